Context: an optimization exercise on an open-source flow, tuned for small area. The choices shown serve that exercise and are no tape-out recipe. Where RTL was checked, it was by simulation tests only, not by an equivalence proof against the original. The runs stand in the order in which they began. Some may have run side by side, so a run need not build on the results above it, and the first need not be the original design. Some runs may be left out. An edit can pass the tests and still lose a function that they never use. Function not checked in run 14: the RTL went through the layout flow alone. Power and IR drop assume default switching activity.

File: flow/config.mk
export PLATFORM = sky130hd
export DESIGN_NAME = usb_link
export DESIGN_NICKNAME = usb_link
export VERILOG_FILES = /design/flow/design.v
export SDC_FILE = /design/flow/constraint.sdc
export NUM_CORES = 4
export LEC_CHECK = 0
export CAP_MARGIN = 20
export CORE_MARGIN = 2
export CORE_UTILIZATION = 40
export SLEW_MARGIN = 20
File: flow/design.v
`timescale 1ns / 1ps
module crc5(c, d, c_out);
input	[4:0]	c;
input	[10:0]	d;
output	[4:0]	c_out;
assign c_out[0] =	d[10] ^ d[9] ^ d[6] ^ d[5] ^ d[3] ^
			d[0] ^ c[0] ^ c[3] ^ c[4];
assign c_out[1] =	d[10] ^ d[7] ^ d[6] ^ d[4] ^ d[1] ^
			c[0] ^ c[1] ^ c[4];
assign c_out[2] =	d[10] ^ d[9] ^ d[8] ^ d[7] ^ d[6] ^
			d[3] ^ d[2] ^ d[0] ^ c[0] ^ c[1] ^
			c[2] ^ c[3] ^ c[4];
assign c_out[3] =	d[10] ^ d[9] ^ d[8] ^ d[7] ^ d[4] ^ d[3] ^
			d[1] ^ c[1] ^ c[2] ^ c[3] ^ c[4];
assign c_out[4] =	d[10] ^ d[9] ^ d[8] ^ d[5] ^ d[4] ^ d[2] ^
			c[2] ^ c[3] ^ c[4];
endmodule
module crc16 (
    input [7:0] data,
    input [15:0] crc_in,
    output [15:0] crc_out
);
wire [7:0] d;
wire [15:0] c;
assign d = data;
assign c = crc_in;
assign crc_out[0] = c[10]^c[11]^c[12]^c[13]^c[14]^c[15]^c[8]^c[9]^d[0]^d[1]^d[2]^d[3]^d[4]^d[5]^d[6]^d[7];
assign crc_out[1] = c[10]^c[11]^c[12]^c[13]^c[14]^c[15]^c[9]^d[0]^d[1]^d[2]^d[3]^d[4]^d[5]^d[6];
assign crc_out[2] = c[8]^c[9]^d[6]^d[7];
assign crc_out[3] = c[10]^c[9]^d[5]^d[6];
assign crc_out[4] = c[10]^c[11]^d[4]^d[5];
assign crc_out[5] = c[11]^c[12]^d[3]^d[4];
assign crc_out[6] = c[12]^c[13]^d[2]^d[3];
assign crc_out[7] = c[13]^c[14]^d[1]^d[2];
assign crc_out[8] = c[0]^c[14]^c[15]^d[0]^d[1];
assign crc_out[9] = c[1]^c[15]^d[0];
assign crc_out[10] = c[2];
assign crc_out[11] = c[3];
assign crc_out[12] = c[4];
assign crc_out[13] = c[5];
assign crc_out[14] = c[6];
assign crc_out[15] = c[10]^c[11]^c[12]^c[13]^c[14]^c[15]^c[7]^c[8]^c[9]^d[0]^d[1]^d[2]^d[3]^d[4]^d[5]^d[6]^d[7];
endmodule
module crc5_r (
    input clk,
    input rst_n,
    input [6:0] self_addr,
    output reg crc5_err,  
    input rx_lp_sop,
    input rx_lp_eop,
    input rx_lp_valid,
    output rx_lp_ready,
    input [7:0] rx_lp_data,
    output reg [3:0] rx_endp,
    input rx_handshake_on,
    output reg [3:0] rx_pid, 
    output reg rx_pid_en, 
    input rx_ready, 
    output [7:0] rx_data,
    output rx_sop,
    output rx_eop,
    output rx_valid
);
    wire rx_lp_transok;
    assign rx_lp_transok = rx_lp_ready && rx_lp_valid;
    assign rx_lp_ready = rx_ready;
    wire addr_match;  
    reg addr_ok; 
    wire crc5_err_temp; 
    wire addr_ok_temp;
    assign addr_match = (rx_lp_data[6:0] == self_addr); 
    always @(posedge clk or negedge rst_n) begin
        if (~rst_n) begin
            addr_ok <= 1'b0;
        end else begin
            addr_ok <= addr_match;
        end
    end
    wire [10:0] d;
    wire [4:0] c_out;
    reg endp_bit; 
    always @(posedge clk or negedge rst_n) begin
        if (~rst_n) begin
            endp_bit <= 1'b0;
        end else if (rx_lp_transok && addr_match) begin
            endp_bit <= rx_lp_data[7];
        end else;
    end
    crc5 crc5_u0 (
    .c(5'h1f),
    .d(d),
    .c_out(c_out)
    );
    assign d = {self_addr[0],self_addr[1],self_addr[2],self_addr[3],self_addr[4],self_addr[5],self_addr[6], endp_bit, rx_lp_data[0], rx_lp_data[1], rx_lp_data[2]};
    assign crc5_right = (rx_lp_data[7:3] == {~c_out[0], ~c_out[1], ~c_out[2], ~c_out[3], ~c_out[4]});
    assign crc5_err_temp = (~addr_ok && crc5_right) || (addr_ok && ~crc5_right);
    assign addr_ok_temp = (addr_ok || crc5_right);
    always @(posedge clk or negedge rst_n) begin
        if (!rst_n) begin
            crc5_err <= 1'b0;
        end else if (crc5_err) begin
            crc5_err <= 1'b0;
        end else if (rx_lp_transok && rx_lp_eop) begin
            crc5_err <= crc5_err_temp;
        end else;
    end
    always @(posedge clk or negedge rst_n) begin
        if (!rst_n) begin
            rx_endp <= 4'b0000;
        end else if (rx_lp_transok && addr_ok && rx_lp_eop) begin
            rx_endp <= {rx_lp_data[2:0], endp_bit};
        end else;
    end
    wire pid_h_l_ok;  
    wire pid_is_not_data;  
    wire pid_ok_en;  
    reg pid_ok;  
    wire rx_pid_en_token;  
    wire rx_pid_en_handshake;  
    assign pid_h_l_ok = (rx_lp_data[3:0] == ~rx_lp_data[7:4]);
    assign pid_is_not_data = (rx_lp_data[3:0] != 4'b0011) && (rx_lp_data[3:0] != 4'b1011);
    assign pid_ok_en = pid_h_l_ok && rx_lp_sop && rx_lp_transok && pid_is_not_data && ~rx_handshake_on;
    assign rx_pid_en_token = rx_lp_transok && rx_lp_eop && addr_ok_temp && pid_ok;
    assign rx_pid_en_handshake = rx_lp_transok && rx_lp_eop && pid_h_l_ok && rx_handshake_on;
    always @(posedge clk or negedge rst_n) begin
        if (!rst_n) begin
           pid_ok <= 1'b0; 
        end else if (pid_ok_en) begin
            pid_ok <= 1'b1;
        end else if (rx_lp_eop && rx_lp_transok) begin
            pid_ok <= 1'b0;
        end else;
    end
    always @(posedge clk or negedge rst_n) begin
        if (!rst_n) begin
            rx_pid <= 4'b0000;
        end else if (rx_lp_transok && rx_lp_sop) begin
            rx_pid <= rx_lp_data[3:0];
        end else;
    end
    always @(posedge clk or negedge rst_n) begin
        if (!rst_n) begin
            rx_pid_en <= 1'b0;
        end else if (rx_pid_en_token || rx_pid_en_handshake) begin
            rx_pid_en <= 1'b1;
        end else begin
            rx_pid_en <= 1'b0;
        end
    end
    assign rx_sop = rx_lp_sop;
    assign rx_eop = rx_lp_eop;
    assign rx_valid = rx_lp_valid;
    assign rx_data = rx_lp_data;
endmodule
module crc16_r(  
    input clk,
    input rst_n,
    input rx_data_on,  
    output rx_sop_en,  
    output rx_lt_eop_en,  
    input rx_sop,
    input rx_eop,
    input rx_valid,
    output rx_ready,
    input [7:0] rx_data,
    output rx_lt_sop,
    output rx_lt_eop,
    output rx_lt_valid,
    input rx_lt_ready,
    output [7:0] rx_lt_data,
    output crc16_err
);
    wire rx_transok;
    wire tran_buf;
    reg sop_reg;
    reg eop_reg;
    reg valid_reg;
    reg [7:0] data_reg;
    assign rx_transok = rx_valid && rx_ready;
    assign tran_buf = rx_data_on && rx_transok;
    always @(posedge clk or negedge rst_n) begin
        if (!rst_n) begin
           sop_reg <= 1'b0; 
        end else if (tran_buf) begin
            sop_reg <= rx_sop;
        end else;
    end
    always @(posedge clk or negedge rst_n) begin
        if (!rst_n) begin
           eop_reg <= 1'b0; 
        end else if (tran_buf) begin
            eop_reg <= rx_eop;
        end else;
    end
    always @(posedge clk or negedge rst_n) begin
        if (!rst_n) begin
           valid_reg <= 1'b0; 
        end else if (rx_ready && rx_data_on) begin
            valid_reg <= rx_valid;
        end else;
    end
    always @(posedge clk or negedge rst_n) begin
        if (!rst_n) begin
           data_reg <= 8'b00000000; 
        end else if (tran_buf) begin
            data_reg <= rx_data;
        end else;
    end
    assign rx_lt_sop = sop_reg;
    assign rx_lt_eop = eop_reg;
    assign rx_lt_valid = valid_reg;
    assign rx_lt_data = data_reg;
    assign rx_sop_en = rx_data_on && rx_transok && rx_sop; 
    assign rx_lt_eop_en = rx_data_on && rx_lt_valid && rx_lt_ready && rx_lt_eop;
    reg [15:0] crc_reg;
    wire [15:0] crc_reg_inv;
    reg crc_check_ok;
    wire [15:0] crc_out;
    crc16 u_crc16(
        .data(data_reg),
        .crc_in(crc_reg),
        .crc_out(crc_out)
    );
    always @(posedge clk or negedge rst_n) begin
        if (!rst_n) begin
            crc_reg <= 16'hffff;
        end else if (tran_buf && sop_reg) begin
            crc_reg <= 16'hffff;
        end else if (tran_buf) begin
            crc_reg <= crc_out;
        end else;
    end
    always@(posedge clk or negedge rst_n) begin
        if (!rst_n) begin
            crc_check_ok <= 1'b1;
        end else if (tran_buf && rx_eop) begin
            crc_check_ok <= (crc_reg_inv == {data_reg, rx_data});
        end else;
    end
    assign crc_reg_inv = ~{crc_reg[8], crc_reg[9],crc_reg[10], crc_reg[11],crc_reg[12], crc_reg[13],crc_reg[14],crc_reg[15],crc_reg[0],crc_reg[1],crc_reg[2],crc_reg[3],crc_reg[4], crc_reg[5],crc_reg[6], crc_reg[7]};
    assign crc16_err = ~crc_check_ok;
    assign rx_ready = rx_lt_ready || (~valid_reg);
endmodule
`timescale 1ns / 1ps
module crc5_t(
    input clk,
    input rst_n,
    output tx_to_sop,
    output reg tx_to_eop,
    output tx_to_valid,
    input tx_to_ready,
    output reg [7:0] tx_to_data,
    output reg tx_con_pid_en,
    output [3:0] tx_con_pid,
    input [3:0] tx_pid,
    input [6:0] tx_addr,
    input [3:0] tx_endp,
    input tx_valid,  
    output reg tx_ready 
);
wire tx_transok;
wire tx_to_transok;
reg [1:0] send_cnt; 
reg valid_reg;  
reg [3:0] pid_reg;
reg [6:0] addr_reg;
reg [3:0] endp_reg;
wire [10:0] d;
wire [4:0] c_out; 
wire [4:0] crc_out; 
assign tx_transok = tx_valid && tx_ready; 
assign tx_to_transok = tx_to_valid && tx_to_ready; 
assign tx_to_sop = (send_cnt == 2'b00);
assign tx_to_valid = valid_reg;
always @(posedge clk or negedge rst_n) begin
    if (!rst_n) begin
        tx_to_eop <= 1'b0;
    end else if (tx_transok && (tx_pid[1:0] == 2'b10)) begin
        tx_to_eop <= 1'b1;
    end else if (tx_transok && (tx_pid[1:0] != 2'b10)) begin 
        tx_to_eop <= 1'b0;
    end else if (tx_to_transok && (send_cnt == 2'b01)) begin
        tx_to_eop <= 1'b1;
    end else if (tx_to_transok && (send_cnt == 2'b10)) begin
        tx_to_eop <= 1'b0;
    end else;
end
always @(posedge clk or negedge rst_n) begin
    if (!rst_n) begin
        tx_to_data <= 8'b11110000;
    end else if (tx_transok) begin
        tx_to_data <= {~tx_pid, tx_pid};
    end else if(tx_to_transok) begin 
        if (send_cnt == 2'b00) begin
            if (pid_reg[1:0] == 2'b10) begin
                tx_to_data <= tx_to_data;
            end else begin
                tx_to_data <= {endp_reg[0], addr_reg};
            end
        end else if (send_cnt == 2'b01) begin
            tx_to_data <= {crc_out, endp_reg[3:1]};
        end else if (send_cnt == 2'b10) begin
            tx_to_data <= {~tx_pid, tx_pid};
        end else;
    end else; 
end
assign tx_con_pid = pid_reg;
always @(posedge clk or negedge rst_n) begin
    if (!rst_n) begin
        tx_con_pid_en <= 1'b0;
    end else if(tx_to_transok) begin
        tx_con_pid_en <=1'b0;
    end else if(tx_transok) begin
        tx_con_pid_en <= 1'b1;
    end else;
end
always @(posedge clk or negedge rst_n) begin
    if (!rst_n) begin
        tx_ready <= 1'b1;
    end else if (tx_to_transok) begin
        if (pid_reg[1:0] == 2'b10) begin  
            tx_ready <= 1'b1;
        end else if ((pid_reg[1:0] == 2'b01) && (send_cnt == 2'b10)) begin  
            tx_ready <= 1'b1;
        end else;
    end else if (tx_valid) begin
        tx_ready <= 1'b0;
    end else;
end
always @(posedge clk or negedge rst_n) begin
    if (!rst_n) begin
        pid_reg <= 4'b0000;
    end else if (tx_transok) begin
        pid_reg <= tx_pid;
    end else;
end
always @(posedge clk or negedge rst_n) begin
    if (!rst_n) begin
        addr_reg <= 7'b0000000;
    end else if (tx_transok) begin
        addr_reg <= tx_addr;
    end else;
end
always @(posedge clk or negedge rst_n) begin
    if (!rst_n) begin
        endp_reg <= 4'b0000;
    end else if (tx_transok) begin
        endp_reg <= tx_endp;
    end else;
end
always @(posedge clk or negedge rst_n) begin
    if (!rst_n) begin
        valid_reg <= 1'b0;
    end else if (tx_to_transok) begin
        if (pid_reg[1:0] == 2'b10) begin  
            valid_reg <= 1'b0;
        end else if ((pid_reg[1:0] == 2'b01) && (send_cnt == 2'b10)) begin  
            valid_reg <= 1'b0;
        end else;
    end else if (tx_transok) begin
        valid_reg <= 1'b1;
    end else;
end
always @(posedge clk or negedge rst_n) begin
    if (!rst_n) begin
        send_cnt <= 2'b00;
    end else if (tx_to_transok) begin
        if (pid_reg[1:0] == 2'b10) begin  
            send_cnt <= 2'b00; 
        end else if (pid_reg[1:0] == 2'b01) begin  
            if (send_cnt == 2'b10) begin
                send_cnt <= 2'b00;
            end else begin
                send_cnt <= send_cnt + 1'b1;
            end
        end else;
    end else;
end
assign d = {addr_reg[0], addr_reg[1], addr_reg[2], addr_reg[3], addr_reg[4], addr_reg[5], addr_reg[6], endp_reg[0], endp_reg[1], endp_reg[2], endp_reg[3]};
assign crc_out = {~c_out[0], ~c_out[1], ~c_out[2], ~c_out[3], ~c_out[4]};
crc5 crc5_tx_u0 (
    .c(5'h1f),
    .d(d),
    .c_out(c_out)
);
endmodule
`timescale 1ns / 1ps
module control_t(
    input clk,
    input rst_n,
    input tx_data_on,
    output tx_lp_eop_en,
    input tx_to_sop,
    input tx_to_eop,
    input tx_to_valid,
    output tx_to_ready,
    input [7:0] tx_to_data,
    input tx_lt_sop,
    input tx_lt_eop,
    input tx_lt_valid,
    output tx_lt_ready,
    input [7:0] tx_lt_data,
    input tx_lt_cancle,  
    output reg tx_lp_sop,
    output reg tx_lp_eop,
    output reg tx_lp_valid,
    input tx_lp_ready,
    output reg [7:0] tx_lp_data,
    output reg tx_lp_cancle  
);
wire sop_buf;
wire eop_buf;
wire valid_buf;
wire ready_buf;
wire [7:0] data_buf;
wire cancle_buf;
assign tx_to_ready = ~tx_data_on && ready_buf;  
assign tx_lt_ready = tx_data_on && ready_buf;  
assign tx_lp_eop_en = tx_lp_valid & tx_lp_ready & tx_lp_eop;  
always @(posedge clk, negedge rst_n) begin
    if (!rst_n) begin
        tx_lp_sop <= 1'b0;
    end else if (ready_buf && valid_buf) begin
        tx_lp_sop <= sop_buf;
    end else;  
end
always @(posedge clk, negedge rst_n) begin
    if (!rst_n) begin
        tx_lp_eop <= 1'b0;
    end else if (ready_buf && valid_buf) begin
        tx_lp_eop <= eop_buf;
    end else;
end
always @(posedge clk, negedge rst_n) begin
    if (!rst_n) begin
        tx_lp_data <= 8'b00000000;
    end else if (ready_buf && valid_buf) begin
        tx_lp_data <= data_buf;
    end else;
end
always @(posedge clk, negedge rst_n) begin
    if (!rst_n) begin
        tx_lp_cancle <= 1'b0;
    end else if (ready_buf && valid_buf) begin
        tx_lp_cancle <= cancle_buf;
    end else;
end
always @(posedge clk, negedge rst_n) begin
    if (!rst_n) begin
        tx_lp_valid <= 1'b0;
    end else if (tx_lp_eop_en) begin
        tx_lp_valid <= 1'b0;
    end else if (ready_buf) begin
        tx_lp_valid <= valid_buf;
    end else;
end
assign sop_buf = tx_data_on ? tx_lt_sop : tx_to_sop;
assign eop_buf = tx_data_on ? tx_lt_eop : tx_to_eop;
assign valid_buf = tx_data_on ? tx_lt_valid : tx_to_valid;
assign data_buf = tx_data_on ? tx_lt_data : tx_to_data;
assign cancle_buf = tx_data_on && tx_lt_cancle; 
assign ready_buf = tx_lp_valid ? tx_lp_ready : 1'b1;
endmodule
`timescale 1ns / 1ps
module link_control(
    input clk,
    input rst_n,
    input rx_pid_en,  
    input [3:0] rx_pid,
    input crc5_err,
    input rx_sop_en,  
    input rx_lt_eop_en,  
    input tx_con_pid_en,  
    input [3:0] tx_con_pid,
    input tx_lp_eop_en,  
    output reg rx_data_on,       
    output reg rx_handshake_on,  
    output reg tx_data_on,       
    input ms,  
    input [15:0] time_threshold,  
    input [5:0] delay_threshole,  
    output reg time_out,  
    output d_oe  
);
wire master_send_rt;  
wire master_send_wt;  
wire slave_receive_rt;  
wire slave_receive_wt;  
wire ms_receive_hs;  
reg slave_has_received_rt;  
reg [1:0] master_finish_sending_wr;
reg master_finish_sending_rt;
reg [5:0] delay_cnt;
wire delay_done;
reg delay_on;
reg master_d_oe;
reg slave_d_oe;
reg [15:0] timer;
reg rx_sop_en_regd;  
assign master_send_rt = ms && (tx_con_pid == 4'b1001) && tx_con_pid_en;
assign master_send_wt = ms && (tx_con_pid == 4'b0001) && tx_con_pid_en;
assign slave_receive_rt = !ms && (rx_pid == 4'b1001) && rx_pid_en && (~crc5_err);  
assign slave_receive_wt = !ms && (rx_pid == 4'b0001) && rx_pid_en && (~crc5_err);
assign ms_receive_hs = (rx_pid == 4'b0010) && rx_pid_en;
always @(posedge clk, negedge rst_n) begin
    if (!rst_n) begin
        slave_has_received_rt <= 1'b0;
    end else if (slave_receive_rt) begin
        slave_has_received_rt <= 1'b1;
    end else if (tx_lp_eop_en) begin
        slave_has_received_rt <= 1'b0;
    end else;
end
always @(posedge clk or negedge rst_n) begin
    if (!rst_n) begin
        master_finish_sending_wr <= 2'd0;
    end else if (master_send_wt) begin
        master_finish_sending_wr <= 2'd1; 
    end else if (tx_lp_eop_en && master_finish_sending_wr == 2'd1) begin
        master_finish_sending_wr <= 2'd2; 
    end else if (tx_lp_eop_en && master_finish_sending_wr == 2'd2) begin
        master_finish_sending_wr <= 2'd0;
    end else;
end
always @(posedge clk or negedge rst_n) begin
    if (!rst_n) begin
        rx_data_on <= 1'b0;
    end else if (slave_receive_wt || master_send_rt) begin  
        rx_data_on <= 1'b1;
    end else if (rx_lt_eop_en) begin
        rx_data_on <= 1'b0;
    end else;
end
always @(posedge clk or negedge rst_n) begin
    if (!rst_n) begin
        rx_handshake_on <= 1'b0;
    end else if (tx_lp_eop_en && (slave_has_received_rt || master_finish_sending_wr == 2'd2)) begin  
        rx_handshake_on <= 1'b1;
    end else if (ms_receive_hs) begin
        rx_handshake_on <= 1'b0;
    end else;
end
always @(posedge clk or negedge rst_n) begin
    if (!rst_n) begin
        tx_data_on <= 1'b0;
    end else if (slave_receive_rt || (tx_lp_eop_en && (master_finish_sending_wr == 2'd1))) begin  
        tx_data_on <= 1'b1;
    end else if (tx_lp_eop_en) begin
        tx_data_on <= 1'b0;
    end else;
end
always @(posedge clk or negedge rst_n) begin
    if (!rst_n) begin
        master_finish_sending_rt <= 1'b0;
    end else if (master_send_rt) begin
        master_finish_sending_rt <= 1'b1; 
    end else if (tx_lp_eop_en) begin
        master_finish_sending_rt <= 1'b0; 
    end else;
end
always @(posedge clk or negedge rst_n) begin
    if (!rst_n) begin
        delay_cnt <= 6'd0;
    end else if (delay_on) begin
        if (delay_done) begin
            delay_cnt <= 6'd0;
        end else begin
            delay_cnt <= delay_cnt + 6'd1;
        end
    end else begin
        delay_cnt <= 6'd0;
    end
end
assign delay_done = (delay_cnt == delay_threshole);
always @(posedge clk or negedge rst_n) begin
    if (!rst_n) begin
        delay_on <= 1'b0;
    end else if (ms) begin
        if (tx_lp_eop_en && (master_finish_sending_rt || (master_finish_sending_wr == 2'd2))) begin  
            delay_on <= 1'b1;
        end else if (delay_done) begin
            delay_on <= 1'b0;
        end else;
    end else begin
        if (tx_lp_eop_en) begin
            delay_on <= 1'b1;
        end else if (delay_done) begin
            delay_on <= 1'b0;
        end else;
    end 
end
always @(posedge clk or negedge rst_n) begin
    if (!rst_n) begin
        master_d_oe <= 1'b1;
    end else if (delay_done) begin
        master_d_oe <= 1'b0;
    end else if (ms_receive_hs || (rx_lt_eop_en && ms)) begin
        master_d_oe <= 1'b1;
    end else;
end
always @(posedge clk or negedge rst_n) begin
    if (!rst_n) begin
        slave_d_oe <= 1'b0;
    end else if (delay_done) begin
        slave_d_oe <= 1'b0;
    end else if (slave_receive_rt || rx_lt_eop_en && (!ms)) begin
        slave_d_oe <= 1'b1;
    end else;
end
assign d_oe = ms ? master_d_oe : slave_d_oe;
always @(posedge clk or negedge rst_n) begin
    if (!rst_n) begin
        timer <= 16'd0;
    end else if (ms_receive_hs || rx_sop_en_regd || rx_sop_en) begin  
        timer <= 16'd0;
    end else if (rx_handshake_on || rx_data_on) begin  
        timer <= timer + 16'd1;
    end else;
end
always @(posedge clk or negedge rst_n) begin
    if (!rst_n) begin
        time_out <= 1'b0;
    end else if (time_out) begin
        time_out <= 1'b0;
    end else if (timer == time_threshold) begin
        time_out <= 1'b1;
    end else;
end
always @(posedge clk or negedge rst_n) begin
    if (!rst_n) begin
        rx_sop_en_regd <= 1'b0;
    end else if (rx_sop_en) begin
        rx_sop_en_regd <= 1'b1;
    end else if (rx_lt_eop_en) begin
        rx_sop_en_regd <= 1'b0;
    end else;
end
endmodule
`timescale 1ns / 1ps
module usb_link(
    input clk,
    input rst_n,
    input [6:0] self_addr,
    output crc5_err,
    output crc16_err,
    input ms,
    input [15:0] time_threshold,
    input [5:0] delay_threshole,
    output time_out,
    output d_oe,
    input rx_lp_sop,
    input rx_lp_eop,
    input rx_lp_valid,
    output rx_lp_ready,
    input [7:0] rx_lp_data,
    output tx_lp_sop,
    output tx_lp_eop,
    output tx_lp_valid,
    input tx_lp_ready,
    output [7:0] tx_lp_data,
    output tx_lp_cancle,
    output rx_pid_en,        
    output [3:0] rx_pid,     
    output [3:0] rx_endp,
    output rx_lt_sop,
    output rx_lt_eop,
    output rx_lt_valid,
    input rx_lt_ready,
    output [7:0] rx_lt_data,
    input [3:0] tx_pid,
    input [6:0] tx_addr,
    input [3:0] tx_endp,
    input tx_valid,
    output tx_ready,
    input tx_lt_sop,
    input tx_lt_eop,
    input tx_lt_valid,
    output tx_lt_ready,
    input [7:0] tx_lt_data,
    input tx_lt_cancle
);
wire rx_handshake_on;
wire rx_sop;
wire rx_eop;
wire rx_valid;
wire rx_ready;  
wire [7:0] rx_data;
wire rx_data_on;
wire rx_sop_en;
wire rx_lt_eop_en;
wire tx_to_sop;
wire tx_to_eop;
wire tx_to_valid;
wire tx_to_ready;
wire [7:0] tx_to_data;
wire tx_con_pid_en;
wire [3:0] tx_con_pid;
wire tx_data_on;
wire tx_lp_eop_en;
crc5_r crc5_ru_u0(
    .clk             ( clk             ),  
    .rst_n           ( rst_n           ),  
    .self_addr       ( self_addr       ),  
    .crc5_err        ( crc5_err        ),  
    .rx_handshake_on ( rx_handshake_on ),  
    .rx_pid_en       ( rx_pid_en       ),  
    .rx_pid          ( rx_pid          ),  
    .rx_lp_sop       ( rx_lp_sop       ),  
    .rx_lp_eop       ( rx_lp_eop       ),  
    .rx_lp_valid     ( rx_lp_valid     ),  
    .rx_lp_ready     ( rx_lp_ready     ),  
    .rx_lp_data      ( rx_lp_data      ),  
    .rx_endp         ( rx_endp         ),  
    .rx_sop          (rx_sop), 
    .rx_eop          (rx_eop), 
    .rx_valid        (rx_valid), 
    .rx_ready        (rx_ready), 
    .rx_data         (rx_data) 
);
crc16_r crc16_ru_u0(
    .clk          ( clk          ),  
    .rst_n        ( rst_n        ),  
    .rx_data_on   ( rx_data_on   ),  
    .rx_sop_en    ( rx_sop_en    ),  
    .rx_lt_eop_en ( rx_lt_eop_en ),  
    .rx_sop       ( rx_sop       ),  
    .rx_eop       ( rx_eop       ),  
    .rx_valid     ( rx_valid     ),  
    .rx_ready     ( rx_ready     ),  
    .rx_data      ( rx_data      ),  
    .rx_lt_sop    ( rx_lt_sop    ),  
    .rx_lt_eop    ( rx_lt_eop    ),  
    .rx_lt_valid  ( rx_lt_valid  ),  
    .rx_lt_ready  ( rx_lt_ready  ),  
    .rx_lt_data   ( rx_lt_data   ),  
    .crc16_err    ( crc16_err    )  
);
crc5_t crc5_tu_u0(
    .clk           ( clk           ),  
    .rst_n         ( rst_n         ),  
    .tx_to_sop     ( tx_to_sop     ),  
    .tx_to_eop     ( tx_to_eop     ),  
    .tx_to_valid   ( tx_to_valid   ),  
    .tx_to_ready   ( tx_to_ready   ),  
    .tx_to_data    ( tx_to_data    ),  
    .tx_con_pid_en ( tx_con_pid_en ),  
    .tx_con_pid    ( tx_con_pid    ),  
    .tx_pid        ( tx_pid        ),  
    .tx_addr       ( tx_addr       ),  
    .tx_endp       ( tx_endp       ),  
    .tx_valid      ( tx_valid      ),  
    .tx_ready      ( tx_ready      )  
);
control_t control_tu_u0(
    .clk          ( clk          ),  
    .rst_n        ( rst_n        ),  
    .tx_data_on   ( tx_data_on   ),  
    .tx_lp_eop_en ( tx_lp_eop_en ),  
    .tx_to_sop    ( tx_to_sop    ),  
    .tx_to_eop    ( tx_to_eop    ),  
    .tx_to_valid  ( tx_to_valid  ),  
    .tx_to_ready  ( tx_to_ready  ),  
    .tx_to_data   ( tx_to_data   ),  
    .tx_lt_sop    ( tx_lt_sop    ),  
    .tx_lt_eop    ( tx_lt_eop    ),  
    .tx_lt_valid  ( tx_lt_valid  ),  
    .tx_lt_ready  ( tx_lt_ready  ),  
    .tx_lt_data   ( tx_lt_data   ),  
    .tx_lt_cancle ( tx_lt_cancle ),  
    .tx_lp_sop    ( tx_lp_sop    ),  
    .tx_lp_eop    ( tx_lp_eop    ),  
    .tx_lp_valid  ( tx_lp_valid  ),  
    .tx_lp_ready  ( tx_lp_ready  ),  
    .tx_lp_data   ( tx_lp_data   ),  
    .tx_lp_cancle ( tx_lp_cancle )  
);
link_control link_control_u0(
    .clk             ( clk             ),  
    .rst_n           ( rst_n           ),  
    .rx_pid_en       ( rx_pid_en       ),  
    .rx_pid          ( rx_pid          ),  
    .crc5_err        ( crc5_err        ),  
    .rx_sop_en       ( rx_sop_en       ),  
    .rx_lt_eop_en    ( rx_lt_eop_en    ),  
    .tx_con_pid_en   ( tx_con_pid_en   ),  
    .tx_con_pid      ( tx_con_pid      ),  
    .tx_lp_eop_en    ( tx_lp_eop_en    ),  
    .rx_data_on      ( rx_data_on      ),  
    .rx_handshake_on ( rx_handshake_on ),  
    .tx_data_on      ( tx_data_on      ),  
    .ms              ( ms              ),  
    .time_threshold  ( time_threshold  ),  
    .delay_threshole ( delay_threshole ),  
    .time_out        ( time_out        ),  
    .d_oe            ( d_oe            )  
);
endmodule
File: flow/run.sh
#!/bin/bash
# synth_recipe.tcl (not shown) runs the flow's synth.tcl, then flattens the netlist and writes it again
# the make line also repeats each setting of config.mk as NAME=value (left out here)
make -C /OpenROAD-flow-scripts/flow DESIGN_CONFIG=/design/flow/config.mk WORK_HOME=/design/flow/orfs CLKGATE_MAP_FILE= SYNTH_SCRIPT=/design/flow/synth_recipe.tcl finish
File: flow/constraint.sdc
create_clock -name core_clock -period 5.0 [get_ports {clk}]
set_input_delay 1.0000 -clock core_clock [delete_from_list [all_inputs] [get_ports {clk}]]
set_output_delay 1.0000 -clock core_clock [all_outputs]
set_load 0.01 [all_outputs]
==> out/qor.yml, run 1 <==
run_status:
  status: "no timing/DRC/antenna violations"
global_route:
  grt_max_degree: 42
  grt_use_met2_pct: 29.3
  busiest_layer: "met2"
  track_usage_pct: 18.4
  grt_pass1_wl_um: 24100
  use_met1_pct: 24.5
  grt-ovfl-total: 0
  grt_antenna_before_repair: 0
  grt_pass1_vias: 5001
  grt_util_met3_pct: 4.34
floorplan:
  die_y_um: 129
  boundaryPins: 112
  die_w_um: 129
  start_util_pct: 41.1
  core_mm2: 0.0153
  num_rows: 45
  fp.dieArea_mm2: 0.0167
worst_setup_path:
  cp_top_family: "buffers and inverters"
  worstPathRequired_ps: 4000
  crit_chain: "clkdlybuf4s50_1, mux2_2, clkdlybuf4s50_1"
  crit_top_cell: "clkdlybuf4s50_1"
  start_kind: "input port"
  crit_cells: 3
  cp_slowest_cell: "clkdlybuf4s50_1"
  critPathMaxFanout: 4
  ff2ff_setup_slack_ps: 2320
  rr_worst_depth: 7
  crit_type: "input port to output pin"
  critPathBufInv: 2
  cp-end-kind: "output pin"
  max_stage_delay_ps: 550
  r2r-start: "crc5_tu_u0.send_cnt[0]"
  reg2reg_to: "crc5_tu_u0.tx_to_data[4]"
  cp_data_arrival_time_ps: 2410
yosys:
  synth_flop_cell: "dfrtp_1"
  synth-edff-count: 0
  synthDistinctLibCells: 52
  synth_warnings: 6
  synth-async-reset-ratio_pct: 100
  ys_ff_latch: 116
  syn_avg_cell_area_um2: 9.58
  netlist_area_mm2: 0.00627
  synth_cells: 654
  synthesis.nets: 736
  ys_seq_area_share_pct: 46.8
place:
  port_buffers: 111
  dp_hpwl_um: 10800
  gp_congestion: 0.817
power:
  power_per_cell_area_mw_per_mm2: 459
  power.leakage_nw: 3.60
  ir_drop_v: 0.000235
  p_total_mw: 3.75
min_path:
  hp-start: "link_control_u0.time_out"
  holdPathEnd: "link_control_u0.time_out"
  hp-class: "flip-flop to flip-flop"
  whs_path_depth: 1
clocking:
  cts_root_buf: "clkbuf_16"
  cts_sinks: 116
  worstSkewPairLatency_ps: 420
  cts_hold_buffers: 0
  cts_setup_buffers: 0
  clk_path_buf_depth: 2
  tritoncts: "done"
  h-tree-depth: 4
  cts_resized: 0
  cts-buffers-inserted: 17
  clk_pin_slew_ps: 50
routing:
  wl_per_cell_um: 15.0
  drc: 0
  drtPass1Iterations: 4
  ant_nets: 0
  via_count: 4848
  vias_per_cell: 4.93
  routed_wl_um: 14700
  dr.first_iter.drc_count: 256
timing:
  hold_viol_final: 0
  fin_skew_ps: 14.1
  max_freq_mhz: 293
  rsz0062_at_grt: "false"
  post-route-min-period_ps: 3410
  relSlewSlack_pct: 30.4
  period_share_pct: 68.2
  drv_slew: 0
  tns_ps: 0
  setup_viol: 0
  tightestPinTransition_ps: 1040
finish:
  layout_commonest_cell: "clkdlybuf4s50_1"
  nets: 841
  drive_above_1_share_pct: 10.1
  diodes: 0
  areaGrowthSynthToFinish_pct: 30.3
  num-fill-cells: 1406
  mostFrequentLayoutCells: "110 x clkdlybuf4s50_1, 109 x nand2_1, 93 x dfrtp_1, 78 x nor2_1, 63 x xnor2_1"
run:
  cap_violations: 0
[area by class of cell]
| class | instances | area (um2) | area share [%] |
|---|---|---|---|
| clock buffer | 23 | 478 | 5.85 |
| sequential | 116 | 2930 | 35.9 |
| timing repair buffer | 113 | 1120 | 13.8 |
| clock inverter | 9 | 150 | 1.84 |
| inverter | 17 | 63.8 | 0.781 |
| tap | 211 | 264 | 3.23 |
| multi-input combinational | 494 | 3160 | 38.6 |
[worst max-delay path by stage]
stage	from	end	slack [ps]
2_1_floorplan	rx_lp_data[0]	crc5_ru_u0.crc5_err	2420
3_3_place_gp	ms	d_oe	1610
3_5_place_dp	ms	d_oe	1590
4_1_cts	ms	d_oe	1580
5_1_grt	ms	d_oe	1540
6_report	ms	d_oe	1590
[metrics by stage]
step / instance area [um2] / setup slack (ps) / cells / hold WS (ps) / util, %
after floorplan: 6270 / 2420 / 654 / 437 / -
after global placement: 7540 / 1610 / 951 / 417 / 49.4
after detailed placement: 7540 / 1590 / 951 / 441 / 49.4
after CTS: 8170 / 1580 / 983 / 448 / 53.5
after global routing: 8170 / 1540 / 983 / 465 / 53.5
final: 8170 / 1590 / 983 / 439 / 53.5
[routing by layer]
metal	up-vias	wire, um
met4	0	283
met5	-	0
met3	20	646
met1	2304	6930
li1	2397	-
met2	127	6860
[worst register-to-register path: stages, from the launching register on]
cell and delay [ps]:
dfrtp_1 400, inv_1 110, ha_1 580, nor2b_1 290
o2111ai_1 400, and2b_2 370, a2111oi_2 360, a21o_1 130
[power breakdown]
part           leakage, nW  internal, mW  switching (mW)
Combinational         1.81         0.632           0.511
Clock                0.303         0.870           0.412
Sequential            1.48          1.15           0.176
[cells in the mapped netlist (all sizes together) (2+ instances only)]
library cell / n / share of area, %
or2: 2 / 0.20
nand2b: 4 / 0.40
nand3: 15 / 1.2
xnor3: 6 / 2.2
xor2: 44 / 6.2
o2111ai: 2 / 0.28
mux2i: 15 / 2.4
nor3b: 3 / 0.36
inv: 17 / 1.0
nor2: 78 / 4.7
o22ai: 7 / 0.70
a221oi: 3 / 0.42
ha: 9 / 1.8
nor3: 7 / 0.56
dfrtp: 93 / 37
and3: 5 / 0.50
nand4: 5 / 0.50
clkbuf: 21 / 1.3
mux2: 13 / 2.3
and2: 3 / 0.30
a211oi: 2 / 0.24
nor4: 12 / 1.2
or3: 2 / 0.20
nor2b: 5 / 0.50
o21ai: 22 / 1.8
xnor2: 65 / 9.5
a21oi: 38 / 3.0
dfstp: 23 / 9.6
a21o: 2 / 0.24
buf: 6 / 0.58
nand2: 110 / 6.6
a31oi: 2 / 0.20
[cells by family (layout without fill, tap and decap cells)]
kind of cell	Yosys count	after routing	share of synthesized area, %
and+or+nand+nor	256	256	17.9
DFF	116	116	46.8
xor gates and xnor gates	115	115	17.9
AOI/OAI and AO/OA	86	86	8.05
buffers and inverters	44	162	2.86
muxes	28	28	4.73
adders and majority gates	9	9	1.80
==> run 2, diff against run 1 <==
==> flow/design.v (replaced) <==
`timescale 1ns / 1ps
module usb_link(
    input clk,
    input rst_n,
    input [6:0] self_addr,
    output reg crc5_err,
    output crc16_err,
    input ms,
    input [15:0] time_threshold,
    input [5:0] delay_threshole,
    output reg time_out,
    output d_oe,
    input rx_lp_sop,
    input rx_lp_eop,
    input rx_lp_valid,
    output rx_lp_ready,
    input [7:0] rx_lp_data,
    output reg tx_lp_sop,
    output reg tx_lp_eop,
    output reg tx_lp_valid,
    input tx_lp_ready,
    output reg [7:0] tx_lp_data,
    output reg tx_lp_cancle,
    output reg rx_pid_en,
    output reg [3:0] rx_pid,
    output reg [3:0] rx_endp,
    output reg rx_lt_sop,
    output reg rx_lt_eop,
    output reg rx_lt_valid,
    input rx_lt_ready,
    output reg [7:0] rx_lt_data,
    input [3:0] tx_pid,
    input [6:0] tx_addr,
    input [3:0] tx_endp,
    input tx_valid,
    output reg tx_ready,
    input tx_lt_sop,
    input tx_lt_eop,
    input tx_lt_valid,
    output tx_lt_ready,
    input [7:0] tx_lt_data,
    input tx_lt_cancle
);
reg rx_handshake_on, rx_data_on, tx_data_on;
wire rx_transok = rx_lp_valid & rx_lp_ready;
wire rx_tok_end = rx_transok & rx_lp_eop;
reg addr_ok;
reg endp_bit;
reg pid_ok;
wire addr_match = (rx_lp_data[6:0] == self_addr);
function [4:0] crc5f;
    input [10:0] d;
    begin
        crc5f[0] = d[10] ^ d[9] ^ d[6] ^ d[5] ^ d[3] ^ d[0] ^ 1'b1;
        crc5f[1] = d[10] ^ d[7] ^ d[6] ^ d[4] ^ d[1] ^ 1'b1;
        crc5f[2] = d[10] ^ d[9] ^ d[8] ^ d[7] ^ d[6] ^ d[3] ^ d[2] ^ d[0] ^ 1'b1;
        crc5f[3] = d[10] ^ d[9] ^ d[8] ^ d[7] ^ d[4] ^ d[3] ^ d[1];
        crc5f[4] = d[10] ^ d[9] ^ d[8] ^ d[5] ^ d[4] ^ d[2] ^ 1'b1;
    end
endfunction
wire [4:0] rc5 = crc5f({self_addr[0], self_addr[1], self_addr[2], self_addr[3], self_addr[4],
                        self_addr[5], self_addr[6], endp_bit, rx_lp_data[0], rx_lp_data[1], rx_lp_data[2]});
wire crc5_right = (rx_lp_data[7:3] == ~{rc5[0], rc5[1], rc5[2], rc5[3], rc5[4]});
wire pid_h_l_ok = (rx_lp_data[3:0] == ~rx_lp_data[7:4]);
wire pid_is_not_data = (rx_lp_data[2:0] != 3'b011);
always @(posedge clk or negedge rst_n) begin
    if (!rst_n) begin
        addr_ok <= 1'b0;
        endp_bit <= 1'b0;
        crc5_err <= 1'b0;
        rx_endp <= 4'b0;
        pid_ok <= 1'b0;
        rx_pid <= 4'b0;
        rx_pid_en <= 1'b0;
    end else begin
        addr_ok <= addr_match;
        if (rx_transok && addr_match) endp_bit <= rx_lp_data[7];
        if (crc5_err) crc5_err <= 1'b0;
        else if (rx_tok_end) crc5_err <= addr_ok ^ crc5_right;
        if (rx_tok_end && addr_ok) rx_endp <= {rx_lp_data[2:0], endp_bit};
        if (pid_h_l_ok && rx_lp_sop && rx_transok && pid_is_not_data && !rx_handshake_on) pid_ok <= 1'b1;
        else if (rx_tok_end) pid_ok <= 1'b0;
        if (rx_transok && rx_lp_sop) rx_pid <= rx_lp_data[3:0];
        rx_pid_en <= rx_tok_end && (((addr_ok || crc5_right) && pid_ok) || (pid_h_l_ok && rx_handshake_on));
    end
end
assign rx_lp_ready = rx_lt_ready | ~rx_lt_valid;
wire tran_buf = rx_data_on & rx_transok;
wire rx_sop_en = tran_buf & rx_lp_sop;
wire rx_lt_eop_en = rx_data_on & rx_lt_valid & rx_lt_ready & rx_lt_eop;
reg [15:0] crc_n;  
reg crc_check_ok;
assign crc16_err = ~crc_check_ok;
wire [15:0] c = ~crc_n;
wire [7:0] d = rx_lt_data;
wire [15:0] crc_out;
assign crc_out[0] = c[10]^c[11]^c[12]^c[13]^c[14]^c[15]^c[8]^c[9]^d[0]^d[1]^d[2]^d[3]^d[4]^d[5]^d[6]^d[7];
assign crc_out[1] = c[10]^c[11]^c[12]^c[13]^c[14]^c[15]^c[9]^d[0]^d[1]^d[2]^d[3]^d[4]^d[5]^d[6];
assign crc_out[2] = c[8]^c[9]^d[6]^d[7];
assign crc_out[3] = c[10]^c[9]^d[5]^d[6];
assign crc_out[4] = c[10]^c[11]^d[4]^d[5];
assign crc_out[5] = c[11]^c[12]^d[3]^d[4];
assign crc_out[6] = c[12]^c[13]^d[2]^d[3];
assign crc_out[7] = c[13]^c[14]^d[1]^d[2];
assign crc_out[8] = c[0]^c[14]^c[15]^d[0]^d[1];
assign crc_out[9] = c[1]^c[15]^d[0];
assign crc_out[10] = c[2];
assign crc_out[11] = c[3];
assign crc_out[12] = c[4];
assign crc_out[13] = c[5];
assign crc_out[14] = c[6];
assign crc_out[15] = c[10]^c[11]^c[12]^c[13]^c[14]^c[15]^c[7]^c[8]^c[9]^d[0]^d[1]^d[2]^d[3]^d[4]^d[5]^d[6]^d[7];
wire [15:0] crc_inv = {crc_n[8], crc_n[9], crc_n[10], crc_n[11], crc_n[12], crc_n[13], crc_n[14], crc_n[15],
                       crc_n[0], crc_n[1], crc_n[2], crc_n[3], crc_n[4], crc_n[5], crc_n[6], crc_n[7]};
always @(posedge clk or negedge rst_n) begin
    if (!rst_n) begin
        rx_lt_sop <= 1'b0;
        rx_lt_eop <= 1'b0;
        rx_lt_valid <= 1'b0;
        rx_lt_data <= 8'b0;
        crc_n <= 16'h0000;
        crc_check_ok <= 1'b1;
    end else begin
        if (tran_buf) begin
            rx_lt_sop <= rx_lp_sop;
            rx_lt_eop <= rx_lp_eop;
            rx_lt_data <= rx_lp_data;
            crc_n <= rx_lt_sop ? 16'h0000 : ~crc_out;
        end
        if (rx_lp_ready && rx_data_on) rx_lt_valid <= rx_lp_valid;
        if (tran_buf && rx_lp_eop) crc_check_ok <= (crc_inv == {rx_lt_data, rx_lp_data});
    end
end
reg [1:0] cnt;
reg [3:0] pid_reg;
reg [6:0] addr_reg;
reg [3:0] endp_reg;
wire to_valid = ~tx_ready;
wire is_hs = (pid_reg[1:0] == 2'b10);
wire is_tok = (pid_reg[1:0] == 2'b01);
wire tx_transok = tx_valid & tx_ready;
wire ready_buf = ~tx_lp_valid | tx_lp_ready;
wire tx_to_transok = to_valid & ~tx_data_on & ready_buf;
wire tx_con_pid_en = to_valid & (cnt == 2'd0);
wire [4:0] tc5 = crc5f({addr_reg[0], addr_reg[1], addr_reg[2], addr_reg[3], addr_reg[4], addr_reg[5],
                        addr_reg[6], endp_reg[0], endp_reg[1], endp_reg[2], endp_reg[3]});
reg [7:0] to_data;
always @(*) begin
    case (cnt)
        2'd0: to_data = {~pid_reg, pid_reg};
        2'd2: to_data = {~tc5[0], ~tc5[1], ~tc5[2], ~tc5[3], ~tc5[4], endp_reg[3:1]};
        default: to_data = {endp_reg[0], addr_reg};
    endcase
end
wire to_sop = cnt[0] ~^ cnt[1];
wire to_eop = (cnt == 2'd2) | ((cnt == 2'd0) & is_hs);
always @(posedge clk or negedge rst_n) begin
    if (!rst_n) begin
        tx_ready <= 1'b1;
        cnt <= 2'd0;
        pid_reg <= 4'b0;
        addr_reg <= 7'b0;
        endp_reg <= 4'b0;
    end else begin
        if (tx_to_transok) begin
            if (is_hs || (is_tok && cnt == 2'd2)) tx_ready <= 1'b1;
        end else if (tx_valid) tx_ready <= 1'b0;
        if (tx_to_transok) begin
            if (is_hs) cnt <= 2'd0;
            else if (is_tok) cnt <= (cnt == 2'd2) ? 2'd0 : cnt + 2'd1;
            else cnt <= 2'd3;
        end
        if (tx_transok) begin
            pid_reg <= tx_pid;
            addr_reg <= tx_addr;
            endp_reg <= tx_endp;
        end
    end
end
assign tx_lt_ready = tx_data_on & ready_buf;
wire tx_lp_eop_en = tx_lp_valid & tx_lp_ready & tx_lp_eop;
wire valid_buf = tx_data_on ? tx_lt_valid : to_valid;
always @(posedge clk or negedge rst_n) begin
    if (!rst_n) begin
        tx_lp_sop <= 1'b0;
        tx_lp_eop <= 1'b0;
        tx_lp_data <= 8'b0;
        tx_lp_cancle <= 1'b0;
        tx_lp_valid <= 1'b0;
    end else begin
        if (ready_buf && valid_buf) begin
            tx_lp_sop <= tx_data_on ? tx_lt_sop : to_sop;
            tx_lp_eop <= tx_data_on ? tx_lt_eop : to_eop;
            tx_lp_data <= tx_data_on ? tx_lt_data : to_data;
            tx_lp_cancle <= tx_data_on & tx_lt_cancle;
        end
        if (tx_lp_eop_en) tx_lp_valid <= 1'b0;
        else if (ready_buf) tx_lp_valid <= valid_buf;
    end
end
wire master_send_rt = ms && (pid_reg == 4'b1001) && tx_con_pid_en;
wire master_send_wt = ms && (pid_reg == 4'b0001) && tx_con_pid_en;
wire slave_receive_rt = !ms && (rx_pid == 4'b1001) && rx_pid_en && !crc5_err;
wire slave_receive_wt = !ms && (rx_pid == 4'b0001) && rx_pid_en && !crc5_err;
wire ms_receive_hs = (rx_pid == 4'b0010) && rx_pid_en;
reg slave_has_received_rt;
reg [1:0] mfs_wr;
reg mfs_rt;
reg [5:0] delay_cnt;
reg delay_on;
reg master_d_oe;
reg slave_d_oe;
reg [15:0] timer;
reg rx_sop_en_regd;
wire delay_done = (delay_cnt == delay_threshole);
assign d_oe = ms ? master_d_oe : slave_d_oe;
always @(posedge clk or negedge rst_n) begin
    if (!rst_n) begin
        slave_has_received_rt <= 1'b0;
        mfs_wr <= 2'd0;
        rx_data_on <= 1'b0;
        rx_handshake_on <= 1'b0;
        tx_data_on <= 1'b0;
        mfs_rt <= 1'b0;
        delay_cnt <= 6'd0;
        delay_on <= 1'b0;
        master_d_oe <= 1'b1;
        slave_d_oe <= 1'b0;
        timer <= 16'd0;
        time_out <= 1'b0;
        rx_sop_en_regd <= 1'b0;
    end else begin
        if (slave_receive_rt) slave_has_received_rt <= 1'b1;
        else if (tx_lp_eop_en) slave_has_received_rt <= 1'b0;
        if (master_send_wt) mfs_wr <= 2'd1;
        else if (tx_lp_eop_en && mfs_wr == 2'd1) mfs_wr <= 2'd2;
        else if (tx_lp_eop_en && mfs_wr == 2'd2) mfs_wr <= 2'd0;
        if (slave_receive_wt || master_send_rt) rx_data_on <= 1'b1;
        else if (rx_lt_eop_en) rx_data_on <= 1'b0;
        if (tx_lp_eop_en && (slave_has_received_rt || mfs_wr == 2'd2)) rx_handshake_on <= 1'b1;
        else if (ms_receive_hs) rx_handshake_on <= 1'b0;
        if (slave_receive_rt || (tx_lp_eop_en && mfs_wr == 2'd1)) tx_data_on <= 1'b1;
        else if (tx_lp_eop_en) tx_data_on <= 1'b0;
        if (master_send_rt) mfs_rt <= 1'b1;
        else if (tx_lp_eop_en) mfs_rt <= 1'b0;
        if (delay_on && !delay_done) delay_cnt <= delay_cnt + 6'd1;
        else delay_cnt <= 6'd0;
        if (ms ? (tx_lp_eop_en && (mfs_rt || mfs_wr == 2'd2)) : tx_lp_eop_en) delay_on <= 1'b1;
        else if (delay_done) delay_on <= 1'b0;
        if (delay_done) master_d_oe <= 1'b0;
        else if (ms_receive_hs || (rx_lt_eop_en && ms)) master_d_oe <= 1'b1;
        if (delay_done) slave_d_oe <= 1'b0;
        else if (slave_receive_rt || (rx_lt_eop_en && !ms)) slave_d_oe <= 1'b1;
        if (ms_receive_hs || rx_sop_en_regd || rx_sop_en) timer <= 16'd0;
        else if (rx_handshake_on || rx_data_on) timer <= timer + 16'd1;
        if (time_out) time_out <= 1'b0;
        else if (timer == time_threshold) time_out <= 1'b1;
        if (rx_sop_en) rx_sop_en_regd <= 1'b1;
        else if (rx_lt_eop_en) rx_sop_en_regd <= 1'b0;
    end
end
endmodule
==> out/qor.yml, run 2 <==
worst_setup_path:
  max_stage_delay_ps: 530
  critPathMaxFanout: 4
  ff2ff_setup_slack_ps: 2820
  rr_worst_depth: 5
  crit_type: "input port to output pin"
  start_kind: "input port"
  crit_top_cell: "clkdlybuf4s50_1"
  cp_slowest_cell: "clkdlybuf4s50_1"
  crit_chain: "clkdlybuf4s50_1, mux2_2, clkdlybuf4s50_1"
  r2r-start: "tx_data_on"
  cp-end-kind: "output pin"
  cp_top_family: "buffers and inverters"
  reg2reg_to: "tx_lp_data[7]"
  critPathBufInv: 2
  cp_data_arrival_time_ps: 2360
  worstPathRequired_ps: 4000
yosys:
  synthDistinctLibCells: 48
  synth_common_cells: "102 x dfrtp_1, 69 x nand2_1, 59 x xnor2_1, 49 x xor2_1, 43 x nor2_1"
  netlist_area_mm2: 0.00565
  synth-async-reset-ratio_pct: 100
  synth_area_leaders: "dfrtp_1 45%, xnor2_1 9.1%, xor2_1 7.6%"
  yosysTopAreaCell: "dfrtp_1"
  yosys.cell_count.top_type: "dfrtp_1"
  synth_cells: 556
  synth_warnings: 1
  syn_avg_cell_area_um2: 10.2
  synth-edff-count: 0
  ys_ff_latch: 105
  ys_seq_area_share_pct: 46.6
  synthesis.nets: 636
  yosysTopAreaCellShare_pct: 45.2
  synth_flop_cell: "dfrtp_1"
timing:
  post-route-min-period_ps: 3360
  rsz0062_at_grt: "false"
  drv_slew: 0
  relSlewSlack_pct: 51.5
  whs_ps: 434
  setup_viol: 0
  period_share_pct: 67.2
  fin_skew_ps: 8.18
  max_freq_mhz: 297
  setup_ws_ps: 1640
  tightestPinTransition_ps: 727
  tns_ps: 0
  hold_viol_final: 0
min_path:
  holdPathEnd: "time_out"
  hp-class: "flip-flop to flip-flop"
  whs_path_depth: 1
  hp-start: "time_out"
clocking:
  tritoncts: "done"
  cts_resized: 0
  clk_path_buf_depth: 2
  cts-buffers-inserted: 9
  worstSkewPairLatency_ps: 350
  cts_root_buf: "clkbuf_16"
  h-tree-depth: 3
  cts_hold_buffers: 0
  cts_sinks: 105
  cts_setup_buffers: 0
  clk_pin_slew_ps: 70
place:
  gp_congestion: 0.853
  dp_hpwl_um: 10400
  dpl.cell_count: 828
  place_ws_ps: 1600
  port_buffers: 111
  placed_area_mm2: 0.00692
floorplan:
  num_rows: 43
  die_w_um: 123
  fp.dieArea_mm2: 0.0151
  die_y_um: 123
  core_mm2: 0.0138
  boundaryPins: 112
  start_util_pct: 40.9
routing:
  drtPass1Iterations: 4
  wl_per_cell_um: 16.3
  drc: 0
  dr.first_iter.drc_count: 255
  ant_nets: 0
  via_count: 4304
  vias_per_cell: 5.10
  routed_wl_um: 13800
finish:
  num-fill-cells: 1251
  final_area_mm2: 0.00721
  fin_util_pct: 52.1
  mostFrequentLayoutCells: "110 x clkdlybuf4s50_1, 102 x dfrtp_1, 69 x nand2_1, 59 x xnor2_1, 49 x xor2_1"
  drive_above_1_share_pct: 7.98
  nets: 739
  layout_commonest_cell: "clkdlybuf4s50_1"
  areaGrowthSynthToFinish_pct: 27.6
  diodes: 0
  stdcell_count: 844
global_route:
  grt_max_degree: 81
  grt_pass1_vias: 4564
  grt_pass1_wl_um: 22400
  grt-ovfl-total: 0
  grt_antenna_before_repair: 0
  track_usage_pct: 19.3
power:
  power.leakage_nw: 3.09
  power_per_cell_area_mw_per_mm2: 602
  p_total_mw: 4.34
  ir_drop_v: 0.000457
run:
  cap_violations: 0
run_status:
  status: "no timing/DRC/antenna violations"
[run 2: changes by cell type in the layout (fill, tap and decap cells not counted), sizes merged, moves of 16 or more]
cell,change
nand2,-41
a21oi,-24
dfstp,-20
o21ai,+16
mux2,+18
nor2,-35
[run 2: worst max path at each step]
| stage | startpoint | end | cells past startpoint |
|---|---|---|---|
| 6_report | ms | d_oe | 3 |
| 5_1_grt | ms | d_oe | 3 |
| 4_1_cts | ms | d_oe | 3 |
| 3_5_place_dp | rx_lp_data[2] | crc5_err | 8 |
| 3_3_place_gp | rx_lp_data[2] | crc5_err | 8 |
| 2_1_floorplan | rx_lp_data[2] | crc5_err | 8 |
[run 2: metal layers]
metal / share of wire, % / GRT usage [%]
met1: 47 / 25.7
met2: 47 / 31.1
met3: 5.2 / 4.23
met4: 1.5 / 6.39
met5: 0 / 0
[run 2: where the power goes]
part           total (mW)  leakage, nW  switching (mW)  internal (mW)
logic                2.18         1.63           0.990           1.19
clock network       0.682        0.139           0.303          0.379
registers            1.48         1.33           0.325           1.15
total                4.34         3.09            1.62           2.72
[run 2: final cells by class]
type / count / area (um2) / area share, %
Sequential cell: 105 / 2630 / 36.5
Multi-Input combinational cell: 416 / 2890 / 40.0
Timing Repair Buffer: 113 / 1130 / 15.6
Inverter: 14 / 52.6 / 0.729
Tap cell: 180 / 225 / 3.12
Clock inverter: 2 / 12.5 / 0.174
Clock buffer: 14 / 274 / 3.80
[run 2: cell families after synthesis]
logic type | count (synthesis) | share of synthesized area [%]
AND/OR/NAND/NOR | 185 | 15.2
flip-flops | 105 | 46.6
buffers and inverters | 35 | 2.35
adder cells (fa/ha/maj) | 7 | 1.55
XOR/XNOR | 116 | 19.9
multiplexers | 32 | 6.36
AO/OA/AOI/OAI | 76 | 8.15
==> run 3, diff against run 2 <==
==> flow/flow/run.sh (new file) <==
#!/bin/bash
# Own layout flow: the standard synthesis, then the combinational logic between the
# (unchanged) registers re-mapped by ABC for area, then the standard ORFS layout with
# minimum-size port buffers.
set -euo pipefail
W=$PWD
R=$W/orfs/results/sky130hd/usb_link/base
LIB=$FLOW_HOME/platforms/sky130hd/lib/sky130_fd_sc_hd__tt_025C_1v80.lib
YOSYS=yosys
if [[ -x $FLOW_HOME/../tools/install/yosys/bin/yosys ]]; then YOSYS=$FLOW_HOME/../tools/install/yosys/bin/yosys; fi

# 1. standard synthesis (the standard flow's own script)
bash standard.sh $R/1_2_yosys.v > $W/1_synth_standard.log 2>&1
cp $R/1_2_yosys.v $W/1_2_yosys_standard.v

# 2. re-map the combinational logic; registers are kept as they are
sed -e "s#LIBFILE#$LIB#g" -e "s#NETIN#$W/1_2_yosys_standard.v#" -e "s#NETOUT#$W/1_2_yosys_reopt.v#" \
    -e "s#ABCSCRIPT#$W/flow/reopt.abc#" $W/flow/reopt.ys > $W/reopt.ys
$YOSYS -l $W/2_reopt_yosys.log -s $W/reopt.ys > /dev/null 2>&1
cp $W/1_2_yosys_reopt.v $R/1_2_yosys.v

# 3. layout, with buf_1 port buffers
BUFFER_PORTS_ARGS="-buffer_cell sky130_fd_sc_hd__buf_1" bash standard.sh finish > $W/3_layout.log 2>&1
==> flow/flow/reopt.abc (new file) <==
strash
&get -n
&deepsyn -T 60
&put
dch
amap
==> flow/flow/reopt.ys (new file) <==
read_liberty -ignore_miss_func -ignore_miss_dir LIBFILE
read_verilog NETIN
hierarchy -top usb_link
setattr -mod -set keep_hierarchy 1 sky130_fd_sc_hd__df*
flatten
opt -purge
abc -script ABCSCRIPT -liberty LIBFILE -dont_use *probe* -dont_use *lpflow*
opt_clean -purge
hilomap -singleton -hicell sky130_fd_sc_hd__conb_1 HI -locell sky130_fd_sc_hd__conb_1 LO
insbuf -buf sky130_fd_sc_hd__buf_4 A X
stat -liberty LIBFILE
select usb_link
write_verilog -noattr -nohex -nodec -selected NETOUT
==> flow/standard.sh (new file) <==
#!/bin/bash
# synth_recipe.tcl (not shown) runs the flow's synth.tcl, then flattens the netlist and writes it again
# the make line also repeats each setting of config.mk as NAME=value (left out here)
make -C /OpenROAD-flow-scripts/flow DESIGN_CONFIG=/design/flow/config.mk WORK_HOME=/design/flow/orfs CLKGATE_MAP_FILE= SYNTH_SCRIPT=/design/flow/synth_recipe.tcl "${@:-finish}"
--- a/flow/config.mk
+++ b/flow/config.mk
@@ -10,2 +10,5 @@
 export CORE_UTILIZATION = 40
+export CTS_BUF_LIST = sky130_fd_sc_hd__clkbuf_8
+export CTS_CLUSTER_DIAMETER = 100
+export CTS_CLUSTER_SIZE = 30
 export SLEW_MARGIN = 20
removed: flow/run.sh
==> out/qor.yml, run 3 <==
worst_setup_path:
  r2r-start: "timer[0]"
  cp_data_arrival_time_ps: 3440
  crit_type: "flip-flop to flip-flop"
  worstSetupStartpoint: "timer[0]"
  critPathMaxFanout: 4
  start_kind: "flip-flop"
  cp-end-kind: "flip-flop"
  worstPathRequired_ps: 5270
floorplan:
  die_w_um: 120
  die_y_um: 120
  fp.dieArea_mm2: 0.0144
  boundaryPins: 112
  core_mm2: 0.0132
  num_rows: 42
  start_util_pct: 40.8
clocking:
  cts_setup_buffers: 0
  clk_path_buf_depth: 2
  cts_sinks: 105
  cts_resized: 0
  cts_hold_buffers: 0
  cts-buffers-inserted: 9
  h-tree-depth: 3
  clk_pin_slew_ps: 100
  worstSkewPairLatency_ps: 370
  tritoncts: "done"
  cts_root_buf: "clkbuf_8"
finish:
  stdcell_count: 916
  nets: 808
  mostFrequentLayoutCells: "119 x clkinv_1, 110 x buf_1, 102 x dfrtp_1, 86 x nor2_1, 83 x o22ai_1"
  diodes: 0
  drive_above_1_share_pct: 2.84
  layout_commonest_cell: "clkinv_1"
  areaGrowthSynthToFinish_pct: 12.5
routing:
  drtPass1Iterations: 5
  dr.first_iter.drc_count: 302
  routed_wl_um: 14200
  vias_per_cell: 5.44
  drc: 0
  via_count: 4983
  wl_per_cell_um: 15.5
  ant_nets: 0
global_route:
  grt-ovfl-total: 0
  grt_pass1_wl_um: 23400
  grt_antenna_before_repair: 0
  grt_pass1_vias: 4672
  use_met1_pct: 29.0
  track_usage_pct: 20.5
  grt_use_met2_pct: 32.2
  grt_util_met3_pct: 2.80
  busiest_layer: "met2"
  grt_max_degree: 60
timing:
  fin_skew_ps: 8.55
  max_freq_mhz: 315
  rsz0062_at_grt: "false"
  period_share_pct: 63.5
  drv_slew: 0
  post-route-min-period_ps: 3180
  hold_viol_final: 0
  setup_viol: 0
  tightestPinTransition_ps: 929
  relSlewSlack_pct: 37.9
  tns_ps: 0
run_status:
  status: "no timing/DRC/antenna violations"
yosys:
  synth_cells: 635
  synthesis.nets: 708
  netlist_area_mm2: 0.00538
  synth_warnings: 1
  syn_avg_cell_area_um2: 8.47
power:
  power.leakage_nw: 2.34
  power_per_cell_area_mw_per_mm2: 561
  ir_drop_v: 0.000335
place:
  port_buffers: 111
  dpl.cell_count: 900
  gp_congestion: 0.955
  dp_hpwl_um: 11000
run:
  cap_violations: 0
min_path:
  hp-class: "flip-flop to flip-flop"
  hp-start: "delay_cnt[0]"
run 3: through the flow:
| stage | setup slack [ps] | hold slack, ps | instance area, um2 | util [%] | total power [mW] |
|---|---|---|---|---|---|
| 6_report | 1820 | 474 | 6050 | 45.9 | 3.40 |
| 5_1_grt | 1250 | 503 | 6050 | 45.9 | 3.70 |
| 4_1_cts | 1810 | 478 | 6050 | 45.9 | 3.41 |
| 3_5_place_dp | 1600 | 464 | 5850 | 44.4 | 2.87 |
| 3_3_place_gp | 1700 | 448 | 5850 | 44.4 | 2.84 |
| 2_1_floorplan | 1600 | 434 | 5380 | - | 2.53 |
run 3: path summary, 6_finish.rpt:
path,slack [ps],cells past startpoint,endpoint
worst min register to register,470,1,delay_cnt[0]
max in group asynchronous,3130,2,rx_pid[0]
worst max-delay path,1820,18,timer[15]
min in group asynchronous,740,1,timer[15]
worst max register to register,1820,18,timer[15]
worst min-delay path,470,1,delay_cnt[0]
run 3: routing by layer:
layer / up-vias / wire, um / share of wire [%]
met1: 2378 / 6650 / 47
met4: 0 / 259 / 1.8
met5: - / 0 / 0
met3: 21 / 639 / 4.5
li1: 2453 / - / -
met2: 131 / 6690 / 47
run 3: critical path, cell delays in order (launching register included):
cell and delay (ps):
dfrtp_1 340, clkinv_1 110, nor2_1 180, nand2_1 110, nor2_1 190, nand2_1 120, nor2_1 230, nand2_1 120
nor2_1 200, nand2_1 100, nor2_1 220, nand2_1 110, nor2_1 200, nand2_1 100, nor2_1 170, nand2_1 130
nor2_1 180, nor2_1 60, a211oi_1 220
run 3: report_power, final:
part	switching, mW	leakage, nW	internal [mW]
Combinational	0.944	0.932	0.540
Clock	0.289	0.108	0.243
Sequential	0.230	1.30	1.15
run 3: final cells by class:
cell class              instances  area, um2
clock buffers                  10        138
inverters                     119        447
well taps                     176        220
flip-flops and latches        105       2630
fillers                      1349       7140
clock inverters                 6       57.6
repair buffers                113        435
multi-input cells             387       2120
==> run 4, diff against run 3 <==
--- a/flow/flow/run.sh
+++ b/flow/flow/run.sh
@@ -22,2 +22,2 @@
 # 3. layout, with buf_1 port buffers
-BUFFER_PORTS_ARGS="-buffer_cell sky130_fd_sc_hd__buf_1" bash standard.sh finish > $W/3_layout.log 2>&1
+CTS_ARGS="-sink_clustering_enable -repair_clock_nets -buf_list sky130_fd_sc_hd__clkbuf_8 -root_buf sky130_fd_sc_hd__clkbuf_8 -dont_use_dummy_load -sink_clustering_size 30 -sink_clustering_max_diameter 100" BUFFER_PORTS_ARGS="-buffer_cell sky130_fd_sc_hd__buf_1" bash standard.sh finish > $W/3_layout.log 2>&1
--- a/flow/config.mk
+++ b/flow/config.mk
@@ -10,5 +10,2 @@
 export CORE_UTILIZATION = 40
-export CTS_BUF_LIST = sky130_fd_sc_hd__clkbuf_8
-export CTS_CLUSTER_DIAMETER = 100
-export CTS_CLUSTER_SIZE = 30
 export SLEW_MARGIN = 20
==> out/qor.yml, run 4 <==
clocking:
  worstSkewPairLatency_ps: 370
  cts-buffers-inserted: 9
  clk_path_buf_depth: 2
  cts_resized: 0
  clk_pin_slew_ps: 100
  tritoncts: "done"
  cts_root_buf: "clkbuf_8"
  cts_setup_buffers: 0
  cts_sinks: 105
  cts_hold_buffers: 0
  h-tree-depth: 3
routing:
  drc: 0
  wl_met1_um: 6580
  top_layer: "met4"
  ant_nets: 0
  via_count: 4957
  vias_per_cell: 5.45
  wl_per_cell_um: 15.7
  drtPass1Iterations: 5
  wl_met2_um: 6710
  wl_met3_um: 633
  routed_wl_um: 14300
  dr.first_iter.drc_count: 367
run:
  cap_violations: 0
timing:
  post-route-min-period_ps: 3170
  hold_viol_final: 0
  period_share_pct: 63.4
  setup_viol: 0
  rsz0062_at_grt: "false"
  fin_skew_ps: 22.6
  tightestPinTransition_ps: 928
  drv_slew: 0
  setup_ws_ps: 1830
  max_freq_mhz: 315
  tns_ps: 0
  relSlewSlack_pct: 38.0
worst_setup_path:
  endpoint: "timer[15]"
  crit_top_cell: "nor2_1"
  crit_type: "flip-flop to flip-flop"
  start_kind: "flip-flop"
  crit_chain: "clkinv_1, nor2_1, nand2_1, nor2_1, nand2_1, nor2_1, nand2_1, nor2_1, nand2_1, nor2_1, nand2_1, nor2_1, nand2_1, nor2_1, nand2_1, nor2_1, nor2_1, a211oi_1"
  rr_worst_depth: 18
  worstSetupStartpoint: "timer[0]"
  reg2reg_to: "timer[15]"
  cp-end-kind: "flip-flop"
  critPathMaxFanout: 4
  max_stage_delay_ps: 330
  cp_slowest_cell: "dfrtp_1"
  cp_data_arrival_time_ps: 3420
  ff2ff_setup_slack_ps: 1830
  r2r-start: "timer[0]"
  worstPathRequired_ps: 5250
min_path:
  hp-class: "flip-flop to flip-flop"
  hp-start: "delay_cnt[0]"
floorplan:
  core_mm2: 0.0132
  fp.dieArea_mm2: 0.0144
  start_util_pct: 40.8
  die_y_um: 120
  boundaryPins: 112
  die_w_um: 120
  num_rows: 42
yosys:
  synth_cells: 635
  syn_avg_cell_area_um2: 8.47
  synthesis.nets: 708
  netlist_area_mm2: 0.00538
  synth_warnings: 1
place:
  gp_congestion: 0.955
  dp_hpwl_um: 11000
  dpl.cell_count: 900
  place_ws_ps: 1600
  port_buffers: 111
finish:
  num-fill-cells: 1360
  drive_above_1_share_pct: 2.05
  areaGrowthSynthToFinish_pct: 11.1
  layout_commonest_cell: "clkinv_1"
  nets: 808
  stdcell_count: 909
  mostFrequentLayoutCells: "119 x clkinv_1, 110 x buf_1, 102 x dfrtp_1, 86 x nor2_1, 83 x o22ai_1"
  diodes: 0
global_route:
  grt_max_degree: 60
  grt_pass1_vias: 4716
  track_usage_pct: 20.6
  grt_antenna_before_repair: 0
  grt_pass1_wl_um: 23500
  grt-ovfl-total: 0
power:
  power_per_cell_area_mw_per_mm2: 551
  power.leakage_nw: 2.30
  ir_drop_v: 0.000334
run_status:
  status: "no timing/DRC/antenna violations"
==> run 4: cell types whose count changed in the layout (fill, tap and decap cells not counted) <==
| cell | change |
|---|---|
| inv_1 | -1 |
| inv_6 | -1 |
| clkbuf_8 | -1 |
| bufinv_16 | -1 |
| clkinv_2 | -3 |
==> run 4: per-layer routing <==
layer / vias up / track usage [%]
li1: 2442 / -
met1: 2359 / 28.7
met2: 129 / 32.7
met3: 27 / 2.85
met4: 0 / 7.79
met5: - / 0
==> run 4: how the worst min path moves through the flow <==
stage,endpoint,slack (ps),cells past startpoint
floorplan,delay_cnt[0],430,1
global placement,delay_cnt[0],450,1
detailed placement,delay_cnt[0],460,1
CTS,delay_cnt[0],480,1
global route,delay_cnt[0],500,1
finish,delay_cnt[0],470,1
==> run 4: cell type report <==
cell class                 instances  area, um2  area share [%]
clock buffer                       9        124            2.07
sequential                       105       2630            44.0
tap                              176        220            3.68
multi-input combinational        387       2120            35.5
timing repair buffer             113        435            7.28
inverter                         119        447            7.47
==> run 4: worst max-delay path, delay by kind of cell, from the launching register on <==
kind / cells / cell delay (ps)
simple gates: 16 / 2420
flops: 1 / 330
compound gates: 1 / 220
buf+inv: 1 / 110
==> run 4: through the flow <==
step           area, um2  hold slack [ps]  power (mW)  utilization (%)
2_1_floorplan       5380              434        2.53                -
3_3_place_gp        5850              448        2.84             44.4
3_5_place_dp        5850              464        2.87             44.4
4_1_cts             5980              478        3.30             45.3
5_1_grt             5980              503        3.59             45.3
6_report            5980              473        3.29             45.3
==> run 4: where the power goes <==
| group | internal [mW] | total, mW | switching [mW] | leakage [nW] |
|---|---|---|---|---|
| Sequential | 1.15 | 1.38 | 0.230 | 1.30 |
| Combinational | 0.540 | 1.49 | 0.950 | 0.932 |
| Clock | 0.162 | 0.424 | 0.262 | 0.0647 |
==> run 5, diff against run 4 <==
--- a/flow/flow/run.sh
+++ b/flow/flow/run.sh
@@ -22,2 +22,2 @@
 # 3. layout, with buf_1 port buffers
-CTS_ARGS="-sink_clustering_enable -repair_clock_nets -buf_list sky130_fd_sc_hd__clkbuf_8 -root_buf sky130_fd_sc_hd__clkbuf_8 -dont_use_dummy_load -sink_clustering_size 30 -sink_clustering_max_diameter 100" BUFFER_PORTS_ARGS="-buffer_cell sky130_fd_sc_hd__buf_1" bash standard.sh finish > $W/3_layout.log 2>&1
+CTS_ARGS="-sink_clustering_enable -repair_clock_nets -buf_list {sky130_fd_sc_hd__clkbuf_4 sky130_fd_sc_hd__clkbuf_8} -root_buf sky130_fd_sc_hd__clkbuf_8 -dont_use_dummy_load" BUFFER_PORTS_ARGS="-buffer_cell sky130_fd_sc_hd__buf_1" bash standard.sh finish > $W/3_layout.log 2>&1
==> out/qor.yml, run 5 <==
yosys:
  synth_warnings: 1
  synth_cells: 635
  syn_avg_cell_area_um2: 8.47
  synthesis.nets: 708
  netlist_area_mm2: 0.00538
timing:
  post-route-min-period_ps: 3170
  setup_ws_ps: 1830
  drv_slew: 0
  tns_ps: 0
  fin_skew_ps: 22.6
  rsz0062_at_grt: "false"
  relSlewSlack_pct: 38.0
  hold_viol_final: 0
  setup_viol: 0
  tightestPinTransition_ps: 928
  period_share_pct: 63.4
  max_freq_mhz: 315
clocking:
  clk_path_buf_depth: 2
  clk_pin_slew_ps: 100
  tritoncts: "done"
  cts-buffers-inserted: 9
  cts_sinks: 105
  cts_setup_buffers: 0
  h-tree-depth: 3
  cts_hold_buffers: 0
  cts_root_buf: "clkbuf_8"
  worstSkewPairLatency_ps: 370
  cts_resized: 0
power:
  power_per_cell_area_mw_per_mm2: 551
  combPwrFrac_pct: 45.2
  p_sw_mw: 1.44
  power.leakage_nw: 2.30
  p_int_mw: 1.85
  netSwitchingFraction_pct: 43.8
  seqPwrFrac_pct: 41.9
  p_clk_share_pct: 12.9
  ir_drop_v: 0.000334
routing:
  drtPass1Iterations: 5
  wl_per_cell_um: 15.7
  vias_per_cell: 5.45
  dr.first_iter.drc_count: 367
  via_count: 4957
  routed_wl_um: 14300
  drc: 0
  ant_nets: 0
global_route:
  grt_max_degree: 60
  track_usage_pct: 20.6
  grt-ovfl-total: 0
  grt_pass1_vias: 4716
  grt_antenna_before_repair: 0
  grt_pass1_wl_um: 23500
place:
  port_buffers: 111
  gp_congestion: 0.955
  dp_hpwl_um: 11000
  place_ws_ps: 1600
worst_setup_path:
  start_kind: "flip-flop"
  ff2ff_setup_slack_ps: 1830
  cp-end-kind: "flip-flop"
  cp_data_arrival_time_ps: 3420
  reg2reg_to: "timer[15]"
  cp_slowest_cell: "dfrtp_1"
  crit_chain: "clkinv_1, nor2_1, nand2_1, nor2_1, nand2_1, nor2_1, nand2_1, nor2_1, nand2_1, nor2_1, nand2_1, nor2_1, nand2_1, nor2_1, nand2_1, nor2_1, nor2_1, a211oi_1"
  r2r-start: "timer[0]"
  max_stage_delay_ps: 330
  crit_top_cell: "nor2_1"
  crit_type: "flip-flop to flip-flop"
  worstPathRequired_ps: 5250
  rr_worst_depth: 18
  critPathMaxFanout: 4
floorplan:
  die_y_um: 120
  boundaryPins: 112
  start_util_pct: 40.8
  fp.dieArea_mm2: 0.0144
  core_mm2: 0.0132
  num_rows: 42
  die_w_um: 120
finish:
  nets: 808
  layout_commonest_cell: "clkinv_1"
  drive_above_1_share_pct: 2.05
  areaGrowthSynthToFinish_pct: 11.1
  diodes: 0
  mostFrequentLayoutCells: "119 x clkinv_1, 110 x buf_1, 102 x dfrtp_1, 86 x nor2_1, 83 x o22ai_1"
min_path:
  whs_path_depth: 1
  hp-start: "delay_cnt[0]"
  holdPathEnd: "delay_cnt[0]"
  hp-class: "flip-flop to flip-flop"
run:
  cap_violations: 0
run_status:
  status: "no timing/DRC/antenna violations"
run 5: worst max path at each step:
stage	from	to	cells past startpoint
detailed placement	rx_lt_ready	timer[6]	11
floorplan	rx_lt_ready	timer[10]	9
CTS	timer[0]	timer[15]	18
finish	timer[0]	timer[15]	18
global route	timer[0]	timer[15]	18
global placement	rx_lt_ready	timer[6]	11
run 5: layer usage:
| layer | GRT usage, % | wire (um) |
|---|---|---|
| met1 | 28.7 | 6580 |
| met2 | 32.7 | 6710 |
| met3 | 2.85 | 633 |
| met4 | 7.79 | 335 |
| met5 | 0 | 0 |
run 5: area by class of cell:
class | instances | area (um2)
tap | 176 | 220
sequential | 105 | 2630
multi-input combinational | 387 | 2120
timing repair buffer | 113 | 435
clock buffer | 9 | 124
inverter | 119 | 447
fill | 1360 | 7210
run 5: worst max-delay path, delay by kind of cell, from the launching register on:
family / cells / cell delay [ps]
buf+inv: 1 / 110
flops: 1 / 330
compound gates: 1 / 220
simple gates: 16 / 2420
run 5: metrics by stage:
stage	hold slack, ps	utilization [%]	power [mW]	std cells	area, um2
after detailed placement	464	44.4	2.87	900	5850
final	473	45.3	3.29	909	5980
after global placement	448	44.4	2.84	900	5850
after CTS	478	45.3	3.30	909	5980
after floorplan	434	-	2.53	635	5380
after global routing	503	45.3	3.59	909	5980
run 5: power by group through the flow:
stage / logic, mW / clock network, mW / registers, mW
final: 1.49 / 0.424 / 1.38
after global routing: 1.70 / 0.475 / 1.42
after CTS: 1.49 / 0.439 / 1.38
after detailed placement: 1.48 / 0 / 1.39
after global placement: 1.46 / 0 / 1.38
after floorplan: 1.18 / 0 / 1.34
==> run 6, diff against run 5 <==
--- a/flow/flow/run.sh
+++ b/flow/flow/run.sh
@@ -22,2 +22,2 @@
 # 3. layout, with buf_1 port buffers
-CTS_ARGS="-sink_clustering_enable -repair_clock_nets -buf_list {sky130_fd_sc_hd__clkbuf_4 sky130_fd_sc_hd__clkbuf_8} -root_buf sky130_fd_sc_hd__clkbuf_8 -dont_use_dummy_load" BUFFER_PORTS_ARGS="-buffer_cell sky130_fd_sc_hd__buf_1" bash standard.sh finish > $W/3_layout.log 2>&1
+CTS_ARGS="-sink_clustering_enable -repair_clock_nets -buf_list sky130_fd_sc_hd__clkbuf_4 -root_buf sky130_fd_sc_hd__clkbuf_8 -dont_use_dummy_load" BUFFER_PORTS_ARGS="-buffer_cell sky130_fd_sc_hd__buf_1" bash standard.sh finish > $W/3_layout.log 2>&1
--- a/flow/config.mk
+++ b/flow/config.mk
@@ -9,3 +9,3 @@
 export CORE_MARGIN = 2
-export CORE_UTILIZATION = 40
+export CORE_UTILIZATION = 70
 export SLEW_MARGIN = 20
==> out/qor.yml, run 6 <==
timing:
  max_freq_mhz: 289
  setup_ws_ps: 1540
  tightestPinTransition_ps: 964
  rsz0062_at_grt: "false"
  hold_viol_final: 0
  tns_ps: 0
  period_share_pct: 69.2
  relSlewSlack_pct: 35.7
  setup_viol: 0
  drv_slew: 0
  post-route-min-period_ps: 3460
  fin_skew_ps: 36.4
worst_setup_path:
  start_kind: "flip-flop"
  cp_data_arrival_time_ps: 3710
  crit_top_cell: "nor2_1"
  cp_top_family: "simple AND/OR/NAND/NOR gates"
  critPathBufInv: 1
  crit_chain: "clkinv_1, nor2_1, nand2_1, nor2_1, nand2_1, nor2_1, nand2_1, nor2_1, nand2_1, nor2_1, nand2_1, nor2_1, nand2_1, nor2_1, nand2_1, nor2_1, nor2_1, a211oi_1"
  cp_slowest_cell: "dfrtp_1"
  crit_type: "flip-flop to flip-flop"
  cp-end-kind: "flip-flop"
  worstPathRequired_ps: 5250
  max_stage_delay_ps: 330
  critPathMaxFanout: 4
global_route:
  busiest_layer: "met2"
  grt_antenna_before_repair: 0
  grt_max_degree: 72
  grt_use_met2_pct: 59.1
  track_usage_pct: 35.4
  use_met1_pct: 46.9
  grt_util_met3_pct: 5.34
  grt_pass1_wl_um: 23800
  grt-ovfl-total: 0
  grt_pass1_vias: 5169
power:
  ir_drop_v: 0.000473
  power_per_cell_area_mw_per_mm2: 568
  power.leakage_nw: 2.30
finish:
  nets: 808
  multiInputGateArea_mm2: 0.00212
  drive_above_1_share_pct: 2.05
  areaGrowthSynthToFinish_pct: 9.35
  layout_commonest_cell: "clkinv_1"
  num-fill-cells: 508
  mostFrequentLayoutCells: "119 x clkinv_1, 110 x buf_1, 102 x dfrtp_1, 86 x nor2_1, 83 x o22ai_1"
  diodes: 0
  ff_latch_area_mm2: 0.00263
  final_area_mm2: 0.00588
yosys:
  synth_warnings: 1
  synthesis.nets: 708
  syn_avg_cell_area_um2: 8.47
  netlist_area_mm2: 0.00538
  synth_cells: 635
floorplan:
  die_w_um: 91.7
  fp.dieArea_mm2: 0.00840
  start_util_pct: 73.4
  core_mm2: 0.00733
  boundaryPins: 112
  die_y_um: 91.7
  num_rows: 31
clocking:
  worstSkewPairLatency_ps: 370
  clk_path_buf_depth: 2
  clk_pin_slew_ps: 120
  cts_resized: 0
  cts_root_buf: "clkbuf_8"
  h-tree-depth: 3
  cts_sinks: 105
  cts-buffers-inserted: 9
  tritoncts: "done"
  cts_setup_buffers: 0
  cts_hold_buffers: 0
place:
  placed_area_mm2: 0.00576
  place_ws_ps: 1650
  gp_congestion: 1.02
  port_buffers: 111
  dp_hpwl_um: 10800
run_status:
  status: "no timing/DRC/antenna violations"
routing:
  ant_nets: 0
  vias_per_cell: 6.28
  drtPass1Iterations: 5
  wl_per_cell_um: 17.0
  routed_wl_um: 14200
  dr.first_iter.drc_count: 419
  via_count: 5227
  drc: 0
min_path:
  hp-class: "flip-flop to flip-flop"
run:
  cap_violations: 0
==> run 6: worst paths after layout <==
kind | startpoint | end | slack [ps] | cells after the start
worst min-delay path | delay_cnt[0] | delay_cnt[0] | 470 | 1
max in group asynchronous | rst_n | timer[7] | 3170 | 2
min in group asynchronous | rst_n | mfs_wr[1] | 820 | 1
worst min register to register | delay_cnt[0] | delay_cnt[0] | 470 | 1
worst max-delay path | timer[0] | timer[15] | 1540 | 18
worst max register to register | timer[0] | timer[15] | 1540 | 18
==> run 6: power breakdown <==
part | internal (mW) | total, mW | leakage (nW) | switching (mW)
Clock | 0.162 | 0.412 | 0.0647 | 0.249
Combinational | 0.541 | 1.55 | 0.932 | 1.00
Sequential | 1.15 | 1.38 | 1.30 | 0.234
Total | 1.85 | 3.34 | 2.30 | 1.49
==> run 6: per-layer routing <==
layer | vias up | wire, um
li1 | 2454 | -
met5 | - | 0
met3 | 43 | 1020
met1 | 2440 | 5730
met4 | 0 | 346
met2 | 290 | 7060
==> run 6: cell type report <==
cell class,count,share of cell area [%]
Sequential cell,105,44.7
Timing Repair Buffer,113,7.40
Tap cell,99,2.11
Clock buffer,9,2.11
Inverter,119,7.59
Multi-Input combinational cell,387,36.1
==> run 6: through the flow <==
stage               cells  util [%]  hold WS (ps)  total power [mW]
finish                832      80.2           474              3.34
detailed placement    823      78.5           461              2.89
floorplan             635         -           434              2.53
CTS                   832      80.2           476              3.31
global placement      823      78.5           445              2.80
global route          832      80.2           502              3.58
==> run 7, diff against run 6 <==
--- a/flow/flow/run.sh
+++ b/flow/flow/run.sh
@@ -22,2 +22,2 @@
 # 3. layout, with buf_1 port buffers
-CTS_ARGS="-sink_clustering_enable -repair_clock_nets -buf_list sky130_fd_sc_hd__clkbuf_4 -root_buf sky130_fd_sc_hd__clkbuf_8 -dont_use_dummy_load" BUFFER_PORTS_ARGS="-buffer_cell sky130_fd_sc_hd__buf_1" bash standard.sh finish > $W/3_layout.log 2>&1
+CTS_ARGS="-sink_clustering_enable -repair_clock_nets -buf_list sky130_fd_sc_hd__clkbuf_2 -root_buf sky130_fd_sc_hd__clkbuf_8 -tree_buf sky130_fd_sc_hd__clkbuf_2 -dont_use_dummy_load" BUFFER_PORTS_ARGS="-buffer_cell sky130_fd_sc_hd__buf_1" bash standard.sh finish > $W/3_layout.log 2>&1
==> out/qor.yml, run 7 <==
floorplan:
  die_w_um: 91.7
  core_mm2: 0.00733
  boundaryPins: 112
  num_rows: 31
  fp.dieArea_mm2: 0.00840
  die_y_um: 91.7
  start_util_pct: 73.4
finish:
  areaGrowthSynthToFinish_pct: 9.35
  diodes: 0
  nets: 808
  fin_util_pct: 80.2
  layout_commonest_cell: "clkinv_1"
  stdcell_count: 832
  drive_above_1_share_pct: 2.05
  mostFrequentLayoutCells: "119 x clkinv_1, 110 x buf_1, 102 x dfrtp_1, 86 x nor2_1, 83 x o22ai_1"
timing:
  setup_viol: 0
  tns_ps: 0
  hold_viol_final: 0
  tightestPinTransition_ps: 964
  relSlewSlack_pct: 35.7
  setup_ws_ps: 1540
  period_share_pct: 69.2
  whs_ps: 474
  rsz0062_at_grt: "false"
  drv_slew: 0
  post-route-min-period_ps: 3460
  max_freq_mhz: 289
  fin_skew_ps: 36.4
routing:
  drc: 0
  drtPass1Iterations: 5
  dr.first_iter.drc_count: 419
  ant_nets: 0
  vias_per_cell: 6.28
  via_count: 5227
  wl_per_cell_um: 17.0
  routed_wl_um: 14200
clocking:
  h-tree-depth: 3
  clk_pin_slew_ps: 120
  worstSkewPairLatency_ps: 370
  tritoncts: "done"
  cts_setup_buffers: 0
  clk_path_buf_depth: 2
  cts_root_buf: "clkbuf_8"
  cts_sinks: 105
  cts-buffers-inserted: 9
  cts_resized: 0
  cts_hold_buffers: 0
yosys:
  syn_avg_cell_area_um2: 8.47
  netlist_area_mm2: 0.00538
  synth_warnings: 1
  synthesis.nets: 708
  synth_cells: 635
worst_setup_path:
  critPathBufInv: 1
  critPathMaxFanout: 4
  cp_data_arrival_time_ps: 3710
  worstPathRequired_ps: 5250
  crit_chain: "clkinv_1, nor2_1, nand2_1, nor2_1, nand2_1, nor2_1, nand2_1, nor2_1, nand2_1, nor2_1, nand2_1, nor2_1, nand2_1, nor2_1, nand2_1, nor2_1, nor2_1, a211oi_1"
  max_stage_delay_ps: 330
  start_kind: "flip-flop"
  cp-end-kind: "flip-flop"
  cp_slowest_cell: "dfrtp_1"
  crit_type: "flip-flop to flip-flop"
  cp_top_family: "simple AND/OR/NAND/NOR gates"
  crit_top_cell: "nor2_1"
global_route:
  track_usage_pct: 35.4
  grt_max_degree: 72
  grt-ovfl-total: 0
  grt_pass1_vias: 5169
  grt_antenna_before_repair: 0
  grt_pass1_wl_um: 23800
power:
  power_per_cell_area_mw_per_mm2: 568
  ir_drop_v: 0.000473
  power.leakage_nw: 2.30
place:
  port_buffers: 111
  dp_hpwl_um: 10800
  dpl.cell_count: 823
  place_ws_ps: 1650
  gp_congestion: 1.02
min_path:
  hp-class: "flip-flop to flip-flop"
run_status:
  status: "no timing/DRC/antenna violations"
run:
  cap_violations: 0
## run 7: power by group
group / internal, mW / leakage [nW] / switching (mW)
sequential: 1.15 / 1.30 / 0.234
clock: 0.162 / 0.0647 / 0.249
combinational: 0.541 / 0.932 / 1.00
total: 1.85 / 2.30 / 1.49
## run 7: through the flow
stage,area [um2],power (mW)
global placement,5760,2.80
finish,5880,3.34
detailed placement,5760,2.89
floorplan,5380,2.53
CTS,5880,3.31
global route,5880,3.58
## run 7: path summary, 6_finish.rpt
kind / endpoint / cells past startpoint / start / slack [ps]
worst max-delay path: timer[15] / 18 / timer[0] / 1540
worst min-delay path: delay_cnt[0] / 1 / delay_cnt[0] / 470
worst max register to register: timer[15] / 18 / timer[0] / 1540
min in group asynchronous: mfs_wr[1] / 1 / rst_n / 820
max in group asynchronous: timer[7] / 2 / rst_n / 3170
worst min register to register: delay_cnt[0] / 1 / delay_cnt[0] / 470
## run 7: cell type report
class / count / area (um2)
repair buffers: 113 / 435
well taps: 99 / 124
fillers: 508 / 1450
flip-flops and latches: 105 / 2630
inverters: 119 / 447
clock buffers: 9 / 124
multi-input cells: 387 / 2120
## run 7: routing by layer
| metal | GRT usage, % | vias to the layer above | share of wire (%) |
|---|---|---|---|
| met5 | 0 | - | 0 |
| met4 | 14.0 | 0 | 2.4 |
| met3 | 5.34 | 43 | 7.2 |
| met2 | 59.1 | 290 | 50 |
| met1 | 46.9 | 2440 | 40 |
| li1 | - | 2454 | - |
==> run 8, diff against run 7 <==
--- a/flow/flow/run.sh
+++ b/flow/flow/run.sh
@@ -22,2 +22,2 @@
 # 3. layout, with buf_1 port buffers
-CTS_ARGS="-sink_clustering_enable -repair_clock_nets -buf_list sky130_fd_sc_hd__clkbuf_2 -root_buf sky130_fd_sc_hd__clkbuf_8 -tree_buf sky130_fd_sc_hd__clkbuf_2 -dont_use_dummy_load" BUFFER_PORTS_ARGS="-buffer_cell sky130_fd_sc_hd__buf_1" bash standard.sh finish > $W/3_layout.log 2>&1
+CTS_ARGS="-sink_clustering_enable -repair_clock_nets -buf_list sky130_fd_sc_hd__clkbuf_4 -root_buf sky130_fd_sc_hd__clkbuf_8 -tree_buf sky130_fd_sc_hd__clkbuf_4 -dont_use_dummy_load" BUFFER_PORTS_ARGS="-buffer_cell sky130_fd_sc_hd__buf_1" bash standard.sh finish > $W/3_layout.log 2>&1
==> out/qor.yml, run 8 <==
clocking:
  worstSkewPairLatency_ps: 370
  clk_pin_slew_ps: 120
  cts_root_buf: "clkbuf_8"
  cts_setup_buffers: 0
  cts_resized: 0
  clk_path_buf_depth: 2
  cts-buffers-inserted: 9
  cts_sinks: 105
  tritoncts: "done"
  h-tree-depth: 3
  cts_hold_buffers: 0
place:
  place_ws_ps: 1650
  dpl.cell_count: 823
  dp_hpwl_um: 10800
  port_buffers: 111
  gp_congestion: 1.02
  placed_area_mm2: 0.00576
power:
  power_per_cell_area_mw_per_mm2: 568
  p_int_mw: 1.85
  power.leakage_nw: 2.30
  p_clk_share_pct: 12.3
  p_sw_mw: 1.49
  combPwrFrac_pct: 46.3
  ir_drop_v: 0.000473
  netSwitchingFraction_pct: 44.5
  seqPwrFrac_pct: 41.4
worst_setup_path:
  critPathBufInv: 1
  worstPathRequired_ps: 5250
  crit_top_cell: "nor2_1"
  worstSetupStartpoint: "timer[0]"
  cp_top_family: "simple AND/OR/NAND/NOR gates"
  cp-end-kind: "flip-flop"
  r2r-start: "timer[0]"
  start_kind: "flip-flop"
  critPathMaxFanout: 4
  max_stage_delay_ps: 330
  crit_chain: "clkinv_1, nor2_1, nand2_1, nor2_1, nand2_1, nor2_1, nand2_1, nor2_1, nand2_1, nor2_1, nand2_1, nor2_1, nand2_1, nor2_1, nand2_1, nor2_1, nor2_1, a211oi_1"
  cp_slowest_cell: "dfrtp_1"
  crit_type: "flip-flop to flip-flop"
  cp_data_arrival_time_ps: 3710
floorplan:
  num_rows: 31
  core_mm2: 0.00733
  boundaryPins: 112
  start_util_pct: 73.4
  die_y_um: 91.7
  fp.dieArea_mm2: 0.00840
  die_w_um: 91.7
finish:
  areaGrowthSynthToFinish_pct: 9.35
  num-fill-cells: 508
  layout_commonest_cell: "clkinv_1"
  diodes: 0
  drive_above_1_share_pct: 2.05
  stdcell_count: 832
  nets: 808
  mostFrequentLayoutCells: "119 x clkinv_1, 110 x buf_1, 102 x dfrtp_1, 86 x nor2_1, 83 x o22ai_1"
  final_area_mm2: 0.00588
global_route:
  grt_antenna_before_repair: 0
  track_usage_pct: 35.4
  use_met1_pct: 46.9
  grt_pass1_vias: 5169
  grt_pass1_wl_um: 23800
  grt_use_met2_pct: 59.1
  grt_max_degree: 72
  busiest_layer: "met2"
  grt-ovfl-total: 0
  grt_util_met3_pct: 5.34
yosys:
  synth_warnings: 1
  synth_cells: 635
  syn_avg_cell_area_um2: 8.47
  synthesis.nets: 708
  netlist_area_mm2: 0.00538
timing:
  rsz0062_at_grt: "false"
  drv_slew: 0
  setup_ws_ps: 1540
  tns_ps: 0
  fin_skew_ps: 36.4
  setup_viol: 0
  max_freq_mhz: 289
  hold_viol_final: 0
  post-route-min-period_ps: 3460
  whs_ps: 474
  period_share_pct: 69.2
  relSlewSlack_pct: 35.7
  tightestPinTransition_ps: 964
routing:
  vias_per_cell: 6.28
  drtPass1Iterations: 5
  ant_nets: 0
  wl_per_cell_um: 17.0
  via_count: 5227
  routed_wl_um: 14200
  dr.first_iter.drc_count: 419
  drc: 0
min_path:
  hp-start: "delay_cnt[0]"
  hp-class: "flip-flop to flip-flop"
run_status:
  status: "no timing/DRC/antenna violations"
run:
  cap_violations: 0
## run 8: per-stage QoR
step	power, mW	utilization (%)
3_3_place_gp	2.80	78.5
6_report	3.34	80.2
4_1_cts	3.31	80.2
5_1_grt	3.58	80.2
2_1_floorplan	2.53	-
3_5_place_dp	2.89	78.5
## run 8: cell type report
class | instances | area (um2) | share of cell area, %
Clock buffer | 9 | 124 | 2.11
Sequential cell | 105 | 2630 | 44.7
Inverter | 119 | 447 | 7.59
Multi-Input combinational cell | 387 | 2120 | 36.1
Timing Repair Buffer | 113 | 435 | 7.40
Tap cell | 99 | 124 | 2.11
## run 8: worst register-to-register path: cells and delay by family (launching register included)
kind	cells	cell delay, ps
AO/OA/AOI/OAI	1	200
AND/OR/NAND/NOR	16	2710
flip-flops	1	330
buffers and inverters	1	130
## run 8: worst paths after layout
check | to | slack [ps] | cells past startpoint
hold reg to reg | delay_cnt[0] | 470 | 1
hold / removal | delay_cnt[0] | 470 | 1
setup / recovery | timer[15] | 1540 | 18
setup reg to reg | timer[15] | 1540 | 18
min in group asynchronous | mfs_wr[1] | 820 | 1
max in group asynchronous | timer[7] | 3170 | 2
## run 8: power by group through the flow
stage	Clock, mW	Combinational [mW]	Sequential [mW]
global placement	0	1.42	1.38
detailed placement	0	1.50	1.39
floorplan	0	1.18	1.34
finish	0.412	1.55	1.38
CTS	0.412	1.52	1.37
global route	0.450	1.71	1.42
## run 8: routing by layer
| layer | wire length [um] | up-vias | part of all wire, % |
|---|---|---|---|
| li1 | - | 2454 | - |
| met1 | 5730 | 2440 | 40 |
| met2 | 7060 | 290 | 50 |
| met3 | 1020 | 43 | 7.2 |
| met4 | 346 | 0 | 2.4 |
| met5 | 0 | - | 0 |
==> run 9, diff against run 8 <==
--- a/flow/design.v
+++ b/flow/design.v
@@ -91,17 +91,19 @@
 reg [15:0] crc_n;  
-reg crc_check_ok;
-assign crc16_err = ~crc_check_ok;
+reg crc_err_q;  
+assign crc16_err = crc_err_q;
 wire [15:0] c = ~crc_n;
 wire [7:0] d = rx_lt_data;
+wire [7:0] e = c[15:8] ^ {d[0], d[1], d[2], d[3], d[4], d[5], d[6], d[7]};
+wire e_all = ^e;
 wire [15:0] crc_out;
-assign crc_out[0] = c[10]^c[11]^c[12]^c[13]^c[14]^c[15]^c[8]^c[9]^d[0]^d[1]^d[2]^d[3]^d[4]^d[5]^d[6]^d[7];
-assign crc_out[1] = c[10]^c[11]^c[12]^c[13]^c[14]^c[15]^c[9]^d[0]^d[1]^d[2]^d[3]^d[4]^d[5]^d[6];
-assign crc_out[2] = c[8]^c[9]^d[6]^d[7];
-assign crc_out[3] = c[10]^c[9]^d[5]^d[6];
-assign crc_out[4] = c[10]^c[11]^d[4]^d[5];
-assign crc_out[5] = c[11]^c[12]^d[3]^d[4];
-assign crc_out[6] = c[12]^c[13]^d[2]^d[3];
-assign crc_out[7] = c[13]^c[14]^d[1]^d[2];
-assign crc_out[8] = c[0]^c[14]^c[15]^d[0]^d[1];
-assign crc_out[9] = c[1]^c[15]^d[0];
+assign crc_out[0] = e_all;
+assign crc_out[1] = e_all ^ e[0];
+assign crc_out[2] = e[0] ^ e[1];
+assign crc_out[3] = e[1] ^ e[2];
+assign crc_out[4] = e[2] ^ e[3];
+assign crc_out[5] = e[3] ^ e[4];
+assign crc_out[6] = e[4] ^ e[5];
+assign crc_out[7] = e[5] ^ e[6];
+assign crc_out[8] = c[0] ^ e[6] ^ e[7];
+assign crc_out[9] = c[1] ^ e[7];
 assign crc_out[10] = c[2];
@@ -111,3 +113,3 @@
 assign crc_out[14] = c[6];
-assign crc_out[15] = c[10]^c[11]^c[12]^c[13]^c[14]^c[15]^c[7]^c[8]^c[9]^d[0]^d[1]^d[2]^d[3]^d[4]^d[5]^d[6]^d[7];
+assign crc_out[15] = e_all ^ c[7];
 wire [15:0] crc_inv = {crc_n[8], crc_n[9], crc_n[10], crc_n[11], crc_n[12], crc_n[13], crc_n[14], crc_n[15],
@@ -121,3 +123,3 @@
         crc_n <= 16'h0000;
-        crc_check_ok <= 1'b1;
+        crc_err_q <= 1'b0;
     end else begin
@@ -130,3 +132,3 @@
         if (rx_lp_ready && rx_data_on) rx_lt_valid <= rx_lp_valid;
-        if (tran_buf && rx_lp_eop) crc_check_ok <= (crc_inv == {rx_lt_data, rx_lp_data});
+        if (tran_buf && rx_lp_eop) crc_err_q <= (crc_inv != {rx_lt_data, rx_lp_data});
     end
@@ -149,4 +151,4 @@
     case (cnt)
-        2'd0: to_data = {~pid_reg, pid_reg};
-        2'd2: to_data = {~tc5[0], ~tc5[1], ~tc5[2], ~tc5[3], ~tc5[4], endp_reg[3:1]};
+        2'b00: to_data = {~pid_reg, pid_reg};
+        2'b11: to_data = {~tc5[0], ~tc5[1], ~tc5[2], ~tc5[3], ~tc5[4], endp_reg[3:1]};
         default: to_data = {endp_reg[0], addr_reg};
@@ -154,4 +156,4 @@
 end
-wire to_sop = cnt[0] ~^ cnt[1];
-wire to_eop = (cnt == 2'd2) | ((cnt == 2'd0) & is_hs);
+wire to_sop = ~cnt[0];
+wire to_eop = (cnt == 2'b11) | ((cnt == 2'b00) & is_hs);
 always @(posedge clk or negedge rst_n) begin
@@ -165,8 +167,8 @@
         if (tx_to_transok) begin
-            if (is_hs || (is_tok && cnt == 2'd2)) tx_ready <= 1'b1;
+            if (is_hs || (is_tok && cnt == 2'b11)) tx_ready <= 1'b1;
         end else if (tx_valid) tx_ready <= 1'b0;
         if (tx_to_transok) begin
-            if (is_hs) cnt <= 2'd0;
-            else if (is_tok) cnt <= (cnt == 2'd2) ? 2'd0 : cnt + 2'd1;
-            else cnt <= 2'd3;
+            if (is_hs) cnt <= 2'b00;
+            else if (is_tok) cnt <= {cnt[0] & ~cnt[1], ~cnt[1]};
+            else cnt <= 2'b10;
         end
@@ -235,9 +237,9 @@
         if (master_send_wt) mfs_wr <= 2'd1;
-        else if (tx_lp_eop_en && mfs_wr == 2'd1) mfs_wr <= 2'd2;
-        else if (tx_lp_eop_en && mfs_wr == 2'd2) mfs_wr <= 2'd0;
+        else if (tx_lp_eop_en && mfs_wr[0]) mfs_wr <= 2'd2;
+        else if (tx_lp_eop_en && mfs_wr[1]) mfs_wr <= 2'd0;
         if (slave_receive_wt || master_send_rt) rx_data_on <= 1'b1;
         else if (rx_lt_eop_en) rx_data_on <= 1'b0;
-        if (tx_lp_eop_en && (slave_has_received_rt || mfs_wr == 2'd2)) rx_handshake_on <= 1'b1;
+        if (tx_lp_eop_en && (slave_has_received_rt || mfs_wr[1])) rx_handshake_on <= 1'b1;
         else if (ms_receive_hs) rx_handshake_on <= 1'b0;
-        if (slave_receive_rt || (tx_lp_eop_en && mfs_wr == 2'd1)) tx_data_on <= 1'b1;
+        if (slave_receive_rt || (tx_lp_eop_en && mfs_wr[0])) tx_data_on <= 1'b1;
         else if (tx_lp_eop_en) tx_data_on <= 1'b0;
@@ -247,3 +249,3 @@
         else delay_cnt <= 6'd0;
-        if (ms ? (tx_lp_eop_en && (mfs_rt || mfs_wr == 2'd2)) : tx_lp_eop_en) delay_on <= 1'b1;
+        if (ms ? (tx_lp_eop_en && (mfs_rt || mfs_wr[1])) : tx_lp_eop_en) delay_on <= 1'b1;
         else if (delay_done) delay_on <= 1'b0;
--- a/flow/flow/run.sh
+++ b/flow/flow/run.sh
@@ -22,2 +22,2 @@
 # 3. layout, with buf_1 port buffers
-CTS_ARGS="-sink_clustering_enable -repair_clock_nets -buf_list sky130_fd_sc_hd__clkbuf_4 -root_buf sky130_fd_sc_hd__clkbuf_8 -tree_buf sky130_fd_sc_hd__clkbuf_4 -dont_use_dummy_load" BUFFER_PORTS_ARGS="-buffer_cell sky130_fd_sc_hd__buf_1" bash standard.sh finish > $W/3_layout.log 2>&1
+CTS_ARGS="-sink_clustering_enable -repair_clock_nets -buf_list {sky130_fd_sc_hd__clkbuf_4 sky130_fd_sc_hd__clkbuf_8} -root_buf sky130_fd_sc_hd__clkbuf_8 -dont_use_dummy_load" BUFFER_PORTS_ARGS="-buffer_cell sky130_fd_sc_hd__buf_1" bash standard.sh finish > $W/3_layout.log 2>&1
--- a/flow/flow/reopt.ys
+++ b/flow/flow/reopt.ys
@@ -3,3 +3,3 @@
 hierarchy -top usb_link
-setattr -mod -set keep_hierarchy 1 sky130_fd_sc_hd__df*
+setattr -mod -set keep_hierarchy 1 sky130_fd_sc_hd__*df* sky130_fd_sc_hd__dl*
 flatten
@@ -8,2 +8,3 @@
 opt_clean -purge
+select -assert-none usb_link/t:$_*
 hilomap -singleton -hicell sky130_fd_sc_hd__conb_1 HI -locell sky130_fd_sc_hd__conb_1 LO
--- a/flow/config.mk
+++ b/flow/config.mk
@@ -9,3 +9,3 @@
 export CORE_MARGIN = 2
-export CORE_UTILIZATION = 70
+export CORE_UTILIZATION = 40
 export SLEW_MARGIN = 20
==> out/qor.yml, run 9 <==
floorplan:
  boundaryPins: 112
  start_util_pct: 40.6
  fp.dieArea_mm2: 0.0143
  die_y_um: 120
  num_rows: 42
  core_mm2: 0.0132
  die_w_um: 120
power:
  power_per_cell_area_mw_per_mm2: 538
  ir_drop_v: 0.000234
  power.leakage_nw: 2.27
  p_total_mw: 3.21
timing:
  drv_slew: 0
  relSlewSlack_pct: 45.9
  rsz0062_at_grt: "false"
  fin_skew_ps: 10.5
  whs_ps: 484
  period_share_pct: 63.1
  tns_ps: 0
  setup_viol: 0
  setup_ws_ps: 1850
  tightestPinTransition_ps: 810
  post-route-min-period_ps: 3150
  max_freq_mhz: 317
  hold_viol_final: 0
worst_setup_path:
  cp_top_family: "simple AND/OR/NAND/NOR gates"
  critPathMaxFanout: 4
  crit_chain: "clkinv_1, nor2_1, nand2_1, nor2_1, nand2_1, nor2_1, nand2_1, nor2_1, nand2_1, nor2_1, nand2_1, nor2_1, nand2_1, nor2_1, nand2_1, nor2_1, nor2_1, a211oi_1"
  cp-end-kind: "flip-flop"
  start_kind: "flip-flop"
  cp_slowest_cell: "dfrtp_1"
  critPathBufInv: 1
  cp_data_arrival_time_ps: 3430
  max_stage_delay_ps: 340
  crit_top_cell: "nor2_1"
  crit_type: "flip-flop to flip-flop"
  worstPathRequired_ps: 5280
finish:
  diodes: 0
  stdcell_count: 909
  layout_commonest_cell: "clkinv_1"
  mostFrequentLayoutCells: "124 x clkinv_1, 110 x buf_1, 103 x dfrtp_1, 83 x nor2_1, 81 x o22ai_1"
  nets: 808
  fin_util_pct: 45.2
  final_area_mm2: 0.00596
  drive_above_1_share_pct: 1.91
  areaGrowthSynthToFinish_pct: 11.2
clocking:
  clk_pin_slew_ps: 90
  cts_hold_buffers: 0
  cts_setup_buffers: 0
  cts_sinks: 105
  cts-buffers-inserted: 9
  clk_path_buf_depth: 2
  tritoncts: "done"
  cts_resized: 0
  cts_root_buf: "clkbuf_8"
  h-tree-depth: 3
  worstSkewPairLatency_ps: 370
place:
  dp_hpwl_um: 10700
  gp_congestion: 0.950
  dpl.cell_count: 900
  placed_area_mm2: 0.00584
  port_buffers: 111
  place_ws_ps: 1690
global_route:
  track_usage_pct: 19.8
  grt_pass1_wl_um: 22600
  grt-ovfl-total: 0
  grt_antenna_before_repair: 0
  grt_max_degree: 57
  grt_pass1_vias: 4691
routing:
  ant_nets: 0
  vias_per_cell: 5.36
  via_count: 4874
  drc: 0
  dr.first_iter.drc_count: 260
  routed_wl_um: 13600
  drtPass1Iterations: 5
  wl_per_cell_um: 15.0
min_path:
  hp-class: "flip-flop to flip-flop"
yosys:
  syn_avg_cell_area_um2: 8.44
  synthesis.nets: 708
  synth_cells: 635
  synth_warnings: 1
  netlist_area_mm2: 0.00536
run:
  cap_violations: 0
run_status:
  status: "no timing/DRC/antenna violations"
-- run 9: path summary, 6_finish.rpt --
check                                         to  slack, ps  cells after the start             startpoint
setup / recovery                       timer[15]       1850                     18               timer[0]
hold / removal             slave_has_received_rt        480                      2  slave_has_received_rt
setup reg to reg                       timer[15]       1850                     18               timer[0]
hold reg to reg            slave_has_received_rt        480                      2  slave_has_received_rt
max in group asynchronous               crc_n[3]       3150                      2                  rst_n
min in group asynchronous              timer[10]        720                      1                  rst_n
-- run 9: final cells by class --
class	count	area (um2)
Fill cell	1378	7230
Sequential cell	105	2630
Tap cell	176	220
Inverter	124	465
Multi-Input combinational cell	382	2090
Clock buffer	9	124
Timing Repair Buffer	113	435
-- run 9: tightest hold or removal path: cells and delay by family (launching register included) --
family / cells / cell delay [ps]
flip-flops: 1 / 350
AND/OR/NAND/NOR: 2 / 100
-- run 9: power breakdown --
group / switching [mW] / internal (mW) / leakage (nW)
combinational: 0.923 / 0.509 / 0.876
sequential: 0.213 / 1.14 / 1.33
clock: 0.261 / 0.162 / 0.0647
total: 1.40 / 1.81 / 2.27
-- run 9: metal layers --
| layer | vias to the layer above | track usage [%] | routed length, um |
|---|---|---|---|
| met5 | - | 0 | 0 |
| met3 | 32 | 3.28 | 602 |
| met2 | 117 | 31.5 | 6340 |
| met1 | 2292 | 26.4 | 6200 |
| met4 | 0 | 9.49 | 480 |
| li1 | 2433 | - | - |
==> run 10, diff against run 9 <==
--- a/flow/design.v
+++ b/flow/design.v
@@ -162,5 +162,2 @@
         cnt <= 2'd0;
-        pid_reg <= 4'b0;
-        addr_reg <= 7'b0;
-        endp_reg <= 4'b0;
     end else begin
@@ -174,7 +171,9 @@
         end
-        if (tx_transok) begin
-            pid_reg <= tx_pid;
-            addr_reg <= tx_addr;
-            endp_reg <= tx_endp;
-        end
+    end
+end
+always @(posedge clk) begin
+    if (tx_transok) begin
+        pid_reg <= tx_pid;
+        addr_reg <= tx_addr;
+        endp_reg <= tx_endp;
     end
==> out/qor.yml, run 10 <==
clocking:
  cts_root_buf: "clkbuf_8"
  cts_hold_buffers: 0
  clk_pin_slew_ps: 80
  cts-buffers-inserted: 9
  tritoncts: "done"
  cts_resized: 0
  worstSkewPairLatency_ps: 360
  cts_sinks: 105
  h-tree-depth: 3
  clk_path_buf_depth: 2
  cts_setup_buffers: 0
routing:
  ant_nets: 0
  via_count: 4648
  wl_per_cell_um: 15.1
  routed_wl_um: 13200
  vias_per_cell: 5.34
  drtPass1Iterations: 5
  dr.first_iter.drc_count: 252
  drc: 0
timing:
  max_freq_mhz: 317
  period_share_pct: 63.1
  fin_skew_ps: 15.6
  tns_ps: 0
  tightestPinTransition_ps: 648
  whs_ps: 466
  drv_slew: 0
  setup_viol: 0
  post-route-min-period_ps: 3160
  relSlewSlack_pct: 56.6
  hold_viol_final: 0
  rsz0062_at_grt: "false"
worst_setup_path:
  cp_top_family: "simple AND/OR/NAND/NOR gates"
  crit_top_cell: "nor2_1"
  critPathBufInv: 1
  r2r-start: "timer[0]"
  critPathMaxFanout: 4
  start_kind: "flip-flop"
  worstSetupStartpoint: "timer[0]"
  crit_chain: "clkinv_1, nor2_1, nand2_1, nor2_1, nand2_1, nor2_1, nand2_1, nor2_1, nand2_1, nor2_1, nand2_1, nor2_1, nand2_1, nor2_1, nand2_1, nor2_1, nor2_1, a211oi_1"
  worstPathRequired_ps: 5270
  cp-end-kind: "flip-flop"
  crit_type: "flip-flop to flip-flop"
  max_stage_delay_ps: 330
  cp_data_arrival_time_ps: 3420
  cp_slowest_cell: "dfrtp_1"
yosys:
  synth_cells: 600
  syn_avg_cell_area_um2: 8.75
  synthesis.nets: 673
  netlist_area_mm2: 0.00525
  synth_warnings: 1
global_route:
  grt-ovfl-total: 0
  track_usage_pct: 19.5
  grt_pass1_wl_um: 22000
  grt_antenna_before_repair: 0
  grt_pass1_vias: 4531
  grt_max_degree: 48
power:
  power.leakage_nw: 2.18
  ir_drop_v: 0.000328
  p_total_mw: 2.85
  power_per_cell_area_mw_per_mm2: 487
floorplan:
  fp.dieArea_mm2: 0.0141
  die_y_um: 119
  start_util_pct: 41.3
  core_mm2: 0.0127
  boundaryPins: 112
  num_rows: 41
  die_w_um: 119
place:
  dp_hpwl_um: 10300
  gp_congestion: 0.966
  port_buffers: 111
min_path:
  hp-class: "flip-flop to flip-flop"
  hp-start: "addr_ok"
finish:
  layout_commonest_cell: "clkinv_1"
  drive_above_1_share_pct: 2.15
  diodes: 0
  areaGrowthSynthToFinish_pct: 11.5
  mostFrequentLayoutCells: "114 x clkinv_1, 110 x buf_1, 88 x dfrtp_1, 81 x nor2_1, 77 x o22ai_1"
  nets: 774
run_status:
  status: "no timing/DRC/antenna violations"
run:
  cap_violations: 0
==> run 10: final timing paths <==
kind                       depth (start not counted)            to  slack (ps)
max                                               18     timer[15]        1840
min                                                1      crc5_err         470
max reg2reg                                       18     timer[15]        1840
min reg2reg                                        1      crc5_err         470
max in group asynchronous                          2  tx_lp_cancle        3310
min in group asynchronous                          1      timer[8]         670
==> run 10: area by class of cell <==
type,instances,area (um2)
Tap cell,172,215
Sequential cell,105,2710
Inverter,114,428
Multi-Input combinational cell,357,1940
Fill cell,1314,6870
Timing Repair Buffer,114,443
Clock buffer,9,124
==> run 10: through the flow <==
step | setup slack (ps) | cell area, um2 | instances | util [%]
floorplan | 1450 | 5250 | 600 | -
global placement | 1860 | 5730 | 862 | 45.0
detailed placement | 1730 | 5730 | 862 | 45.0
CTS | 1860 | 5850 | 871 | 46.0
global route | 1400 | 5850 | 871 | 46.0
finish | 1840 | 5850 | 871 | 46.0
==> run 10: metal layers <==
| metal | routed length (um) | track usage [%] |
|---|---|---|
| met1 | 6230 | 26.9 |
| met2 | 6110 | 30.7 |
| met4 | 268 | 7.51 |
| met5 | 0 | 0 |
| met3 | 577 | 3.09 |
==> run 10: where the power goes <==
group,internal [mW],leakage (nW),total [mW],switching (mW)
Clock,0.162,0.0647,0.413,0.251
Sequential,1.12,1.29,1.30,0.176
Combinational,0.408,0.827,1.14,0.730
==> run 11, diff against run 10 <==
--- a/flow/config.mk
+++ b/flow/config.mk
@@ -7,5 +7,6 @@
 export LEC_CHECK = 0
-export CAP_MARGIN = 20
+export CAP_MARGIN = 0
 export CORE_MARGIN = 2
 export CORE_UTILIZATION = 40
-export SLEW_MARGIN = 20
+export SLEW_MARGIN = 0
+export TNS_END_PERCENT = 0
==> out/qor.yml, run 11 <==
finish:
  drive_above_1_share_pct: 2.15
  layout_commonest_cell: "clkinv_1"
  num-fill-cells: 1314
  diodes: 0
  areaGrowthSynthToFinish_pct: 11.5
  nets: 774
  fin_util_pct: 46.0
  stdcell_count: 871
  mostFrequentLayoutCells: "114 x clkinv_1, 110 x buf_1, 88 x dfrtp_1, 81 x nor2_1, 77 x o22ai_1"
power:
  ir_drop_v: 0.000328
  power.leakage_nw: 2.18
  power_per_cell_area_mw_per_mm2: 487
  p_total_mw: 2.85
timing:
  tns_ps: 0
  max_freq_mhz: 317
  period_share_pct: 63.1
  tightestPinTransition_ps: 648
  rsz0062_at_grt: "false"
  setup_viol: 0
  setup_ws_ps: 1840
  drv_slew: 0
  post-route-min-period_ps: 3160
  hold_viol_final: 0
  relSlewSlack_pct: 56.6
  fin_skew_ps: 15.6
worst_setup_path:
  start_kind: "flip-flop"
  critPathMaxFanout: 4
  cp_top_family: "simple AND/OR/NAND/NOR gates"
  critPathBufInv: 1
  max_stage_delay_ps: 330
  cp_slowest_cell: "dfrtp_1"
  crit_top_cell: "nor2_1"
  cp-end-kind: "flip-flop"
  crit_type: "flip-flop to flip-flop"
  worstPathRequired_ps: 5270
  cp_data_arrival_time_ps: 3420
  crit_chain: "clkinv_1, nor2_1, nand2_1, nor2_1, nand2_1, nor2_1, nand2_1, nor2_1, nand2_1, nor2_1, nand2_1, nor2_1, nand2_1, nor2_1, nand2_1, nor2_1, nor2_1, a211oi_1"
clocking:
  clk_pin_slew_ps: 80
  clk_path_buf_depth: 2
  worstSkewPairLatency_ps: 360
  cts_hold_buffers: 0
  cts_resized: 0
  cts_root_buf: "clkbuf_8"
  cts-buffers-inserted: 9
  cts_setup_buffers: 0
  h-tree-depth: 3
  tritoncts: "done"
  cts_sinks: 105
routing:
  routed_wl_um: 13200
  vias_per_cell: 5.34
  drtPass1Iterations: 5
  dr.first_iter.drc_count: 252
  wl_per_cell_um: 15.1
  via_count: 4648
  ant_nets: 0
  drc: 0
place:
  place_ws_ps: 1730
  port_buffers: 111
  gp_congestion: 0.966
  dp_hpwl_um: 10300
  dpl.cell_count: 862
global_route:
  grt_pass1_vias: 4531
  grt_max_degree: 48
  grt_pass1_wl_um: 22000
  grt_antenna_before_repair: 0
  grt-ovfl-total: 0
  track_usage_pct: 19.5
run:
  cap_violations: 0
floorplan:
  boundaryPins: 112
  fp.dieArea_mm2: 0.0141
  die_y_um: 119
  start_util_pct: 41.3
  num_rows: 41
  die_w_um: 119
  core_mm2: 0.0127
yosys:
  synth_warnings: 1
  syn_avg_cell_area_um2: 8.75
  synthesis.nets: 673
  netlist_area_mm2: 0.00525
  synth_cells: 600
min_path:
  hp-class: "flip-flop to flip-flop"
run_status:
  status: "no timing/DRC/antenna violations"
## run 11: cell counts in the layout (fill, tap and decap cells not counted)
Identical to the previous run, type by type.
## run 11: where the power goes
part	total [mW]	internal, mW	switching [mW]
combinational	1.14	0.408	0.730
sequential	1.30	1.12	0.176
clock	0.413	0.162	0.251
## run 11: final timing paths
| check | slack [ps] | start | cells past startpoint | endpoint |
|---|---|---|---|---|
| worst max-delay path | 1840 | timer[0] | 18 | timer[15] |
| worst min-delay path | 470 | addr_ok | 1 | crc5_err |
| worst max register to register | 1840 | timer[0] | 18 | timer[15] |
| worst min register to register | 470 | addr_ok | 1 | crc5_err |
| max in group asynchronous | 3310 | rst_n | 2 | tx_lp_cancle |
| min in group asynchronous | 670 | rst_n | 1 | timer[8] |
## run 11: area by class of cell
| class | instances | area, um2 | area share (%) |
|---|---|---|---|
| sequential | 105 | 2710 | 46.2 |
| multi-input combinational | 357 | 1940 | 33.1 |
| timing repair buffer | 114 | 443 | 7.57 |
| inverter | 114 | 428 | 7.31 |
| tap | 172 | 215 | 3.68 |
| clock buffer | 9 | 124 | 2.12 |
## run 11: worst reg2reg max path: stages, from the launching register on
cell and delay [ps]:
dfrtp_1 330, clkinv_1 120, nor2_1 210, nand2_1 120, nor2_1 170, nand2_1 110, nor2_1 220, nand2_1 110
nor2_1 210, nand2_1 110, nor2_1 210, nand2_1 110, nor2_1 210, nand2_1 100, nor2_1 200, nand2_1 100
nor2_1 180, nor2_1 60, a211oi_1 180
## run 11: metal layers
metal  global-route usage (%)  wire, um  up-vias
met5                        0         0        -
met4                     7.51       268        0
met3                     3.09       577       21
met2                     30.7      6110      129
met1                     26.9      6230     2176
li1                         -         -     2322
## run 11: through the flow
step,area (um2),hold slack (ps)
5_1_grt,5850,507
6_report,5850,466
4_1_cts,5850,468
3_3_place_gp,5730,449
2_1_floorplan,5250,435
3_5_place_dp,5730,454
==> run 12, diff against run 11 <==
--- a/flow/flow/run.sh
+++ b/flow/flow/run.sh
@@ -22,2 +22,2 @@
 # 3. layout, with buf_1 port buffers
-CTS_ARGS="-sink_clustering_enable -repair_clock_nets -buf_list {sky130_fd_sc_hd__clkbuf_4 sky130_fd_sc_hd__clkbuf_8} -root_buf sky130_fd_sc_hd__clkbuf_8 -dont_use_dummy_load" BUFFER_PORTS_ARGS="-buffer_cell sky130_fd_sc_hd__buf_1" bash standard.sh finish > $W/3_layout.log 2>&1
+CTS_ARGS="-sink_clustering_enable -repair_clock_nets -buf_list {sky130_fd_sc_hd__clkbuf_4 sky130_fd_sc_hd__clkbuf_8} -root_buf sky130_fd_sc_hd__clkbuf_8 -sink_clustering_size 30 -sink_clustering_max_diameter 80 -sink_clustering_buffer sky130_fd_sc_hd__clkbuf_8 -dont_use_dummy_load" BUFFER_PORTS_ARGS="-buffer_cell sky130_fd_sc_hd__buf_1" bash standard.sh finish > $W/3_layout.log 2>&1
--- a/flow/config.mk
+++ b/flow/config.mk
@@ -7,6 +7,5 @@
 export LEC_CHECK = 0
-export CAP_MARGIN = 0
+export CAP_MARGIN = 20
 export CORE_MARGIN = 2
 export CORE_UTILIZATION = 40
-export SLEW_MARGIN = 0
-export TNS_END_PERCENT = 0
+export SLEW_MARGIN = 20
==> out/qor.yml, run 12 <==
run_status:
  status: "no timing/DRC/antenna violations"
floorplan:
  core_mm2: 0.0127
  boundaryPins: 112
  die_w_um: 119
  fp.dieArea_mm2: 0.0141
  num_rows: 41
  start_util_pct: 41.3
  die_y_um: 119
timing:
  hold_viol_final: 0
  period_share_pct: 63.1
  drv_slew: 0
  rsz0062_at_grt: "false"
  max_freq_mhz: 317
  post-route-min-period_ps: 3160
  fin_skew_ps: 15.6
  tns_ps: 0
  tightestPinTransition_ps: 648
  setup_viol: 0
  relSlewSlack_pct: 56.6
  setup_ws_ps: 1840
power:
  ir_drop_v: 0.000328
  combPwrFrac_pct: 40.0
  netSwitchingFraction_pct: 40.6
  power_per_cell_area_mw_per_mm2: 487
  p_total_mw: 2.85
  p_sw_mw: 1.16
  seqPwrFrac_pct: 45.5
  power.leakage_nw: 2.18
  p_int_mw: 1.69
  p_clk_share_pct: 14.5
routing:
  routed_wl_um: 13200
  drc: 0
  dr.first_iter.drc_count: 252
  vias_per_cell: 5.34
  via_count: 4648
  drtPass1Iterations: 5
  ant_nets: 0
  wl_per_cell_um: 15.1
clocking:
  h-tree-depth: 3
  cts_setup_buffers: 0
  clk_pin_slew_ps: 80
  cts-buffers-inserted: 9
  cts_sinks: 105
  cts_root_buf: "clkbuf_8"
  cts_hold_buffers: 0
  worstSkewPairLatency_ps: 360
  cts_resized: 0
  tritoncts: "done"
  clk_path_buf_depth: 2
worst_setup_path:
  cp-end-kind: "flip-flop"
  start_kind: "flip-flop"
  max_stage_delay_ps: 330
  critPathMaxFanout: 4
  crit_type: "flip-flop to flip-flop"
  crit_top_cell: "nor2_1"
  cp_data_arrival_time_ps: 3420
  crit_chain: "clkinv_1, nor2_1, nand2_1, nor2_1, nand2_1, nor2_1, nand2_1, nor2_1, nand2_1, nor2_1, nand2_1, nor2_1, nand2_1, nor2_1, nand2_1, nor2_1, nor2_1, a211oi_1"
  worstPathRequired_ps: 5270
  cp_slowest_cell: "dfrtp_1"
finish:
  drive_above_1_share_pct: 2.15
  nets: 774
  layout_commonest_cell: "clkinv_1"
  mostFrequentLayoutCells: "114 x clkinv_1, 110 x buf_1, 88 x dfrtp_1, 81 x nor2_1, 77 x o22ai_1"
  diodes: 0
  areaGrowthSynthToFinish_pct: 11.5
global_route:
  grt_max_degree: 48
  grt_pass1_vias: 4531
  track_usage_pct: 19.5
  grt_pass1_wl_um: 22000
  grt-ovfl-total: 0
  grt_antenna_before_repair: 0
yosys:
  synth_warnings: 1
  synthesis.nets: 673
  netlist_area_mm2: 0.00525
  syn_avg_cell_area_um2: 8.75
  synth_cells: 600
place:
  place_ws_ps: 1730
  dp_hpwl_um: 10300
  port_buffers: 111
  gp_congestion: 0.966
run:
  cap_violations: 0
min_path:
  hp-class: "flip-flop to flip-flop"
run 12: cell counts in the layout (fill, tap and decap cells not counted):
Identical to the previous run, type by type.
run 12: layer usage:
layer | share of wire, % | track usage [%] | vias to the layer above
li1 | - | - | 2322
met1 | 47 | 26.9 | 2176
met2 | 46 | 30.7 | 129
met3 | 4.4 | 3.09 | 21
met4 | 2.0 | 7.51 | 0
met5 | 0 | 0 | -
run 12: cell type report:
type | count | area (um2)
fill | 1314 | 6870
sequential | 105 | 2710
multi-input combinational | 357 | 1940
timing repair buffer | 114 | 443
inverter | 114 | 428
tap | 172 | 215
clock buffer | 9 | 124
run 12: critical path: cells and delay by family (launching register included):
family	cells	cell delay (ps)
flops	1	330
compound gates	1	180
buf+inv	1	120
simple gates	16	2420
run 12: worst paths after layout:
kind	startpoint	endpoint	slack (ps)	cells after the start
setup / recovery	timer[0]	timer[15]	1840	18
hold / removal	addr_ok	crc5_err	470	1
setup reg to reg	timer[0]	timer[15]	1840	18
hold reg to reg	addr_ok	crc5_err	470	1
max in group asynchronous	rst_n	tx_lp_cancle	3310	2
min in group asynchronous	rst_n	timer[8]	670	1
run 12: power by group through the flow:
stage	Clock (mW)	Sequential (mW)	Combinational (mW)
3_3_place_gp	0	1.31	1.12
4_1_cts	0.437	1.30	1.14
6_report	0.413	1.30	1.14
5_1_grt	0.471	1.33	1.30
3_5_place_dp	0	1.31	1.14
2_1_floorplan	0	1.27	0.907
run 12: through the flow:
| stage | instances | util (%) | cell area (um2) | hold WS, ps |
|---|---|---|---|---|
| after floorplan | 600 | - | 5250 | 435 |
| after global placement | 862 | 45.0 | 5730 | 449 |
| after detailed placement | 862 | 45.0 | 5730 | 454 |
| after CTS | 871 | 46.0 | 5850 | 468 |
| after global routing | 871 | 46.0 | 5850 | 507 |
| final | 871 | 46.0 | 5850 | 466 |
==> run 13, diff against run 12 <==
==> flow/flow/run.sh (replaced) <==
#!/bin/bash
# Own layout flow: the standard synthesis, then the combinational logic between the
# (unchanged) registers re-mapped by ABC for area (a few seeds, smallest kept), then the
# standard ORFS layout with minimum-size port buffers and a clock tree without dummy loads.
set -euo pipefail
W=$PWD
R=$W/orfs/results/sky130hd/usb_link/base
LIB=$FLOW_HOME/platforms/sky130hd/lib/sky130_fd_sc_hd__tt_025C_1v80.lib
YOSYS=yosys
if [[ -x $FLOW_HOME/../tools/install/yosys/bin/yosys ]]; then YOSYS=$FLOW_HOME/../tools/install/yosys/bin/yosys; fi

# 1. standard synthesis (the standard flow's own script)
bash standard.sh $R/1_2_yosys.v > $W/1_synth_standard.log 2>&1
cp $R/1_2_yosys.v $W/1_2_yosys_standard.v

# 2. re-map the combinational logic; registers are kept as they are
for S in 0 1 2 3; do
  printf 'strash\n&get -n\n&deepsyn -S %s -T 40\n&put\ndch\namap\n' $S > $W/reopt_$S.abc
  sed -e "s#LIBFILE#$LIB#g" -e "s#NETIN#$W/1_2_yosys_standard.v#" -e "s#NETOUT#$W/1_2_yosys_reopt_$S.v#" \
      -e "s#ABCSCRIPT#$W/reopt_$S.abc#" $W/flow/reopt.ys > $W/reopt_$S.ys
  $YOSYS -l $W/2_reopt_yosys_$S.log -s $W/reopt_$S.ys > /dev/null 2>&1 &
done
wait
best=""; besta=""
for S in 0 1 2 3; do
  a=$(grep "Chip area for top module" $W/2_reopt_yosys_$S.log | tail -1 | awk '{print $NF}') || true
  echo "seed $S area $a" >> $W/2_reopt_choice.log
  if [[ -n "$a" && -s $W/1_2_yosys_reopt_$S.v ]]; then
    if [[ -z "$besta" ]] || awk "BEGIN{exit !($a < $besta)}"; then best=$S; besta=$a; fi
  fi
done
echo "chosen seed $best area $besta" >> $W/2_reopt_choice.log
cp $W/1_2_yosys_reopt_$best.v $R/1_2_yosys.v

# 3. layout, with buf_1 port buffers
CTS_ARGS="-sink_clustering_enable -repair_clock_nets -buf_list {sky130_fd_sc_hd__clkbuf_4 sky130_fd_sc_hd__clkbuf_8} -root_buf sky130_fd_sc_hd__clkbuf_8 -dont_use_dummy_load" BUFFER_PORTS_ARGS="-buffer_cell sky130_fd_sc_hd__buf_1" bash standard.sh finish > $W/3_layout.log 2>&1
removed: flow/flow/reopt.abc
==> out/qor.yml, run 13 <==
worst_setup_path:
  crit_cells: 18
  start_kind: "flip-flop"
  cp-end-kind: "flip-flop"
  cp_slowest_cell: "dfrtp_1"
  crit_type: "flip-flop to flip-flop"
  max_stage_delay_ps: 330
  cp_data_arrival_time_ps: 3420
  critPathBufInv: 1
  crit_top_cell: "nor2_1"
  crit_chain: "clkinv_1, nor2_1, nand2_1, nor2_1, nand2_1, nor2_1, nand2_1, nor2_1, nand2_1, nor2_1, nand2_1, nor2_1, nand2_1, nor2_1, nand2_1, nor2_1, nor2_1, a211oi_1"
  worstPathRequired_ps: 5270
  ff2ff_setup_slack_ps: 1840
  critPathMaxFanout: 4
  r2r-start: "timer[0]"
  cp_top_family: "simple AND/OR/NAND/NOR gates"
  rr_worst_depth: 18
  reg2reg_to: "timer[15]"
place:
  gp_congestion: 0.966
  dpl.cell_count: 862
  dp_hpwl_um: 10300
  placed_area_mm2: 0.00573
  port_buffers: 111
timing:
  hold_viol_final: 0
  tns_ps: 0
  post-route-min-period_ps: 3160
  setup_viol: 0
  relSlewSlack_pct: 56.6
  drv_slew: 0
  tightestPinTransition_ps: 648
  rsz0062_at_grt: "false"
  period_share_pct: 63.1
  max_freq_mhz: 317
  fin_skew_ps: 15.6
global_route:
  grt_max_degree: 48
  track_usage_pct: 19.5
  grt-ovfl-total: 0
  grt_pass1_vias: 4531
  grt_pass1_wl_um: 22000
  grt_antenna_before_repair: 0
finish:
  nets: 774
  drive_above_1_share_pct: 2.15
  final_area_mm2: 0.00585
  num-fill-cells: 1314
  mostFrequentLayoutCells: "114 x clkinv_1, 110 x buf_1, 88 x dfrtp_1, 81 x nor2_1, 77 x o22ai_1"
  multiInputGateArea_mm2: 0.00194
  diodes: 0
  ff_latch_area_mm2: 0.00271
  stdcell_count: 871
  layout_commonest_cell: "clkinv_1"
  areaGrowthSynthToFinish_pct: 11.5
floorplan:
  start_util_pct: 41.3
  core_mm2: 0.0127
  die_y_um: 119
  boundaryPins: 112
  die_w_um: 119
  fp.dieArea_mm2: 0.0141
  num_rows: 41
power:
  p_clk_share_pct: 14.5
  p_sw_mw: 1.16
  power.leakage_nw: 2.18
  netSwitchingFraction_pct: 40.6
  combPwrFrac_pct: 40.0
  p_int_mw: 1.69
  seqPwrFrac_pct: 45.5
  power_per_cell_area_mw_per_mm2: 487
  ir_drop_v: 0.000328
clocking:
  clk_pin_slew_ps: 80
  clk_path_buf_depth: 2
  cts_resized: 0
  h-tree-depth: 3
  cts_sinks: 105
  tritoncts: "done"
  cts_root_buf: "clkbuf_8"
  cts_setup_buffers: 0
  cts_hold_buffers: 0
  worstSkewPairLatency_ps: 360
  cts-buffers-inserted: 9
routing:
  wl_met1_um: 6230
  drtPass1Iterations: 5
  wl_per_cell_um: 15.1
  ant_nets: 0
  routed_wl_um: 13200
  via_count: 4648
  drc: 0
  dr.first_iter.drc_count: 252
  vias_per_cell: 5.34
  wl_met2_um: 6110
  top_layer: "met4"
  wl_met3_um: 577
min_path:
  holdPathEnd: "crc5_err"
  whs_path_depth: 1
  hp-start: "addr_ok"
  hp-class: "flip-flop to flip-flop"
yosys:
  synth_warnings: 1
  netlist_area_mm2: 0.00525
  syn_avg_cell_area_um2: 8.75
  synthesis.nets: 673
  synth_cells: 600
run:
  cap_violations: 0
run_status:
  status: "no timing/DRC/antenna violations"
run 13: cell type report:
| cell class | instances | area share, % |
|---|---|---|
| tap | 172 | 3.68 |
| multi-input combinational | 357 | 33.1 |
| inverter | 114 | 7.31 |
| sequential | 105 | 46.2 |
| timing repair buffer | 114 | 7.57 |
| clock buffer | 9 | 2.12 |
run 13: worst reg2reg max path: stages, from the launching register on:
cell and delay (ps):
dfrtp_1 330, clkinv_1 120, nor2_1 210, nand2_1 120, nor2_1 170, nand2_1 110
nor2_1 220, nand2_1 110, nor2_1 210, nand2_1 110, nor2_1 210, nand2_1 110
nor2_1 210, nand2_1 100, nor2_1 200, nand2_1 100, nor2_1 180, nor2_1 60
a211oi_1 180
run 13: how the worst max path moves through the flow:
| stage | start | to |
|---|---|---|
| floorplan | rx_lt_ready | crc_n[15] |
| global placement | rx_lp_data[2] | crc5_err |
| detailed placement | tx_lp_ready | tx_lp_data[1] |
| CTS | timer[0] | timer[15] |
| global route | timer[0] | timer[15] |
| finish | timer[0] | timer[15] |
run 13: power groups by stage:
| stage | clock network (mW) | registers, mW | logic, mW |
|---|---|---|---|
| after floorplan | 0 | 1.27 | 0.907 |
| after global placement | 0 | 1.31 | 1.12 |
| after detailed placement | 0 | 1.31 | 1.14 |
| after CTS | 0.437 | 1.30 | 1.14 |
| after global routing | 0.471 | 1.33 | 1.30 |
| final | 0.413 | 1.30 | 1.14 |
run 13: per-stage QoR:
step | power, mW | hold slack (ps) | setup WS [ps] | utilization (%)
after floorplan | 2.18 | 435 | 1450 | -
after global placement | 2.43 | 449 | 1860 | 45.0
after detailed placement | 2.45 | 454 | 1730 | 45.0
after CTS | 2.88 | 468 | 1860 | 46.0
after global routing | 3.10 | 507 | 1400 | 46.0
final | 2.85 | 466 | 1840 | 46.0
run 13: layer usage:
layer | vias up | GRT usage (%)
li1 | 2322 | -
met4 | 0 | 7.51
met2 | 129 | 30.7
met3 | 21 | 3.09
met1 | 2176 | 26.9
met5 | - | 0
==> run 14, diff against run 13 <==
--- a/flow/design.v
+++ b/flow/design.v
@@ -142,3 +142,2 @@
 wire is_tok = (pid_reg[1:0] == 2'b01);
-wire tx_transok = tx_valid & tx_ready;
 wire ready_buf = ~tx_lp_valid | tx_lp_ready;
@@ -174,3 +173,3 @@
 always @(posedge clk) begin
-    if (tx_transok) begin
+    if (tx_ready) begin
         pid_reg <= tx_pid;
==> flow/flow/run.sh (replaced) <==
#!/bin/bash
# Own layout flow: the standard synthesis, then the combinational logic between the
# (unchanged) registers re-mapped by ABC for area, then the standard ORFS layout with
# minimum-size port buffers.
set -euo pipefail
W=$PWD
R=$W/orfs/results/sky130hd/usb_link/base
LIB=$FLOW_HOME/platforms/sky130hd/lib/sky130_fd_sc_hd__tt_025C_1v80.lib
YOSYS=yosys
if [[ -x $FLOW_HOME/../tools/install/yosys/bin/yosys ]]; then YOSYS=$FLOW_HOME/../tools/install/yosys/bin/yosys; fi

# 1. standard synthesis (the standard flow's own script)
bash standard.sh $R/1_2_yosys.v > $W/1_synth_standard.log 2>&1
cp $R/1_2_yosys.v $W/1_2_yosys_standard.v

# 2. re-map the combinational logic; registers are kept as they are
sed -e "s#LIBFILE#$LIB#g" -e "s#NETIN#$W/1_2_yosys_standard.v#" -e "s#NETOUT#$W/1_2_yosys_reopt.v#" \
    -e "s#ABCSCRIPT#$W/flow/reopt.abc#" $W/flow/reopt.ys > $W/reopt.ys
$YOSYS -l $W/2_reopt_yosys.log -s $W/reopt.ys > /dev/null 2>&1
cp $W/1_2_yosys_reopt.v $R/1_2_yosys.v

# 3. layout, with buf_1 port buffers
CTS_ARGS="-sink_clustering_enable -repair_clock_nets -buf_list {sky130_fd_sc_hd__clkbuf_4 sky130_fd_sc_hd__clkbuf_8} -root_buf sky130_fd_sc_hd__clkbuf_8 -dont_use_dummy_load" BUFFER_PORTS_ARGS="-buffer_cell sky130_fd_sc_hd__buf_1" bash standard.sh finish > $W/3_layout.log 2>&1
==> flow/flow/reopt.abc (new file) <==
strash
&get -n
&deepsyn -T 60
&put
dch
amap
==> out/qor.yml, run 14 <==
routing:
  routed_wl_um: 13200
  vias_per_cell: 5.31
  via_count: 4584
  dr.first_iter.drc_count: 298
  wl_per_cell_um: 15.3
  ant_nets: 0
  drc: 0
  drtPass1Iterations: 4
worst_setup_path:
  start_kind: "input port"
  cp-end-kind: "flip-flop"
  critPathMaxFanout: 8
  crit_type: "input port to flip-flop"
  cp_data_arrival_time_ps: 3350
  crit_chain: "buf_1, clkinv_1, o22ai_1, nor2_1, a21oi_1, o22ai_1, a211o_1, a2111oi_0, a21oi_1, a211oi_1"
  critPathBufInv: 2
  max_stage_delay_ps: 420
  cp_slowest_cell: "a2111oi_0"
  cp_top_family: "compound AO/OA/AOI/OAI gates"
  worstPathRequired_ps: 5290
finish:
  areaGrowthSynthToFinish_pct: 11.3
  diodes: 0
  drive_above_1_share_pct: 2.03
  layout_commonest_cell: "buf_1"
  final_area_mm2: 0.00585
  mostFrequentLayoutCells: "110 x buf_1, 105 x clkinv_1, 88 x dfrtp_1, 84 x nor2_1, 72 x o22ai_1"
  multiInputGateArea_mm2: 0.00198
  num-fill-cells: 1310
  ff_latch_area_mm2: 0.00271
  fin_util_pct: 46.0
  nets: 766
min_path:
  hp-class: "flip-flop to flip-flop"
clocking:
  cts_hold_buffers: 0
  cts_resized: 0
  worstSkewPairLatency_ps: 390
  tritoncts: "done"
  cts_root_buf: "clkbuf_8"
  cts_sinks: 105
  cts_setup_buffers: 0
  clk_pin_slew_ps: 100
  cts-buffers-inserted: 9
  h-tree-depth: 3
  clk_path_buf_depth: 2
place:
  dp_hpwl_um: 10100
  port_buffers: 111
  place_ws_ps: 1590
  gp_congestion: 0.847
  placed_area_mm2: 0.00573
global_route:
  grt-ovfl-total: 0
  grt_pass1_wl_um: 21500
  track_usage_pct: 19.2
  grt_pass1_vias: 4446
  grt_max_degree: 50
  grt_antenna_before_repair: 0
run_status:
  status: "no timing/DRC/antenna violations"
power:
  ir_drop_v: 0.000284
  power.leakage_nw: 2.21
  power_per_cell_area_mw_per_mm2: 519
floorplan:
  num_rows: 41
  die_w_um: 119
  start_util_pct: 41.3
  fp.dieArea_mm2: 0.0141
  core_mm2: 0.0127
  die_y_um: 119
  boundaryPins: 112
timing:
  setup_viol: 0
  setup_ws_ps: 1940
  drv_slew: 0
  post-route-min-period_ps: 3060
  rsz0062_at_grt: "false"
  hold_viol_final: 0
  max_freq_mhz: 327
  period_share_pct: 61.2
  tns_ps: 0
  relSlewSlack_pct: 50.6
  fin_skew_ps: 25.2
  tightestPinTransition_ps: 738
yosys:
  syn_avg_cell_area_um2: 8.87
  synth_warnings: 1
  netlist_area_mm2: 0.00526
  synth_cells: 593
  synthesis.nets: 666
run:
  cap_violations: 0
[run 14: power by group]
part	switching, mW	leakage, nW	internal [mW]
Sequential	0.205	1.29	1.15
Clock	0.265	0.0647	0.162
Combinational	0.796	0.854	0.465
Total	1.27	2.21	1.77
[run 14: worst paths after layout]
check / start / end / slack (ps) / depth (start not counted)
max in group asynchronous: rst_n / crc_n[8] / 3300 / 2
worst max-delay path: rx_lp_data[1] / crc5_err / 1940 / 10
worst min-delay path: master_d_oe / master_d_oe / 490 / 2
worst min register to register: master_d_oe / master_d_oe / 490 / 2
worst max register to register: rx_handshake_on / timer[15] / 2000 / 18
min in group asynchronous: rst_n / timer[15] / 630 / 1
[run 14: area by class of cell]
class | count | share of cell area [%]
tap | 172 | 3.68
multi-input combinational | 359 | 33.8
inverter | 105 | 6.73
sequential | 105 | 46.2
clock buffer | 9 | 2.12
timing repair buffer | 113 | 7.44
[run 14: metrics by stage]
step / total power [mW] / hold WS (ps) / cells
after floorplan: 2.33 / 421 / 593
after global placement: 2.61 / 463 / 854
after detailed placement: 2.63 / 471 / 854
after CTS: 3.07 / 492 / 863
after global routing: 3.29 / 507 / 863
final: 3.04 / 488 / 863
[run 14: per-layer routing]
metal  GRT usage, %  routed length, um  up-vias
met2           29.3               6090      101
li1               -                  -     2307
met1           26.6               6250     2156
met3           3.72                596       20
met5              0                  0        -
met4           8.11                254        0
[run 14: worst register-to-register path, cell delays in order (launching register included)]
cell	delay, ps
dfrtp_1	430
nor2_1	90
nor2_1	160
nand2_1	110
nor2_1	170
nand2_1	120
nor2_1	170
nand2_1	110
nor2_1	160
nand2_1	110
nor2_1	170
nand2_1	110
nor2_1	180
nand2_1	110
nor2_1	170
nand2_1	120
nor2_1	190
nor2_1	60
a211oi_1	160

what the ideal ports hide:
The results above use ideal ports. As a check the final layouts listed here were re-extracted and re-timed, cells and wires unchanged.
Step 1 (the two cells are an assumption about what drives the block):
set clk [get_ports {clk}]
set_driving_cell -lib_cell sky130_fd_sc_hd__clkbuf_16 $clk
set_driving_cell -lib_cell sky130_fd_sc_hd__buf_2 [delete_from_list [all_inputs] $clk]
Step 2 times the ports against the registers' clock, not the clock port: input delays grow and output delays shrink by t, the midpoint of the rising clock arrivals with the driver on.
Slacks: ideal / step 1 / step 2; pairs: ideal / step 1.
run | t, ns | slack for setup (ns) | hold slack, ns | worst setup path at the end | cell pins on the clock port's net
run 1 | 0.451 | 1.589 / 1.546 / 1.546 | 0.439 / 0.439 / 0.439 | input to output | 1
run 2 | 0.381 | 1.638 / 1.605 / 1.546 | 0.434 / 0.434 / 0.434 | input to register | 1
run 3 | 0.398 | 1.824 / 1.824 / 1.549 | 0.474 / 0.474 / 0.474 | input to register | 1
run 4 | 0.396 | 1.830 / 1.830 / 1.574 | 0.473 / 0.473 / 0.473 | input to register | 1
run 5 | 0.396 | 1.830 / 1.830 / 1.574 | 0.473 / 0.473 / 0.473 | input to register | 1
run 6 | 0.385 | 1.542 / 1.542 / 1.518 | 0.474 / 0.474 / 0.474 | input to register | 1
run 7 | 0.385 | 1.542 / 1.542 / 1.518 | 0.474 / 0.474 / 0.474 | input to register | 1
run 8 | 0.385 | 1.542 / 1.542 / 1.518 | 0.474 / 0.474 / 0.474 | input to register | 1
run 9 | 0.398 | 1.847 / 1.847 / 1.627 | 0.484 / 0.484 / 0.484 | input to register | 1
run 10 | 0.392 | 1.844 / 1.844 / 1.638 | 0.466 / 0.466 / 0.466 | input to register | 1
run 11 | 0.392 | 1.844 / 1.844 / 1.638 | 0.466 / 0.466 / 0.466 | input to register | 1
run 12 | 0.392 | 1.844 / 1.844 / 1.638 | 0.466 / 0.466 / 0.466 | input to register | 1
run 13 | 0.392 | 1.844 / 1.844 / 1.638 | 0.466 / 0.466 / 0.466 | input to register | 1
run 14 | 0.407 | 1.940 / 1.952 / 1.545 | 0.488 / 0.488 / 0.488 | input to register | 1
After both steps setup and hold are still met in every run listed. The setup slack of run 14, which loses most, moves by +0.012 ns with the drivers and by -0.395 ns with both steps.
